Source: an optimization exercise on an open RTL-to-GDS flow (aim: a short achievable clock period and few clock cycles). Production flows keep margins and buffers that such runs may drop. The RTL was checked by simulation tests, not by an equivalence proof against the original design. Runs are listed by start time; runs that overlapped did not see each other's results, and the first one shown may already differ from the original design. Not every run is shown, and edits may drop behaviour that the tests do not exercise. No activity file was given, so power comes from the tool's default toggle rates.

`run.sh`:
```
#!/bin/bash
# synth_recipe.tcl (not shown) runs the flow's synth.tcl, then flattens the netlist and writes it again
# the make line also repeats each setting of config.mk as NAME=value (left out here)
make -C /OpenROAD-flow-scripts/flow DESIGN_CONFIG=/design/flow/config.mk WORK_HOME=/design/flow/orfs CLKGATE_MAP_FILE= SYNTH_SCRIPT=/design/flow/synth_recipe.tcl finish
```
`config.mk`:
```
export PLATFORM = sky130hd
export DESIGN_NAME = sm_pcpu
export DESIGN_NICKNAME = sm_pcpu
export VERILOG_FILES = /design/flow/design.v
export SDC_FILE = /design/flow/constraint.sdc
export NUM_CORES = 4
export LEC_CHECK = 0
export CAP_MARGIN = 20
export CORE_MARGIN = 2
export CORE_UTILIZATION = 30
export SETUP_SLACK_MARGIN = 0.3
export SLEW_MARGIN = 20
```
`constraint.sdc`:
```
create_clock -name core_clock -period 6.5 [get_ports {clk}]
set_input_delay 1.3000 -clock core_clock [delete_from_list [all_inputs] [get_ports {clk}]]
set_output_delay 1.3000 -clock core_clock [all_outputs]
set_load 0.01 [all_outputs]
```
`design.v`:
```
module sm_register
#(
    parameter WIDTH = 1
)
(
    input                        clk,
    input      [ WIDTH - 1 : 0 ] d,
    output reg [ WIDTH - 1 : 0 ] q
);
    always @ (posedge clk)
        q <= d;
endmodule
module sm_register_c
#(
    parameter WIDTH = 1
)
(
    input                        clk,
    input                        rst_n,
    input      [ WIDTH - 1 : 0 ] d,
    output reg [ WIDTH - 1 : 0 ] q
);
    localparam RESET = { WIDTH { 1'b0 } };
    always @ (posedge clk or negedge rst_n)
        if(~rst_n)
            q <= RESET;
        else
            q <= d;
endmodule
module sm_register_we
#(
    parameter WIDTH = 1
)
(
    input                        clk,
    input                        rst_n,
    input                        we,
    input      [ WIDTH - 1 : 0 ] d,
    output reg [ WIDTH - 1 : 0 ] q
);
    localparam RESET = { WIDTH { 1'b0 } };
    always @ (posedge clk or negedge rst_n)
        if(~rst_n)
            q <= RESET;
        else
            if(we) q <= d;
endmodule
module sm_register_cs
#(
    parameter WIDTH = 1
)
(
    input                        clk,
    input                        rst_n,
    input                        clr_n,
    input      [ WIDTH - 1 : 0 ] d,
    output     [ WIDTH - 1 : 0 ] q
);
    localparam RESET = { WIDTH { 1'b0 } };
    wire [ WIDTH - 1 : 0 ] dc = ~clr_n ? RESET : d;
    sm_register_c #(WIDTH) r_cs (clk, rst_n, dc, q);
endmodule
module sm_register_wes
#(
    parameter WIDTH = 1
)
(
    input                        clk,
    input                        rst_n,
    input                        clr_n,
    input                        we,
    input      [ WIDTH - 1 : 0 ] d,
    output     [ WIDTH - 1 : 0 ] q
);
    localparam RESET = { WIDTH { 1'b0 } };
    wire [ WIDTH - 1 : 0 ] dc = ~clr_n ? RESET : d;
    sm_register_we #(WIDTH) r_cs (clk, rst_n, we, dc, q);
endmodule
module sm_cpu
(
    input           clk,         
    input           rst_n,       
    input   [ 4:0]  regAddr,     
    output  [31:0]  regData,     
    output  [31:0]  imAddr,      
    input   [31:0]  imData,      
    output  [31:0]  dmAddr,      
    output          dmWe,        
    output  [31:0]  dmWData,     
    output          dmValid,     
    input           dmReady,     
    input   [31:0]  dmRData      
);
    wire        pcSrc;
    wire [ 1:0] pcExc;
    wire        regDst;
    wire        regWrite;
    wire        aluSrc;
    wire        aluZero;
    wire [ 2:0] aluControl;
    wire        memToReg;
    wire        memWrite;
    wire        memAccess;
    wire        hz_stall;
    wire        hz_mem_en;
    wire [31:0] pc;
    wire [31:0] pcBranch;
    wire [31:0] pcNext  = pc + 4;
    wire [31:0] pc_new;
    wire [31:0] pc_flow = ~pcSrc ? pcNext : pcBranch;
    sm_register_we #(32) r_pc(clk ,rst_n, ~hz_stall, pc_new, pc);
    assign imAddr = pc >> 2;   
    wire [31:0] instr = imData;
    wire [31:0] rd0;
    assign regData = (regAddr != 0) ? rd0 : pc;
    wire [ 4:0] a3  = regDst ? instr[15:11] : instr[20:16];
    wire [31:0] rd1;
    wire [31:0] rd2;
    wire [31:0] wd3;
    sm_register_file rf
    (
        .clk        ( clk          ),
        .a0         ( regAddr      ),
        .a1         ( instr[25:21] ),
        .a2         ( instr[20:16] ),
        .a3         ( a3           ),
        .rd0        ( rd0          ),
        .rd1        ( rd1          ),
        .rd2        ( rd2          ),
        .wd3        ( wd3          ),
        .we3        ( regWrite     )
    );
    wire [31:0] signImm = { {16 { instr[15] }}, instr[15:0] };
    assign pcBranch = pcNext + (signImm << 2);
    wire [31:0] aluResult;
    wire [31:0] srcB = aluSrc ? signImm : rd2;
    sm_alu alu
    (
        .srcA       ( rd1          ),
        .srcB       ( srcB         ),
        .oper       ( aluControl   ),
        .shift      ( instr[10:6 ] ),
        .zero       ( aluZero      ),
        .result     ( aluResult    )
    );
    assign dmWe = memWrite;
    assign dmAddr = aluResult;
    assign dmWData = rd2;
    assign dmValid = hz_mem_en;
    wire        cw_cpzToReg;
    wire        cw_cpzRegWrite;
    wire        cp0_ExcAsync;        
    wire        cp0_ExcSync;         
    wire        cw_cpzExcEret;       
    wire        excRiFound;          
    wire        cw_epcSrc;
    wire        cw_branch;           
    sm_control sm_control
    (
        .cmdOper    ( instr[31:26] ),
        .cmdRegS    ( instr[25:21] ),
        .cmdFunk    ( instr[ 5:0 ] ),
        .aluZero    ( aluZero      ),
        .pcSrc      ( pcSrc        ),
        .pcExc      ( pcExc        ),
        .regDst     ( regDst       ),
        .regWrite   ( regWrite     ),
        .aluSrc     ( aluSrc       ),
        .aluControl ( aluControl   ),
        .memWrite   ( memWrite     ),
        .memToReg   ( memToReg     ),
        .memAccess  ( memAccess    ),
        .branch     ( cw_branch    ),
        .cw_cpzToReg    ( cw_cpzToReg    ),
        .cw_cpzRegWrite ( cw_cpzRegWrite ),
        .cw_cpzExcEret  ( cw_cpzExcEret  ),
        .excAsync       ( cp0_ExcAsync   ),
        .excSync        ( cp0_ExcSync    ),
        .cw_epcSrc      ( cw_epcSrc      ),
        .excRiFound     ( excRiFound     )
    );
    wire [31:0] cp0_EPC;                     
    wire [31:0] cp0_ExcHandler;              
    wire [ 4:0] cp0_regNum = instr[15:11];   
    wire [ 2:0] cp0_regSel = instr[ 2:0 ];   
    wire [31:0] cp0_regRD;                   
    wire [31:0] cp0_regWD   = rd2;           
    wire        cp0_TI;                      
    wire [ 5:0] cp0_ExcIP = { cp0_TI, 5'b0 };  
    wire        cp0_ExcRI   = excRiFound;    
    wire        cp0_ExcOv   = 1'b0;          
    wire        cp0_ExcAsyncRq;              
    wire [31:0] cp0_PC = cw_epcSrc ? pc : pc_flow;
    sm_cpz sm_cpz
    (
        .clk            ( clk            ),
        .rst_n          ( rst_n          ),
        .cp0_PC         ( cp0_PC         ),
        .cp0_EPC        ( cp0_EPC        ),
        .cp0_ExcHandler ( cp0_ExcHandler ),
        .cp0_ExcAsyncReq( cp0_ExcAsyncRq ),
        .cp0_ExcAsyncAck( cp0_ExcAsyncRq ),
        .cp0_ExcAsync   ( cp0_ExcAsync   ),
        .cp0_ExcSync    ( cp0_ExcSync    ),
        .cp0_ExcEret    ( cw_cpzExcEret  ),
        .cp0_regNum     ( cp0_regNum     ),
        .cp0_regSel     ( cp0_regSel     ),
        .cp0_regRD      ( cp0_regRD      ),
        .cp0_regWD      ( cp0_regWD      ),
        .cp0_regWE      ( cw_cpzRegWrite ),
        .cp0_ExcIP      ( cp0_ExcIP      ),
        .cp0_ExcRI      ( cp0_ExcRI      ),
        .cp0_ExcOv      ( cp0_ExcOv      ),
        .cp0_TI         ( cp0_TI         )
    );
    assign wd3 = memToReg    ? dmRData   :
                ( cw_cpzToReg ? cp0_regRD : aluResult );
    assign pc_new = pcExc == 2'b01  ?  cp0_ExcHandler :
                    pcExc == 2'b10 ?  cp0_EPC        :
                   pc_flow;
    wire memWait;
    wire memAccessStart    = ~memWait &  memAccess;
    wire memAccessDone     =  memWait &  dmReady;
    wire memAccessProgress =  memWait & ~dmReady;
    wire memWait_new = memAccessStart ? 1 :  
                       memAccessDone  ? 0 :  
                       memWait;
    sm_register_c r_memWait(clk ,rst_n, memWait_new, memWait);
    assign hz_stall  = memAccessStart | memAccessProgress;
    assign hz_mem_en = memAccessStart;
endmodule
module sm_control
(
    input      [5:0] cmdOper,
    input      [4:0] cmdRegS,
    input      [5:0] cmdFunk,
    input            aluZero,
    output           pcSrc,
    output     [1:0] pcExc,
    output reg       regDst,
    output reg       regWrite,
    output reg       aluSrc,
    output reg [2:0] aluControl,
    output reg       memWrite,
    output reg       memToReg,
    output reg       memAccess,
    output reg       branch,
    output reg       cw_cpzToReg,
    output reg       cw_cpzRegWrite,
    output reg       cw_cpzExcEret,
    input            excAsync,
    input            excSync,
    output           cw_epcSrc,
    output reg       excRiFound      
);
    reg          condZero;
    assign pcSrc = branch & (aluZero == condZero);
    assign cw_epcSrc = excSync;
    wire   exception = excAsync | excSync;
    assign pcExc = exception      ? 2'b01  :
                   cw_cpzExcEret  ? 2'b10 : 2'b00;
    always @ (*) begin
        branch      = 1'b0;
        condZero    = 1'b0;
        regDst      = 1'b0;
        regWrite    = 1'b0;
        aluSrc      = 1'b0;
        aluControl  = 3'b000;
        memWrite    = 1'b0;
        memToReg    = 1'b0;
        memAccess   = 1'b0;
        cw_cpzToReg    = 1'b0;
        cw_cpzRegWrite = 1'b0;
        cw_cpzExcEret  = 1'b0;
        excRiFound  = 1'b0;
        casez( {cmdOper,cmdFunk, cmdRegS} )
            default               : excRiFound = 1'b1;
            { 6'b000000,  6'b100001, 5'b????? } : begin regDst = 1'b1; regWrite = 1'b1; aluControl = 3'b000;  end
            { 6'b000000,  6'b100101,   5'b????? } : begin regDst = 1'b1; regWrite = 1'b1; aluControl = 3'b001;   end
            { 6'b000000,  6'b000010,  5'b????? } : begin regDst = 1'b1; regWrite = 1'b1; aluControl = 3'b011;  end
            { 6'b000000,  6'b000000,  5'b????? } : begin regDst = 1'b1; regWrite = 1'b1; aluControl = 3'b110;  end
            { 6'b000000,  6'b101011, 5'b????? } : begin regDst = 1'b1; regWrite = 1'b1; aluControl = 3'b100; end
            { 6'b000000,  6'b100011, 5'b????? } : begin regDst = 1'b1; regWrite = 1'b1; aluControl = 3'b101; end
            { 6'b001001, 6'b??????,  5'b????? } : begin regWrite = 1'b1; aluSrc = 1'b1; aluControl = 3'b000;  end
            { 6'b001111,   6'b??????,  5'b????? } : begin regWrite = 1'b1; aluSrc = 1'b1; aluControl = 3'b010;  end
            { 6'b100011,    6'b??????,  5'b????? } : begin regWrite = 1'b1; aluSrc = 1'b1; aluControl = 3'b000; 
                                                  memToReg = 1'b1; memAccess = 1'b1; end
            { 6'b101011,    6'b??????,  5'b????? } : begin memWrite = 1'b1; aluSrc = 1'b1; aluControl = 3'b000; 
                                                  memAccess = 1'b1; end
            { 6'b000100,   6'b??????,  5'b????? } : begin branch = 1'b1; condZero = 1'b1; aluControl = 3'b101; end
            { 6'b000101,   6'b??????,  5'b????? } : begin branch = 1'b1; aluControl = 3'b101; end
            { 6'b010000, 6'b??????, 5'b00000 } : begin cw_cpzToReg = 1'b1; regWrite = 1'b1; end
            { 6'b010000, 6'b??????, 5'b00100 } : begin cw_cpzRegWrite = 1'b1; end
            { 6'b010000, 6'b011000, 5'b10000   } : begin cw_cpzExcEret  = 1'b1; end
            { 6'b000000,  6'b000000,  5'b00000    } : ;
        endcase
    end
endmodule
module sm_alu
(
    input  [31:0] srcA,
    input  [31:0] srcB,
    input  [ 2:0] oper,
    input  [ 4:0] shift,
    output        zero,
    output reg [31:0] result
);
    always @ (*) begin
        case (oper)
            default   : result = srcA + srcB;
            3'b000  : result = srcA + srcB;
            3'b001   : result = srcA | srcB;
            3'b010  : result = (srcB << 16);
            3'b011  : result = srcB >> shift;
            3'b110  : result = srcB << shift;
            3'b100 : result = (srcA < srcB) ? 1 : 0;
            3'b101 : result = srcA - srcB;
        endcase
    end
    assign zero   = (result == 0);
endmodule
module sm_register_file
(
    input         clk,
    input  [ 4:0] a0,
    input  [ 4:0] a1,
    input  [ 4:0] a2,
    input  [ 4:0] a3,
    output [31:0] rd0,
    output [31:0] rd1,
    output [31:0] rd2,
    input  [31:0] wd3,
    input         we3
);
    reg [31:0] rf [31:0];
        assign rd0 = ( a0 == 5'b0      ) ? 32'b0 :
                     ( a0 == a3 && we3 ) ? wd3   : rf [a0];
        assign rd1 = ( a1 == 5'b0      ) ? 32'b0 :
                     ( a1 == a3 && we3 ) ? wd3   : rf [a1];
        assign rd2 = ( a2 == 5'b0      ) ? 32'b0 :
                     ( a2 == a3 && we3 ) ? wd3   : rf [a2];
    always @ (posedge clk)
        if(we3) rf [a3] <= wd3;
endmodule
module sm_cpz
(
    input         clk,
    input         rst_n,
    input  [31:0] cp0_PC,            
    output [31:0] cp0_EPC,           
    output [31:0] cp0_ExcHandler,    
    output        cp0_ExcAsyncReq,  
    input         cp0_ExcAsyncAck,
    output        cp0_ExcAsync,   
    output        cp0_ExcSync,    
    input         cp0_ExcEret,       
    input  [ 4:0] cp0_regNum,        
    input  [ 2:0] cp0_regSel,        
    output [31:0] cp0_regRD,         
    input  [31:0] cp0_regWD,         
    input         cp0_regWE,         
    input  [ 5:0] cp0_ExcIP,         
    input         cp0_ExcRI,         
    input         cp0_ExcOv,         
    output        cp0_TI             
);
    assign cp0_ExcHandler = 32'h100;
    wire [31:0] cp0_Status;          
    wire [ 7:0] cp0_StatusIM;        
    wire        cp0_StatusEXL;       
    wire        cp0_StatusIE;        
    wire [31:0] cp0_Cause;           
    wire        cp0_CauseTI;         
    wire        cp0_CauseDC;         
    wire [ 7:0] cp0_CauseIP;         
    wire [ 4:0] cp0_CauseExcCode;    
    wire [31:0] cp0_Compare;         
    wire [31:0] cp0_Count;           
    assign cp0_Status = {   16'b0,
                            cp0_StatusIM, 
                            6'b0, 
                            cp0_StatusEXL, 
                            cp0_StatusIE 
                        };
    assign cp0_Cause  = {   1'b0, 
                            cp0_CauseTI, 
                            2'b0, 
                            cp0_CauseDC, 
                            11'b0, 
                            cp0_CauseIP, 
                            1'b0, 
                            cp0_CauseExcCode, 
                            2'b0 
                        };
    wire cp0_Status_sel  =  (cp0_regNum == 5'd12)
                         && (cp0_regSel == 3'd0);
    wire cp0_Cause_sel   =  (cp0_regNum == 5'd13)
                         && (cp0_regSel == 3'd0);
    wire cp0_EPC_sel     =  (cp0_regNum == 5'd14)
                         && (cp0_regSel == 3'd0);
    wire cp0_Compare_sel =  (cp0_regNum == 5'd11)
                         && (cp0_regSel == 3'd0);
    wire cp0_Count_sel   =  (cp0_regNum == 5'd9)
                         && (cp0_regSel == 3'd0);
    assign cp0_regRD =  cp0_Compare_sel ? cp0_Compare : (
                        cp0_Count_sel   ? cp0_Count   : (
                        cp0_Status_sel  ? cp0_Status  : (
                        cp0_Cause_sel   ? cp0_Cause   : (
                        cp0_EPC_sel     ? cp0_EPC     : 32'b0 ))));
    wire        cp0_Compare_load  = cp0_Compare_sel & cp0_regWE;
    sm_register_we #(32) r_cp0_Compare(clk, rst_n, cp0_Compare_load, cp0_regWD, cp0_Compare);
    wire        cp0_Count_load  = cp0_Count_sel  & cp0_regWE;
    wire [31:0] cp0_Count_new   = cp0_Count_load ? cp0_regWD : cp0_Count + 1;
    wire        cp0_Count_we    = cp0_Count_load | ~cp0_CauseDC;
    sm_register_we #(32) r_cp0_Count(clk, rst_n, cp0_Count_we, cp0_Count_new, cp0_Count);
    wire cp0_Status_load = (cp0_regWE && cp0_Status_sel);
    wire cp0_StatusIE_new = cp0_regWD [0];
    sm_register_we r_cp0_StatusIE(clk, rst_n, cp0_Status_load, cp0_StatusIE_new, cp0_StatusIE);
    wire [ 7:0] cp0_StatusIM_new = cp0_regWD [15:8];
    sm_register_we #(8) r_cp0_StatusIM(clk, rst_n, cp0_Status_load, cp0_StatusIM_new, cp0_StatusIM);
    assign cp0_ExcAsyncReq =  |(cp0_CauseIP & cp0_StatusIM) & ~cp0_StatusEXL;
    wire cp0_RequestForSync  = cp0_ExcRI | cp0_ExcOv;
    wire cp0_StatusEXL_new = cp0_Status_load ? cp0_regWD [1] :
                             cp0_ExcEret     ? 1'b0          :
                             cp0_StatusEXL | cp0_ExcAsyncAck | cp0_RequestForSync;
    sm_register_c  r_cp0_StatusEXL(clk, rst_n, cp0_StatusEXL_new, cp0_StatusEXL);
    assign cp0_ExcAsync = cp0_ExcAsyncAck     & ~cp0_StatusEXL;
    assign cp0_ExcSync  = cp0_RequestForSync  & ~cp0_StatusEXL;
    wire cp0_ExcRequest = cp0_ExcAsync | cp0_ExcSync;
    wire cp0_Cause_load = (cp0_regWE && cp0_Cause_sel);
    wire cp0_CauseDC_next = cp0_regWD [27];
    sm_register_we r_cp0_CauseDC(clk, rst_n, cp0_Cause_load, cp0_CauseDC_next, cp0_CauseDC);
    assign cp0_TI = cp0_CauseTI;
    wire cp0_CauseTI_next = cp0_Compare_load ? 1'b0 :
                            cp0_CauseTI      ? 1'b1 :
                            cp0_StatusIE & ~cp0_CauseDC & (cp0_Compare == cp0_Count);
    sm_register_c r_cp0_CauseTI(clk, rst_n, cp0_CauseTI_next, cp0_CauseTI);
    wire [ 7:0] cp0_CauseIP_next;
    assign cp0_CauseIP_next [1:0] = cp0_Cause_load ? cp0_regWD [9:8] : cp0_CauseIP [1:0];
    assign cp0_CauseIP_next [7:2] = cp0_ExcEret   ? 6'b0              :
                                    cp0_StatusEXL ? cp0_CauseIP [7:2] :
                                    cp0_StatusIE  ? cp0_ExcIP         : cp0_CauseIP [7:2];
    sm_register_c #(8) r_cp0_CauseIP(clk, rst_n, cp0_CauseIP_next, cp0_CauseIP);
    wire [ 4:0] cp0_CauseExcCode_next = cp0_ExcRI ? 5'h0a : (
                                        cp0_ExcOv ? 5'h0c : 5'h00 );
    sm_register_we #(5) r_cp0_CauseExcCode(clk, rst_n, cp0_ExcRequest, cp0_CauseExcCode_next, cp0_CauseExcCode);
    wire cp0_EPC_load = (cp0_regWE && cp0_EPC_sel);
    wire [31:0] cp0_EPC_next = cp0_EPC_load   ? cp0_regWD : 
                               cp0_ExcRequest ? cp0_PC    : cp0_EPC;
    sm_register_c #(32) r_cp0_epc(clk, rst_n, cp0_EPC_next, cp0_EPC);
endmodule
module sm_pcpu
(
    input           clk,         
    input           rst_n,       
    input   [ 4:0]  regAddr,     
    output  [31:0]  regData,     
    output  [31:0]  imAddr,      
    input   [31:0]  imData,      
    output  [31:0]  dmAddr,      
    output          dmWe,        
    output  [31:0]  dmWData,     
    output          dmValid,     
    input           dmReady,     
    input   [31:0]  dmRData      
);
    wire cw_pcSrc_D;
    wire [ 1:0] cw_pcExc_D;
    wire hz_stall_n_F;
    wire hz_cancel_branch_F;
    wire hz_stall_n_D;
    wire hz_flush_n_D;    
    wire [1:0] hz_forwardEPC_F;
    wire [31:0] pc_F;
    wire [31:0] pcBranch_D;
    wire [31:0] pcNext_F  = pc_F + 4;
    wire [31:0] pcFlow_F  = cw_pcSrc_D & ~hz_cancel_branch_F ? pcBranch_D : pcNext_F;
    wire [31:0] cp0_ExcHandler_M;
    wire [31:0] cp0_EPC_M;
    wire [31:0] writeData_E;
    wire [31:0] writeData_M;
    wire [31:0] EPC_F     = ( hz_forwardEPC_F == 2'b10 ) ? writeData_E :
                            ( hz_forwardEPC_F == 2'b01 ) ? writeData_M :
                             cp0_EPC_M;
    wire [31:0] pcNew_F   = cw_pcExc_D == 2'b01  ?  cp0_ExcHandler_M :
                            cw_pcExc_D == 2'b10 ?  EPC_F            :
                           pcFlow_F;
    sm_register_we #(32) r_pc_f (clk ,rst_n, hz_stall_n_F, pcNew_F, pc_F);
    assign imAddr = pc_F >> 2;   
    wire [31:0] instr_F = imData;
    wire [31:0] pc_D;
    wire [31:0] pcNext_D;
    wire [31:0] instr_D;
    sm_register_wes #(32) r_pc_D (clk, rst_n, hz_flush_n_D, hz_stall_n_D, pc_F, pc_D);
    sm_register_wes #(32) r_pcNext_D (clk, rst_n, hz_flush_n_D, hz_stall_n_D, pcNext_F, pcNext_D);
    sm_register_wes #(32) r_instr_D  (clk, rst_n, hz_flush_n_D, hz_stall_n_D, instr_F, instr_D);
    wire [31:0] regData0_D;
    assign regData = (regAddr != 0) ? regData0_D : pc_F;
    wire cw_regWrite_W;
    wire cw_branch_D;
    wire hz_forwardA_D;   
    wire hz_forwardB_D;   
    wire hz_irq_disable_D;
    wire hz_flush_n_E;
    wire hz_stall_n_E;
    wire [ 5:0] instrOp_D  = instr_D[31:26];
    wire [ 5:0] instrFn_D  = instr_D[ 5:0 ];
    wire [ 4:0] instrRs_D  = instr_D[25:21];
    wire [ 4:0] instrRt_D  = instr_D[20:16];
    wire [ 4:0] instrRd_D  = instr_D[15:11];
    wire [15:0] instrImm_D = instr_D[15:0 ];
    wire [ 4:0] instrSa_D  = instr_D[10:6 ];
    wire [ 2:0] instrSel_D = instr_D[ 2:0 ];
    wire [ 4:0] writeReg_W;
    wire [31:0] regData1_D;
    wire [31:0] regData2_D;
    wire [31:0] writeData_W;
    sm_register_file rf
    (
        .clk        ( clk           ),
        .a0         ( regAddr       ),
        .a1         ( instrRs_D     ),
        .a2         ( instrRt_D     ),
        .a3         ( writeReg_W    ),
        .rd0        ( regData0_D    ),
        .rd1        ( regData1_D    ),
        .rd2        ( regData2_D    ),
        .wd3        ( writeData_W   ),
        .we3        ( cw_regWrite_W )
    );
    wire [31:0] signImm_D = { {16 { instrImm_D[15] }}, instrImm_D };
    assign pcBranch_D = pcNext_D + (signImm_D << 2);
    wire [31:0] aluResult_M;
    wire [31:0] regData1F_D = hz_forwardA_D ? aluResult_M : regData1_D;
    wire [31:0] regData2F_D = hz_forwardB_D ? aluResult_M : regData2_D;
    wire        aluZero_D = ( regData1F_D == regData2F_D );
    wire        cw_regDst_D;
    wire        cw_regWrite_D;
    wire        cw_aluSrc_D;
    wire [ 2:0] cw_aluCtrl_D;
    wire        cw_memWrite_D;
    wire        cw_memToReg_D;
    wire        cw_memAccess_D;
    wire        cw_cpzToReg_D;
    wire        cw_cpzRegWrite_D;
    wire        cw_cpzExcEret_D;
    wire        excRiFound_D;
    wire        cp0_ExcAsyncReq_M;
    wire        irqRequest_D  = cp0_ExcAsyncReq_M & ~hz_irq_disable_D;  
    wire        excSync_D     = excRiFound_D;
    wire        cw_epcSrc_D;
    wire [31:0] epcNext_D =  cw_epcSrc_D ? pc_D : pcFlow_F;
    sm_control sm_control
    (
        .cmdOper    ( instrOp_D       ),
        .cmdRegS    ( instrRs_D       ),
        .cmdFunk    ( instrFn_D       ),
        .aluZero    ( aluZero_D       ),
        .pcSrc      ( cw_pcSrc_D      ),
        .pcExc      ( cw_pcExc_D      ),
        .regDst     ( cw_regDst_D     ),
        .regWrite   ( cw_regWrite_D   ),
        .aluSrc     ( cw_aluSrc_D     ),
        .aluControl ( cw_aluCtrl_D    ),
        .memWrite   ( cw_memWrite_D   ),
        .memToReg   ( cw_memToReg_D   ),
        .memAccess  ( cw_memAccess_D  ),
        .branch     ( cw_branch_D     ),
        .cw_cpzToReg    ( cw_cpzToReg_D    ),
        .cw_cpzRegWrite ( cw_cpzRegWrite_D ),
        .cw_cpzExcEret  ( cw_cpzExcEret_D  ),
        .excAsync       ( irqRequest_D     ),
        .excSync        ( excSync_D        ),
        .cw_epcSrc      ( cw_epcSrc_D      ),
        .excRiFound     ( excRiFound_D     ) 
    );
    wire [31:0] epcNext_E;
    wire [31:0] regData1_E;
    wire [31:0] regData2_E;
    wire [31:0] signImm_E;
    wire [ 4:0] instrRs_E;
    wire [ 4:0] instrRt_E;
    wire [ 4:0] instrRd_E;
    wire [ 4:0] instrSa_E;
    wire [ 2:0] instrSel_E;
    wire        excRiFound_E;
    wire        irqRequest_E;
    sm_register_wes #(32) r_epcNext_E    (clk, rst_n, hz_flush_n_E, hz_stall_n_E, epcNext_D,    epcNext_E);
    sm_register_wes #(32) r_regData1_E   (clk, rst_n, hz_flush_n_E, hz_stall_n_E, regData1_D,   regData1_E);
    sm_register_wes #(32) r_regData2_E   (clk, rst_n, hz_flush_n_E, hz_stall_n_E, regData2_D,   regData2_E);
    sm_register_wes #(32) r_signImm_E    (clk, rst_n, hz_flush_n_E, hz_stall_n_E, signImm_D,    signImm_E);
    sm_register_wes #( 5) r_instrRs_E    (clk, rst_n, hz_flush_n_E, hz_stall_n_E, instrRs_D,    instrRs_E);
    sm_register_wes #( 5) r_instrRt_E    (clk, rst_n, hz_flush_n_E, hz_stall_n_E, instrRt_D,    instrRt_E);
    sm_register_wes #( 5) r_instrRd_E    (clk, rst_n, hz_flush_n_E, hz_stall_n_E, instrRd_D,    instrRd_E);
    sm_register_wes #( 5) r_instrSa_E    (clk, rst_n, hz_flush_n_E, hz_stall_n_E, instrSa_D,    instrSa_E);
    sm_register_wes #( 3) r_instrSel_E   (clk, rst_n, hz_flush_n_E, hz_stall_n_E, instrSel_D,   instrSel_E);
    sm_register_wes       r_excRiFound_E (clk, rst_n, hz_flush_n_E, hz_stall_n_E, excRiFound_D, excRiFound_E);
    sm_register_wes       r_irqRequest_E (clk, rst_n, hz_flush_n_E, hz_stall_n_E, irqRequest_D, irqRequest_E);
    wire        cw_regWrite_E;
    wire        cw_regDst_E;
    wire        cw_aluSrc_E;
    wire [2:0]  cw_aluCtrl_E;
    wire        cw_memWrite_E;
    wire        cw_memToReg_E;
    wire        cw_memAccess_E;
    wire        cw_cpzRegWrite_E;
    wire        cw_cpzExcEret_E;
    wire        cw_cpzToReg_E;
    sm_register_wes      r_cw_regWrite_E    (clk, rst_n, hz_flush_n_E, hz_stall_n_E, cw_regWrite_D, cw_regWrite_E);
    sm_register_wes      r_cw_regDst_E      (clk, rst_n, hz_flush_n_E, hz_stall_n_E, cw_regDst_D,   cw_regDst_E);
    sm_register_wes      r_cw_aluSrc_E      (clk, rst_n, hz_flush_n_E, hz_stall_n_E, cw_aluSrc_D,   cw_aluSrc_E);
    sm_register_wes #(3) r_cw_aluCtrl_E     (clk, rst_n, hz_flush_n_E, hz_stall_n_E, cw_aluCtrl_D,  cw_aluCtrl_E);
    sm_register_wes      r_cw_memWrite_E    (clk, rst_n, hz_flush_n_E, hz_stall_n_E, cw_memWrite_D, cw_memWrite_E);
    sm_register_wes      r_cw_memToReg_E    (clk, rst_n, hz_flush_n_E, hz_stall_n_E, cw_memToReg_D, cw_memToReg_E);
    sm_register_wes      r_cw_memAccess_E   (clk, rst_n, hz_flush_n_E, hz_stall_n_E, cw_memAccess_D,   cw_memAccess_E);
    sm_register_wes      r_cw_cpzRegWrite_E (clk, rst_n, hz_flush_n_E, hz_stall_n_E, cw_cpzRegWrite_D, cw_cpzRegWrite_E);
    sm_register_wes      r_cw_cpzExcEret_E  (clk, rst_n, hz_flush_n_E, hz_stall_n_E, cw_cpzExcEret_D,  cw_cpzExcEret_E);
    sm_register_wes      r_cw_cpzToReg_E    (clk, rst_n, hz_flush_n_E, hz_stall_n_E, cw_cpzToReg_D,    cw_cpzToReg_E);
    wire [31:0] instr_E;
    sm_register_wes #(32) r_instr_E  (clk, rst_n, hz_flush_n_E, hz_stall_n_E, instr_D, instr_E);
    wire [ 1:0] hz_forwardA_E;   
    wire [ 1:0] hz_forwardB_E;   
    wire        hz_forwardEPC_E;
    wire        hz_stall_n_M;
    wire [31:0] aluSrcA_E = ( hz_forwardA_E == 2'b01 ) ? writeData_W : (
                            ( hz_forwardA_E == 2'b10 ) ? aluResult_M : regData1_E );
    assign      writeData_E = ( hz_forwardB_E == 2'b01 ) ? writeData_W : (
                              ( hz_forwardB_E == 2'b10 ) ? aluResult_M : regData2_E );
    wire [31:0] aluSrcB_E =   cw_aluSrc_E ? signImm_E : writeData_E;
    wire        aluZero_E;       
    wire [31:0] aluResult_E;
    sm_alu alu
    (
        .srcA       ( aluSrcA_E    ),
        .srcB       ( aluSrcB_E    ),
        .oper       ( cw_aluCtrl_E ),
        .shift      ( instrSa_E    ),
        .zero       ( aluZero_E    ),
        .result     ( aluResult_E  ) 
    );
    wire [ 4:0] writeReg_E = cw_regDst_E ? instrRd_E : instrRt_E;
    wire [31:0] epcNext_f_E = hz_forwardEPC_E ? pcBranch_D : epcNext_E;
    wire [31:0] epcNext_M;
    wire [ 4:0] writeReg_M;
    wire [ 4:0] instrRd_M;
    wire [ 2:0] instrSel_M;
    wire        excRiFound_M;
    wire        irqRequest_M;
    sm_register_we #(32) r_epcNext_M    (clk, rst_n, hz_stall_n_M, epcNext_f_E,   epcNext_M);
    sm_register_we #(32) r_aluResult_M  (clk, rst_n, hz_stall_n_M, aluResult_E, aluResult_M);
    sm_register_we #(32) r_writeData_M  (clk, rst_n, hz_stall_n_M, writeData_E, writeData_M);
    sm_register_we #( 5) r_writeReg_M   (clk, rst_n, hz_stall_n_M, writeReg_E,  writeReg_M);
    sm_register_we #( 5) r_instrRd_M    (clk, rst_n, hz_stall_n_M, instrRd_E,   instrRd_M);
    sm_register_we #( 3) r_instrSel_M   (clk, rst_n, hz_stall_n_M, instrSel_E,  instrSel_M);
    sm_register_we       r_excRiFound_M (clk, rst_n, hz_stall_n_M, excRiFound_E, excRiFound_M);
    sm_register_we       r_irqRequest_M (clk, rst_n, hz_stall_n_M, irqRequest_E,  irqRequest_M);
    wire          cw_regWrite_M;
    wire          cw_memWrite_M;
    wire          cw_memToReg_M;
    wire          cw_memAccess_M;
    wire          cw_cpzRegWrite_M;
    wire          cw_cpzExcEret_M;
    wire          cw_cpzToReg_M;
    sm_register_we r_cw_regWrite_M    (clk, rst_n, hz_stall_n_M, cw_regWrite_E, cw_regWrite_M);
    sm_register_we r_cw_memWrite_M    (clk, rst_n, hz_stall_n_M, cw_memWrite_E, cw_memWrite_M);
    sm_register_we r_cw_memToReg_M    (clk, rst_n, hz_stall_n_M, cw_memToReg_E, cw_memToReg_M);
    sm_register_we r_cw_memAccess_M   (clk, rst_n, hz_stall_n_M, cw_memAccess_E,   cw_memAccess_M);
    sm_register_we r_cw_cpzRegWrite_M (clk, rst_n, hz_stall_n_M, cw_cpzRegWrite_E, cw_cpzRegWrite_M);
    sm_register_we r_cw_cpzExcEret_M  (clk, rst_n, hz_stall_n_M, cw_cpzExcEret_E,  cw_cpzExcEret_M);
    sm_register_we r_cw_cpzToReg_M    (clk, rst_n, hz_stall_n_M, cw_cpzToReg_E,    cw_cpzToReg_M);
    wire [31:0] instr_M;
    sm_register_we #(32) r_instr_M  (clk, rst_n, hz_stall_n_M, instr_E, instr_M);
    wire hz_stall_n_W;
    assign dmWe    = cw_memWrite_M;
    assign dmAddr  = aluResult_M;
    assign dmWData = writeData_M;
    assign dmValid = cw_memAccess_M;
    wire cp0_ExcSync_M;          
    wire cp0_ExcAsync_M;         
    wire cp0_ExcOv_M  = 1'b0;    
    wire [31:0] cp0_Data_M;
    wire cp0_TI_M;
    wire [5:0] cp0_ExcIP_M = { cp0_TI_M, 5'b0 };
    sm_cpz sm_cpz
    (
        .clk            ( clk              ),
        .rst_n          ( rst_n            ),
        .cp0_PC         ( epcNext_M        ),
        .cp0_EPC        ( cp0_EPC_M        ),
        .cp0_ExcHandler ( cp0_ExcHandler_M ),
        .cp0_ExcAsyncReq ( cp0_ExcAsyncReq_M ),
        .cp0_ExcAsyncAck ( irqRequest_M    ),
        .cp0_ExcAsync   ( cp0_ExcAsync_M   ),
        .cp0_ExcSync    ( cp0_ExcSync_M    ),
        .cp0_ExcEret    ( cw_cpzExcEret_M  ),
        .cp0_regNum     ( instrRd_M        ),
        .cp0_regSel     ( instrSel_M       ),
        .cp0_regRD      ( cp0_Data_M       ),
        .cp0_regWD      ( writeData_M      ),
        .cp0_regWE      ( cw_cpzRegWrite_M ),
        .cp0_ExcIP      ( cp0_ExcIP_M      ),
        .cp0_ExcRI      ( excRiFound_M     ),
        .cp0_ExcOv      ( cp0_ExcOv_M      ),
        .cp0_TI         ( cp0_TI_M         )
    );
    wire [31:0] aluResult_W;
    wire [31:0] cp0_Data_W;
    sm_register_we #(32) r_aluResult_W (clk, rst_n, hz_stall_n_W, aluResult_M, aluResult_W);
    sm_register_we #(32) r_cp0_Data_W  (clk, rst_n, hz_stall_n_W, cp0_Data_M,  cp0_Data_W);
    sm_register_we #(5)  r_writeReg_W  (clk, rst_n, hz_stall_n_W, writeReg_M,  writeReg_W);
    wire          cw_memToReg_W;
    wire          cw_cpzToReg_W;
    sm_register_we r_cw_memToReg_W (clk, rst_n, hz_stall_n_W, cw_memToReg_M, cw_memToReg_W);
    sm_register_we r_cw_cpzToReg_W (clk, rst_n, hz_stall_n_W, cw_cpzToReg_M, cw_cpzToReg_W);
    sm_register_we r_cw_regWrite_W (clk, rst_n, hz_stall_n_W, cw_regWrite_M, cw_regWrite_W);
    wire [31:0] instr_W;
    sm_register_we #(32) r_instr_W (clk, rst_n, hz_stall_n_W, instr_M, instr_W);
    wire [31:0] readData_W =  dmRData;
    wire         memBusy_W = ~dmReady;
    assign writeData_W = cw_memToReg_W ? readData_W : 
                         cw_cpzToReg_W ? cp0_Data_W : aluResult_W;
    sm_hazard_unit sm_hazard_unit
    (
        .instrRs_E      ( instrRs_E     ),
        .instrRt_E      ( instrRt_E     ),
        .writeReg_M     ( writeReg_M    ),
        .writeReg_W     ( writeReg_W    ),
        .cw_regWrite_M  ( cw_regWrite_M ),
        .cw_regWrite_W  ( cw_regWrite_W ),
        .hz_forwardA_E  ( hz_forwardA_E ),
        .hz_forwardB_E  ( hz_forwardB_E ),
        .instrRs_D      ( instrRs_D     ),
        .instrRt_D      ( instrRt_D     ),
        .writeReg_E     ( writeReg_E    ),
        .cw_memToReg_E  ( cw_memToReg_E ),
        .hz_stall_n_F   ( hz_stall_n_F  ),
        .hz_stall_n_D   ( hz_stall_n_D  ),
        .hz_flush_n_E   ( hz_flush_n_E  ),
        .memBusy_W      ( memBusy_W     ),
        .cw_memWrite_M  ( cw_memWrite_M ),
        .hz_stall_n_E   ( hz_stall_n_E  ),
        .hz_stall_n_M   ( hz_stall_n_M  ),
        .hz_stall_n_W   ( hz_stall_n_W  ),
        .cw_branch_D    ( cw_branch_D   ),
        .cw_regWrite_E  ( cw_regWrite_E ),
        .cw_memToReg_M  ( cw_memToReg_M ),
        .cw_cpzToReg_M  ( cw_cpzToReg_M ),
        .hz_forwardA_D  ( hz_forwardA_D ),
        .hz_forwardB_D  ( hz_forwardB_D ),
        .cw_cpzToReg_E      ( cw_cpzToReg_E      ),
        .cw_pcSrc_D         ( cw_pcSrc_D         ),
        .irqRequest_E       ( irqRequest_E       ),
        .irqRequest_M       ( irqRequest_M       ),
        .hz_flush_n_D       ( hz_flush_n_D       ),
        .cw_cpzExcEret_D    ( cw_cpzExcEret_D    ),
        .excSync_D          ( excSync_D          ),
        .hz_cancel_branch_F ( hz_cancel_branch_F ),
        .hz_forwardEPC_E    ( hz_forwardEPC_E    ),
        .hz_irq_disable_D   ( hz_irq_disable_D   ),
        .hz_forwardEPC_F    ( hz_forwardEPC_F    ),
        .cw_cpzRegWrite_E   ( cw_cpzRegWrite_E   ),
        .cw_cpzRegWrite_M   ( cw_cpzRegWrite_M   ),
        .instrRd_E          ( instrRd_E          ),
        .instrRd_M          ( instrRd_M          ),
        .instrSel_E         ( instrSel_E         ),
        .instrSel_M         ( instrSel_M         )
    );
endmodule
module sm_hazard_unit
(
    input   [ 4:0]  instrRs_E,
    input   [ 4:0]  instrRt_E,
    input   [ 4:0]  writeReg_M,
    input   [ 4:0]  writeReg_W,
    input           cw_regWrite_M,
    input           cw_regWrite_W,
    output  [ 1:0]  hz_forwardA_E,   
    output  [ 1:0]  hz_forwardB_E,   
    input   [ 4:0]  instrRs_D,
    input   [ 4:0]  instrRt_D,
    input   [ 4:0]  writeReg_E,
    input           cw_memToReg_E,
    output          hz_stall_n_F,    
    output          hz_stall_n_D,    
    output          hz_flush_n_E,    
    input           memBusy_W,
    input           cw_memWrite_M,
    output          hz_stall_n_E,
    output          hz_stall_n_M,
    output          hz_stall_n_W,
    input           cw_branch_D,
    input           cw_regWrite_E,
    input           cw_memToReg_M,
    input           cw_cpzToReg_M,
    output          hz_forwardA_D,   
    output          hz_forwardB_D,   
    input           cw_cpzToReg_E,
    input           cw_pcSrc_D,
    input           irqRequest_E,
    input           irqRequest_M,
    output          hz_flush_n_D,       
    input           cw_cpzExcEret_D,
    input           excSync_D,
    output          hz_cancel_branch_F,
    output          hz_forwardEPC_E,
    output          hz_irq_disable_D,
    output   [ 1:0] hz_forwardEPC_F,
    input           cw_cpzRegWrite_E,
    input           cw_cpzRegWrite_M,
    input   [ 4:0]  instrRd_E,
    input   [ 4:0]  instrRd_M,
    input   [ 2:0]  instrSel_E,
    input   [ 2:0]  instrSel_M
);
    assign hz_forwardA_E =  ( instrRs_E == 5'b0                        ) ? 2'b00 : (
                            ( instrRs_E == writeReg_M && cw_regWrite_M ) ? 2'b10   : (
                            ( instrRs_E == writeReg_W && cw_regWrite_W ) ? 2'b01   : 2'b00 ));
    assign hz_forwardB_E =  ( instrRt_E == 5'b0                        ) ? 2'b00 : (
                            ( instrRt_E == writeReg_M && cw_regWrite_M ) ? 2'b10   : (
                            ( instrRt_E == writeReg_W && cw_regWrite_W ) ? 2'b01   : 2'b00 ));
    wire hz_mem_stall = ( cw_cpzToReg_E || cw_memToReg_E ) && ( instrRs_D == writeReg_E || instrRt_D == writeReg_E );
    assign hz_forwardA_D = ( instrRs_D != 5'b0 && instrRs_D == writeReg_M && cw_regWrite_M );
    assign hz_forwardB_D = ( instrRt_D != 5'b0 && instrRt_D == writeReg_M && cw_regWrite_M );
    wire hz_branch_stall =  cw_branch_D && (
                             ( cw_regWrite_E && ( instrRs_D == writeReg_E || instrRt_D == writeReg_E ))
                          || ( (cw_memToReg_M || cw_cpzToReg_M) && ( instrRs_D == writeReg_M || instrRt_D == writeReg_M ))
                            );
    wire hz_stall_prior_to_E = hz_mem_stall || hz_branch_stall;
    wire   hz_branch_after_irq = cw_pcSrc_D & irqRequest_E;      
    assign hz_cancel_branch_F  = hz_branch_after_irq;            
    assign hz_forwardEPC_E     = hz_branch_after_irq;            
    assign hz_irq_disable_D = irqRequest_E | irqRequest_M;
    assign hz_flush_n_D = ~((cw_pcSrc_D & ~irqRequest_E)  
                           | cw_cpzExcEret_D              
                           | excSync_D );                 
    assign hz_forwardEPC_F = ( cw_cpzExcEret_D && cw_cpzRegWrite_E && 
                               instrRd_E  == 5'd14 && 
                               instrSel_E == 3'd0 ) ? 2'b10 :
                             ( cw_cpzExcEret_D && cw_cpzRegWrite_M && 
                               instrRd_M  == 5'd14 && 
                               instrSel_M == 3'd0 ) ? 2'b01 : 2'b00;
    wire hz_stall_prior_to_W = memBusy_W;
    assign hz_stall_n_F = ~hz_stall_prior_to_E & ~hz_stall_prior_to_W;
    assign hz_stall_n_D = ~hz_stall_prior_to_E & ~hz_stall_prior_to_W;
    assign hz_flush_n_E = ~hz_stall_prior_to_E;
    assign hz_stall_n_E = ~hz_stall_prior_to_W;
    assign hz_stall_n_M = ~hz_stall_prior_to_W;
    assign hz_stall_n_W = ~hz_stall_prior_to_W;
endmodule
```
==> results.py, run 1 <==
metrics = {
    "logic_synthesis": {
        "yosysMostFrequentCell": "edfxtp_1",
        "synth_common_cells": "edfxtp_1, mux4_2, dfrtp_1, nand2_1, mux2i_1",
        "ys_ff_latch": 1588,
        "seq_area_frac_synth_pct": 47.1,
        "yosysTopAreaCell": "edfxtp_1",
        "syn_area_per_cell_um2": 12.7,
        "synthArstFlopShare_pct": 35.5,
        "synth_flop_cell": "edfxtp_1",
        "synthTopCellsByArea": "edfxtp_1, mux4_2, dfrtp_1",
        "syn_inst": 7505,
        "ys_warn_count": 12,
        "synthesis.area_um2": 95200,
        "synth_edf_count": 1024,
        "synth_top_area_share_pct": 32.3,
        "ys_types": 101,
    },
    "global_route": {
        "grt_pass1_wl_um": 588000,
        "grt_pass1_vias": 73700,
        "grt_max_degree": 180,
        "antenna_found_initial": 27,
        "grt_usage_pct": 25.7,
        "grt-ovfl-total": 0,
    },
    "final_layout": {
        "ff_latch_area_um2": 44900,
        "multiInputGateArea_um2": 47400,
        "stdcell_count": 12200,
        "syn_to_final_growth_pct": 16.7,
        "drive_gt1_share_pct": 24.4,
        "n_fill_cell": 30500,
        "nNetsFinal": 8039,
    },
    "sta": {
        "maxSlewViolCount": 0,
        "fin_skew_ns": 0.0645,
        "period_needed_ns": 6.17,
        "hold_viol": 0,
        "rsz0062_at_grt": "true",
        "setup_tns_ns": 0,
        "min_period_over_period_pct": 95.0,
        "setup_viol": 0,
        "fmax_mhz": 162,
        "relSlewSlack_pct": 10.5,
        "tightest_slew_ns": 1.33,
    },
    "setup_path": {
        "arrival_ns": 6.93,
        "start_kind": "flop",
        "rr_worst_depth": 20,
        "path_max_fanout": 19,
        "crit_start": "r_instr_D.r_cs.q[19]$_DFFE_PN0P_",
        "cp.required_ns": 7.25,
        "reg2reg_slack_ns": 0.33,
        "r2r_end": "r_epcNext_E.r_cs.q[18]$_DFFE_PN0P_",
        "crit_type": "flop to flop",
        "rr_startpoint": "r_instr_D.r_cs.q[19]$_DFFE_PN0P_",
        "endpoint_kind": "flop",
    },
    "clocking": {
        "cts_num_sinks": 1588,
        "cts_root_buffer": "clkbuf_16",
        "clkLatencyLatePin_ns": 0.88,
        "htree_num_levels": 4,
        "numCtsBuffers": 171,
        "clk_pin_slew_worst_paths_ns": 0.06,
        "tritoncts": "built",
        "cts_max_path_buffers": 3,
        "cts_hold_repair.buffers": 0,
    },
    "placement": {
        "port_buffers": 199,
        "gp_congestion": 1.01,
        "hpwl_um": 296000,
        "place_inst": 11800,
    },
    "detailed_routing": {
        "wl_per_cell_um": 35.1,
        "drtIter0Drc": 11900,
        "first_pass_iters": 8,
        "detail_route.wirelength_um": 426000,
        "route.antenna.remaining_nets": 0,
        "via_count": 76500,
        "drcViolationCount": 0,
        "vias_per_cell": 6.30,
    },
    "power": {
        "pwr-share-comb_pct": 48.0,
        "p_seq_share_pct": 30.7,
        "leakage_nw": 39.5,
        "power_frac_clock_pct": 21.2,
        "p_per_area_nw_per_um2": 420,
        "p_switching_mw": 20.7,
        "switching_share_pct": 44.3,
        "internal_power_mw": 26.0,
        "irDropWorstVdd_mv": 0.410,
        "finalPower_mw": 46.7,
    },
    "floorplan": {
        "core_um2": 315000,
        "ios": 202,
        "die_h_um": 567,
        "die_w_um": 567,
        "dieArea_um2": 322000,
        "fp-row-count": 206,
        "start_util_pct": 30.2,
    },
    "min_path": {
        "min-delay-path-class": "input port to asynchronous set/reset pin",
    },
    "status": {
        "status": "no timing/DRC/antenna violations",
    },
    "flow_run": {
        "maxCapViolCount": 0,
    },
}
==> per-layer routing <==
metal | vias up | routed length, um | global-route usage, % | part of all wire [%]
li1 | 30300 | - | - | -
met1 | 39300 | 160000 | 33.3 | 38
met2 | 5690 | 184000 | 37.8 | 43
met3 | 1121 | 54700 | 8.19 | 13
met4 | 28 | 27600 | 14.2 | 6.5
met5 | - | 207 | 0 | 0.049
==> timing repair <==
action | 4_1_cts | 5_1_grt
resized for setup | 0 | 11
buffers inserted | 0 | 13
endpoints found under the setup margin | 0 | 166
==> critical path: stages (launching register included) <==
cell and delay (ns):
dfrtp_1 0.84, buf_4 0.31, nor2_4 0.08, nand4_1 0.22, buf_4 0.33, o21a_2 0.20
buf_4 0.27, nand3_1 0.42, and2_1 0.39, a2111oi_1 0.49, nand4_1 0.14, nor4_1 0.42
o2111ai_1 0.23, nor3_2 0.23, buf_4 0.18, mux2i_4 0.26, buf_12 0.20, buf_4 0.24
mux2i_1 0.27, mux2i_1 0.12, o2bb2ai_1 0.17
==> kinds of logic after synthesis <==
kind of cell               count (synthesis)  share of synthesized area (%)
AOI/OAI and AO/OA                       1784                           12.7
xor gates and xnor gates                 228                           2.11
adders and majority gates                129                           1.72
buffers and inverters                    828                           3.88
DFF                                     1588                           47.1
muxes                                   1438                           25.3
other                                      1                        0.00394
and+or+nand+nor                         1509                           7.08
==> worst max-delay path by stage <==
stage	end	slack [ns]	cells after the start
global route	r_aluResult_M.q[31]$_DFFE_PN0P_	0.18	24
CTS	r_aluResult_M.q[31]$_DFFE_PN0P_	0.36	19
floorplan	r_aluResult_M.q[31]$_DFFE_PN0P_	0.47	20
detailed placement	r_aluResult_M.q[31]$_DFFE_PN0P_	0.06	22
finish	r_epcNext_E.r_cs.q[18]$_DFFE_PN0P_	0.33	20
global placement	r_aluResult_M.q[31]$_DFFE_PN0P_	0.05	22
==> sequential cells by signal, summed over array words and instances, names as in the netlist, 8 cells and up <==
register / flops
r_writeData_M.q: 32
r_instr_D.r_cs.q: 32
r_aluResult_M.q: 32
sm_cpz.r_cp0_Compare.q: 32
r_cp0_Data_W.q: 32
r_pc_f.q: 32
r_epcNext_E.r_cs.q: 32
r_pcNext_D.r_cs.q: 30
sm_cpz.r_cp0_StatusIM.q: 8
r_regData1_E.r_cs.q: 32
sm_cpz.r_cp0_epc.q: 32
sm_cpz.r_cp0_Count.q: 32
r_pc_D.r_cs.q: 32
r_epcNext_M.q: 32
r_regData2_E.r_cs.q: 32
r_aluResult_W.q: 32
r_signImm_E.r_cs.q: 16
rf.rf: 1024
==> area by class of cell <==
type	instances	area share (%)
Multi-Input combinational cell	5090	42.7
Sequential cell	1588	40.4
Timing Repair Buffer	787	6.49
Tap cell	4160	4.69
Clock buffer	219	4.17
Clock inverter	93	0.835
Inverter	200	0.681
Antenna cell	14	0.0316
==> placed cells by master (no fill, tap or decap), types with 68 or more instances in the layout <==
master / n
clkdlybuf4s50_1: 192
dfrtp_1: 551
mux2_2: 171
o21ai_0: 332
a21oi_1: 370
nand3_1: 87
mux2i_1: 506
a22o_1: 145
o2bb2ai_1: 68
nor3_1: 98
xor2_1: 80
nand2_1: 560
mux4_2: 759
a22oi_1: 94
ha_1: 126
o22ai_1: 71
clkbuf_16: 174
o221ai_1: 83
xnor2_1: 147
buf_4: 529
inv_1: 189
nor2_1: 431
edfxtp_1: 1024
a211oi_1: 77
==> through the flow <==
step	setup WS [ns]	utilization (%)	instance area (um^2)	hold slack, ns
floorplan	0.470	-	95200	0.422
global placement	0.0464	33.3	105000	0.465
detailed placement	0.0593	33.4	105000	0.472
CTS	0.365	35.1	111000	0.407
global route	0.176	35.2	111000	0.444
finish	0.328	35.2	111000	0.418
==> power by group through the flow <==
stage | Clock [mW] | Combinational (mW) | Sequential (mW)
finish | 9.91 | 22.4 | 14.3
global route | 10.4 | 23.1 | 14.4
CTS | 9.98 | 21.5 | 14.3
detailed placement | 0 | 21.5 | 14.5
global placement | 0 | 21.4 | 14.5
floorplan | 0 | 11.8 | 13.6
Testbench counts, summed over its fixed seeds: cycles 99,369.
==> inputs of run 2 (changes only) <==
==> design.v (replaced) <==
module sm_register
#(
    parameter WIDTH = 1
)
(
    input                        clk,
    input      [ WIDTH - 1 : 0 ] d,
    output reg [ WIDTH - 1 : 0 ] q
);
    always @ (posedge clk)
        q <= d;
endmodule
module sm_register_c
#(
    parameter WIDTH = 1
)
(
    input                        clk,
    input                        rst_n,
    input      [ WIDTH - 1 : 0 ] d,
    output reg [ WIDTH - 1 : 0 ] q
);
    localparam RESET = { WIDTH { 1'b0 } };
    always @ (posedge clk or negedge rst_n)
        if(~rst_n)
            q <= RESET;
        else
            q <= d;
endmodule
module sm_register_we
#(
    parameter WIDTH = 1
)
(
    input                        clk,
    input                        rst_n,
    input                        we,
    input      [ WIDTH - 1 : 0 ] d,
    output reg [ WIDTH - 1 : 0 ] q
);
    localparam RESET = { WIDTH { 1'b0 } };
    always @ (posedge clk or negedge rst_n)
        if(~rst_n)
            q <= RESET;
        else
            if(we) q <= d;
endmodule
module sm_register_cs
#(
    parameter WIDTH = 1
)
(
    input                        clk,
    input                        rst_n,
    input                        clr_n,
    input      [ WIDTH - 1 : 0 ] d,
    output     [ WIDTH - 1 : 0 ] q
);
    localparam RESET = { WIDTH { 1'b0 } };
    wire [ WIDTH - 1 : 0 ] dc = ~clr_n ? RESET : d;
    sm_register_c #(WIDTH) r_cs (clk, rst_n, dc, q);
endmodule
module sm_register_wes
#(
    parameter WIDTH = 1
)
(
    input                        clk,
    input                        rst_n,
    input                        clr_n,
    input                        we,
    input      [ WIDTH - 1 : 0 ] d,
    output     [ WIDTH - 1 : 0 ] q
);
    localparam RESET = { WIDTH { 1'b0 } };
    wire [ WIDTH - 1 : 0 ] dc = ~clr_n ? RESET : d;
    sm_register_we #(WIDTH) r_cs (clk, rst_n, we, dc, q);
endmodule
module sm_cpu
(
    input           clk,         
    input           rst_n,       
    input   [ 4:0]  regAddr,     
    output  [31:0]  regData,     
    output  [31:0]  imAddr,      
    input   [31:0]  imData,      
    output  [31:0]  dmAddr,      
    output          dmWe,        
    output  [31:0]  dmWData,     
    output          dmValid,     
    input           dmReady,     
    input   [31:0]  dmRData      
);
    wire        pcSrc;
    wire [ 1:0] pcExc;
    wire        regDst;
    wire        regWrite;
    wire        aluSrc;
    wire        aluZero;
    wire [ 2:0] aluControl;
    wire        memToReg;
    wire        memWrite;
    wire        memAccess;
    wire        hz_stall;
    wire        hz_mem_en;
    wire [31:0] pc;
    wire [31:0] pcBranch;
    wire [31:0] pcNext  = pc + 4;
    wire [31:0] pc_new;
    wire [31:0] pc_flow = ~pcSrc ? pcNext : pcBranch;
    sm_register_we #(32) r_pc(clk ,rst_n, ~hz_stall, pc_new, pc);
    assign imAddr = pc >> 2;   
    wire [31:0] instr = imData;
    wire [31:0] rd0;
    assign regData = (regAddr != 0) ? rd0 : pc;
    wire [ 4:0] a3  = regDst ? instr[15:11] : instr[20:16];
    wire [31:0] rd1;
    wire [31:0] rd2;
    wire [31:0] wd3;
    sm_register_file rf
    (
        .clk        ( clk          ),
        .a0         ( regAddr      ),
        .a1         ( instr[25:21] ),
        .a2         ( instr[20:16] ),
        .a3         ( a3           ),
        .rd0        ( rd0          ),
        .rd1        ( rd1          ),
        .rd2        ( rd2          ),
        .wd3        ( wd3          ),
        .we3        ( regWrite     )
    );
    wire [31:0] signImm = { {16 { instr[15] }}, instr[15:0] };
    assign pcBranch = pcNext + (signImm << 2);
    wire [31:0] aluResult;
    wire [31:0] srcB = aluSrc ? signImm : rd2;
    sm_alu alu
    (
        .srcA       ( rd1          ),
        .srcB       ( srcB         ),
        .oper       ( aluControl   ),
        .shift      ( instr[10:6 ] ),
        .zero       ( aluZero      ),
        .result     ( aluResult    )
    );
    assign dmWe = memWrite;
    assign dmAddr = aluResult;
    assign dmWData = rd2;
    assign dmValid = hz_mem_en;
    wire        cw_cpzToReg;
    wire        cw_cpzRegWrite;
    wire        cp0_ExcAsync;        
    wire        cp0_ExcSync;         
    wire        cw_cpzExcEret;       
    wire        excRiFound;          
    wire        cw_epcSrc;
    wire        cw_branch;           
    sm_control sm_control
    (
        .cmdOper    ( instr[31:26] ),
        .cmdRegS    ( instr[25:21] ),
        .cmdFunk    ( instr[ 5:0 ] ),
        .aluZero    ( aluZero      ),
        .pcSrc      ( pcSrc        ),
        .pcExc      ( pcExc        ),
        .regDst     ( regDst       ),
        .regWrite   ( regWrite     ),
        .aluSrc     ( aluSrc       ),
        .aluControl ( aluControl   ),
        .memWrite   ( memWrite     ),
        .memToReg   ( memToReg     ),
        .memAccess  ( memAccess    ),
        .branch     ( cw_branch    ),
        .cw_cpzToReg    ( cw_cpzToReg    ),
        .cw_cpzRegWrite ( cw_cpzRegWrite ),
        .cw_cpzExcEret  ( cw_cpzExcEret  ),
        .excAsync       ( cp0_ExcAsync   ),
        .excSync        ( cp0_ExcSync    ),
        .cw_epcSrc      ( cw_epcSrc      ),
        .excRiFound     ( excRiFound     )
    );
    wire [31:0] cp0_EPC;                     
    wire [31:0] cp0_ExcHandler;              
    wire [ 4:0] cp0_regNum = instr[15:11];   
    wire [ 2:0] cp0_regSel = instr[ 2:0 ];   
    wire [31:0] cp0_regRD;                   
    wire [31:0] cp0_regWD   = rd2;           
    wire        cp0_TI;                      
    wire [ 5:0] cp0_ExcIP = { cp0_TI, 5'b0 };  
    wire        cp0_ExcRI   = excRiFound;    
    wire        cp0_ExcOv   = 1'b0;          
    wire        cp0_ExcAsyncRq;              
    wire [31:0] cp0_PC = cw_epcSrc ? pc : pc_flow;
    sm_cpz sm_cpz
    (
        .clk            ( clk            ),
        .rst_n          ( rst_n          ),
        .cp0_PC         ( cp0_PC         ),
        .cp0_EPC        ( cp0_EPC        ),
        .cp0_ExcHandler ( cp0_ExcHandler ),
        .cp0_ExcAsyncReq( cp0_ExcAsyncRq ),
        .cp0_ExcAsyncAck( cp0_ExcAsyncRq ),
        .cp0_ExcAsync   ( cp0_ExcAsync   ),
        .cp0_ExcSync    ( cp0_ExcSync    ),
        .cp0_ExcEret    ( cw_cpzExcEret  ),
        .cp0_regNum     ( cp0_regNum     ),
        .cp0_regSel     ( cp0_regSel     ),
        .cp0_regRD      ( cp0_regRD      ),
        .cp0_regWD      ( cp0_regWD      ),
        .cp0_regWE      ( cw_cpzRegWrite ),
        .cp0_ExcIP      ( cp0_ExcIP      ),
        .cp0_ExcRI      ( cp0_ExcRI      ),
        .cp0_ExcOv      ( cp0_ExcOv      ),
        .cp0_TI         ( cp0_TI         )
    );
    assign wd3 = memToReg    ? dmRData   :
                ( cw_cpzToReg ? cp0_regRD : aluResult );
    assign pc_new = pcExc == 2'b01  ?  cp0_ExcHandler :
                    pcExc == 2'b10 ?  cp0_EPC        :
                   pc_flow;
    wire memWait;
    wire memAccessStart    = ~memWait &  memAccess;
    wire memAccessDone     =  memWait &  dmReady;
    wire memAccessProgress =  memWait & ~dmReady;
    wire memWait_new = memAccessStart ? 1 :  
                       memAccessDone  ? 0 :  
                       memWait;
    sm_register_c r_memWait(clk ,rst_n, memWait_new, memWait);
    assign hz_stall  = memAccessStart | memAccessProgress;
    assign hz_mem_en = memAccessStart;
endmodule
module sm_control
(
    input      [5:0] cmdOper,
    input      [4:0] cmdRegS,
    input      [5:0] cmdFunk,
    input            aluZero,
    output           pcSrc,
    output     [1:0] pcExc,
    output reg       regDst,
    output reg       regWrite,
    output reg       aluSrc,
    output reg [2:0] aluControl,
    output reg       memWrite,
    output reg       memToReg,
    output reg       memAccess,
    output reg       branch,
    output reg       cw_cpzToReg,
    output reg       cw_cpzRegWrite,
    output reg       cw_cpzExcEret,
    input            excAsync,
    input            excSync,
    output           cw_epcSrc,
    output reg       excRiFound      
);
    reg          condZero;
    assign pcSrc = branch & (aluZero == condZero);
    assign cw_epcSrc = excSync;
    wire   exception = excAsync | excSync;
    assign pcExc = exception      ? 2'b01  :
                   cw_cpzExcEret  ? 2'b10 : 2'b00;
    always @ (*) begin
        branch      = 1'b0;
        condZero    = 1'b0;
        regDst      = 1'b0;
        regWrite    = 1'b0;
        aluSrc      = 1'b0;
        aluControl  = 3'b000;
        memWrite    = 1'b0;
        memToReg    = 1'b0;
        memAccess   = 1'b0;
        cw_cpzToReg    = 1'b0;
        cw_cpzRegWrite = 1'b0;
        cw_cpzExcEret  = 1'b0;
        excRiFound  = 1'b0;
        casez( {cmdOper,cmdFunk, cmdRegS} )
            default               : excRiFound = 1'b1;
            { 6'b000000,  6'b100001, 5'b????? } : begin regDst = 1'b1; regWrite = 1'b1; aluControl = 3'b000;  end
            { 6'b000000,  6'b100101,   5'b????? } : begin regDst = 1'b1; regWrite = 1'b1; aluControl = 3'b001;   end
            { 6'b000000,  6'b000010,  5'b????? } : begin regDst = 1'b1; regWrite = 1'b1; aluControl = 3'b011;  end
            { 6'b000000,  6'b000000,  5'b????? } : begin regDst = 1'b1; regWrite = 1'b1; aluControl = 3'b110;  end
            { 6'b000000,  6'b101011, 5'b????? } : begin regDst = 1'b1; regWrite = 1'b1; aluControl = 3'b100; end
            { 6'b000000,  6'b100011, 5'b????? } : begin regDst = 1'b1; regWrite = 1'b1; aluControl = 3'b101; end
            { 6'b001001, 6'b??????,  5'b????? } : begin regWrite = 1'b1; aluSrc = 1'b1; aluControl = 3'b000;  end
            { 6'b001111,   6'b??????,  5'b????? } : begin regWrite = 1'b1; aluSrc = 1'b1; aluControl = 3'b010;  end
            { 6'b100011,    6'b??????,  5'b????? } : begin regWrite = 1'b1; aluSrc = 1'b1; aluControl = 3'b000; 
                                                  memToReg = 1'b1; memAccess = 1'b1; end
            { 6'b101011,    6'b??????,  5'b????? } : begin memWrite = 1'b1; aluSrc = 1'b1; aluControl = 3'b000; 
                                                  memAccess = 1'b1; end
            { 6'b000100,   6'b??????,  5'b????? } : begin branch = 1'b1; condZero = 1'b1; aluControl = 3'b101; end
            { 6'b000101,   6'b??????,  5'b????? } : begin branch = 1'b1; aluControl = 3'b101; end
            { 6'b010000, 6'b??????, 5'b00000 } : begin cw_cpzToReg = 1'b1; regWrite = 1'b1; end
            { 6'b010000, 6'b??????, 5'b00100 } : begin cw_cpzRegWrite = 1'b1; end
            { 6'b010000, 6'b011000, 5'b10000   } : begin cw_cpzExcEret  = 1'b1; end
            { 6'b000000,  6'b000000,  5'b00000    } : ;
        endcase
    end
endmodule
module sm_alu
(
    input  [31:0] srcA,
    input  [31:0] srcB,
    input  [ 2:0] oper,
    input  [ 4:0] shift,
    output        zero,
    output reg [31:0] result
);
    always @ (*) begin
        case (oper)
            default   : result = srcA + srcB;
            3'b000  : result = srcA + srcB;
            3'b001   : result = srcA | srcB;
            3'b010  : result = (srcB << 16);
            3'b011  : result = srcB >> shift;
            3'b110  : result = srcB << shift;
            3'b100 : result = (srcA < srcB) ? 1 : 0;
            3'b101 : result = srcA - srcB;
        endcase
    end
    assign zero   = (result == 0);
endmodule
module sm_register_file
(
    input         clk,
    input  [ 4:0] a0,
    input  [ 4:0] a1,
    input  [ 4:0] a2,
    input  [ 4:0] a3,
    output [31:0] rd0,
    output [31:0] rd1,
    output [31:0] rd2,
    input  [31:0] wd3,
    input         we3
);
    reg [31:0] rf [31:0];
        assign rd0 = ( a0 == 5'b0      ) ? 32'b0 :
                     ( a0 == a3 && we3 ) ? wd3   : rf [a0];
        assign rd1 = ( a1 == 5'b0      ) ? 32'b0 :
                     ( a1 == a3 && we3 ) ? wd3   : rf [a1];
        assign rd2 = ( a2 == 5'b0      ) ? 32'b0 :
                     ( a2 == a3 && we3 ) ? wd3   : rf [a2];
    always @ (posedge clk)
        if(we3) rf [a3] <= wd3;
endmodule
module sm_cpz
(
    input         clk,
    input         rst_n,
    input  [31:0] cp0_PC,            
    output [31:0] cp0_EPC,           
    output [31:0] cp0_ExcHandler,    
    output        cp0_ExcAsyncReq,  
    input         cp0_ExcAsyncAck,
    output        cp0_ExcAsync,   
    output        cp0_ExcSync,    
    input         cp0_ExcEret,       
    input  [ 4:0] cp0_regNum,        
    input  [ 2:0] cp0_regSel,        
    output [31:0] cp0_regRD,         
    input  [31:0] cp0_regWD,         
    input         cp0_regWE,         
    input  [ 5:0] cp0_ExcIP,         
    input         cp0_ExcRI,         
    input         cp0_ExcOv,         
    output        cp0_TI             
);
    assign cp0_ExcHandler = 32'h100;
    wire [31:0] cp0_Status;          
    wire [ 7:0] cp0_StatusIM;        
    wire        cp0_StatusEXL;       
    wire        cp0_StatusIE;        
    wire [31:0] cp0_Cause;           
    wire        cp0_CauseTI;         
    wire        cp0_CauseDC;         
    wire [ 7:0] cp0_CauseIP;         
    wire [ 4:0] cp0_CauseExcCode;    
    wire [31:0] cp0_Compare;         
    wire [31:0] cp0_Count;           
    assign cp0_Status = {   16'b0,
                            cp0_StatusIM, 
                            6'b0, 
                            cp0_StatusEXL, 
                            cp0_StatusIE 
                        };
    assign cp0_Cause  = {   1'b0, 
                            cp0_CauseTI, 
                            2'b0, 
                            cp0_CauseDC, 
                            11'b0, 
                            cp0_CauseIP, 
                            1'b0, 
                            cp0_CauseExcCode, 
                            2'b0 
                        };
    wire cp0_Status_sel  =  (cp0_regNum == 5'd12)
                         && (cp0_regSel == 3'd0);
    wire cp0_Cause_sel   =  (cp0_regNum == 5'd13)
                         && (cp0_regSel == 3'd0);
    wire cp0_EPC_sel     =  (cp0_regNum == 5'd14)
                         && (cp0_regSel == 3'd0);
    wire cp0_Compare_sel =  (cp0_regNum == 5'd11)
                         && (cp0_regSel == 3'd0);
    wire cp0_Count_sel   =  (cp0_regNum == 5'd9)
                         && (cp0_regSel == 3'd0);
    assign cp0_regRD =  cp0_Compare_sel ? cp0_Compare : (
                        cp0_Count_sel   ? cp0_Count   : (
                        cp0_Status_sel  ? cp0_Status  : (
                        cp0_Cause_sel   ? cp0_Cause   : (
                        cp0_EPC_sel     ? cp0_EPC     : 32'b0 ))));
    wire        cp0_Compare_load  = cp0_Compare_sel & cp0_regWE;
    sm_register_we #(32) r_cp0_Compare(clk, rst_n, cp0_Compare_load, cp0_regWD, cp0_Compare);
    wire        cp0_Count_load  = cp0_Count_sel  & cp0_regWE;
    wire [31:0] cp0_Count_new   = cp0_Count_load ? cp0_regWD : cp0_Count + 1;
    wire        cp0_Count_we    = cp0_Count_load | ~cp0_CauseDC;
    sm_register_we #(32) r_cp0_Count(clk, rst_n, cp0_Count_we, cp0_Count_new, cp0_Count);
    wire cp0_Status_load = (cp0_regWE && cp0_Status_sel);
    wire cp0_StatusIE_new = cp0_regWD [0];
    sm_register_we r_cp0_StatusIE(clk, rst_n, cp0_Status_load, cp0_StatusIE_new, cp0_StatusIE);
    wire [ 7:0] cp0_StatusIM_new = cp0_regWD [15:8];
    sm_register_we #(8) r_cp0_StatusIM(clk, rst_n, cp0_Status_load, cp0_StatusIM_new, cp0_StatusIM);
    assign cp0_ExcAsyncReq =  |(cp0_CauseIP & cp0_StatusIM) & ~cp0_StatusEXL;
    wire cp0_RequestForSync  = cp0_ExcRI | cp0_ExcOv;
    wire cp0_StatusEXL_new = cp0_Status_load ? cp0_regWD [1] :
                             cp0_ExcEret     ? 1'b0          :
                             cp0_StatusEXL | cp0_ExcAsyncAck | cp0_RequestForSync;
    sm_register_c  r_cp0_StatusEXL(clk, rst_n, cp0_StatusEXL_new, cp0_StatusEXL);
    assign cp0_ExcAsync = cp0_ExcAsyncAck     & ~cp0_StatusEXL;
    assign cp0_ExcSync  = cp0_RequestForSync  & ~cp0_StatusEXL;
    wire cp0_ExcRequest = cp0_ExcAsync | cp0_ExcSync;
    wire cp0_Cause_load = (cp0_regWE && cp0_Cause_sel);
    wire cp0_CauseDC_next = cp0_regWD [27];
    sm_register_we r_cp0_CauseDC(clk, rst_n, cp0_Cause_load, cp0_CauseDC_next, cp0_CauseDC);
    assign cp0_TI = cp0_CauseTI;
    wire cp0_CauseTI_next = cp0_Compare_load ? 1'b0 :
                            cp0_CauseTI      ? 1'b1 :
                            cp0_StatusIE & ~cp0_CauseDC & (cp0_Compare == cp0_Count);
    sm_register_c r_cp0_CauseTI(clk, rst_n, cp0_CauseTI_next, cp0_CauseTI);
    wire [ 7:0] cp0_CauseIP_next;
    assign cp0_CauseIP_next [1:0] = cp0_Cause_load ? cp0_regWD [9:8] : cp0_CauseIP [1:0];
    assign cp0_CauseIP_next [7:2] = cp0_ExcEret   ? 6'b0              :
                                    cp0_StatusEXL ? cp0_CauseIP [7:2] :
                                    cp0_StatusIE  ? cp0_ExcIP         : cp0_CauseIP [7:2];
    sm_register_c #(8) r_cp0_CauseIP(clk, rst_n, cp0_CauseIP_next, cp0_CauseIP);
    wire [ 4:0] cp0_CauseExcCode_next = cp0_ExcRI ? 5'h0a : (
                                        cp0_ExcOv ? 5'h0c : 5'h00 );
    sm_register_we #(5) r_cp0_CauseExcCode(clk, rst_n, cp0_ExcRequest, cp0_CauseExcCode_next, cp0_CauseExcCode);
    wire cp0_EPC_load = (cp0_regWE && cp0_EPC_sel);
    wire [31:0] cp0_EPC_next = cp0_EPC_load   ? cp0_regWD : 
                               cp0_ExcRequest ? cp0_PC    : cp0_EPC;
    sm_register_c #(32) r_cp0_epc(clk, rst_n, cp0_EPC_next, cp0_EPC);
endmodule
module sm_pcpu
(
    input           clk,         
    input           rst_n,       
    input   [ 4:0]  regAddr,     
    output  [31:0]  regData,     
    output  [31:0]  imAddr,      
    input   [31:0]  imData,      
    output  [31:0]  dmAddr,      
    output          dmWe,        
    output  [31:0]  dmWData,     
    output          dmValid,     
    input           dmReady,     
    input   [31:0]  dmRData      
);
    localparam BHT_IW = 6;
    localparam BHT_N  = 1 << BHT_IW;
    localparam RS_ADD = 0, RS_SUB = 1, RS_OR = 2, RS_SLTU = 3,
               RS_SLL = 4, RS_SRL = 5, RS_IMM = 6, RS_CP0 = 7;
    reg  [31:0] pc_F;
    reg         v_E;
    reg  [31:0] pc_E;
    reg  [31:0] pcp4_E;
    reg  [31:0] btgt_E;
    reg         pred_E;
    reg  [31:0] opA_E;
    reg  [31:0] opB_E;
    reg  [31:0] opI_E;       
    reg         fwdA_E;      
    reg         fwdB_E;      
    reg         fwdI_E;
    reg         fwdWA_E;     
    reg         fwdWB_E;     
    reg         fwdWI_E;
    reg  [31:0] imm_E;
    reg  [ 4:0] sa_E;
    reg  [ 7:0] rsel_E;
    reg  [ 4:0] dst_E;
    reg         rw_E;
    reg         ld_E;
    reg         st_E;
    reg         br_E;
    reg         bne_E;
    reg         mtc0_E;
    reg         eret_E;
    reg         ri_E;
    reg  [ 4:0] cp0sel_E;    
    reg         v_M;
    reg  [31:0] res_M;
    reg  [31:0] wd_M;
    reg  [ 4:0] dst_M;
    reg         rw_M;
    reg         ld_M;
    reg         req_M;       
    reg         we_M;        
    reg  [31:0] cp0_Count;
    reg  [31:0] cp0_Compare;
    reg  [ 7:0] cp0_StatusIM;
    reg         cp0_StatusEXL;
    reg         cp0_StatusIE;
    reg         cp0_CauseDC;
    reg         cp0_CauseTI;
    reg  [ 7:0] cp0_CauseIP;
    reg  [ 4:0] cp0_CauseExcCode;
    reg  [31:0] cp0_EPC;
    reg         v_W;
    reg  [ 4:0] dst_W;
    reg         rw_W;
    reg         ld_W;
    wire hz_F;
    wire redirect_E;
    wire selBT_E, selP4_E, selH_E, selEPC_E;
    wire stall_W = v_W & ld_W & ~dmReady;
    wire stall_M = stall_W | (req_M & ~dmReady);
    wire stall_E = stall_M;
    wire stall_F = stall_E | hz_F;
    assign imAddr = pc_F >> 2;
    wire [31:0] instr_F = imData;
    wire [ 5:0] op_F  = instr_F[31:26];
    wire [ 4:0] rs_F  = instr_F[25:21];
    wire [ 4:0] rt_F  = instr_F[20:16];
    wire [ 4:0] rd_F  = instr_F[15:11];
    wire [ 4:0] sa_F  = instr_F[10:6 ];
    wire [ 5:0] fn_F  = instr_F[ 5:0 ];
    wire [15:0] imm_F = instr_F[15:0 ];
    wire [ 2:0] sel_F = instr_F[ 2:0 ];
    wire spec_F  = (op_F == 6'b000000);
    wire addu_F  = spec_F & (fn_F == 6'b100001);
    wire or_F    = spec_F & (fn_F == 6'b100101  );
    wire srl_F   = spec_F & (fn_F == 6'b000010 );
    wire sll_F   = spec_F & (fn_F == 6'b000000 );
    wire sltu_F  = spec_F & (fn_F == 6'b101011);
    wire subu_F  = spec_F & (fn_F == 6'b100011);
    wire addiu_F = (op_F == 6'b001001);
    wire lui_F   = (op_F == 6'b001111  );
    wire lw_F    = (op_F == 6'b100011   );
    wire sw_F    = (op_F == 6'b101011   );
    wire beq_F   = (op_F == 6'b000100  );
    wire bne_F   = (op_F == 6'b000101  );
    wire cop0_F  = (op_F == 6'b010000 );
    wire mfc0_F  = cop0_F & (rs_F == 5'b00000);
    wire mtc0_F  = cop0_F & (rs_F == 5'b00100);
    wire eret_F  = cop0_F & (rs_F == 5'b10000) & (fn_F == 6'b011000);
    wire rtype_F = addu_F | or_F | srl_F | sll_F | sltu_F | subu_F;
    wire br_F    = beq_F | bne_F;
    wire ri_F    = ~(rtype_F | addiu_F | lui_F | lw_F | sw_F | br_F
                   | mfc0_F | mtc0_F | eret_F);
    wire        useRs_F = addu_F | or_F | sltu_F | subu_F | addiu_F | lw_F | sw_F | br_F;
    wire        useRt_F = rtype_F | sw_F | br_F | mtc0_F;
    wire [ 4:0] dst_F   = rtype_F ? rd_F : rt_F;
    wire        wr_F    = rtype_F | addiu_F | lui_F | lw_F | mfc0_F;
    wire        rw_F    = wr_F & (dst_F != 5'b0);
    wire [ 7:0] rsel_F;
    assign rsel_F[RS_ADD ] = addu_F | addiu_F | lw_F | sw_F;
    assign rsel_F[RS_SUB ] = subu_F;
    assign rsel_F[RS_OR  ] = or_F;
    assign rsel_F[RS_SLTU] = sltu_F;
    assign rsel_F[RS_SLL ] = sll_F;
    assign rsel_F[RS_SRL ] = srl_F;
    assign rsel_F[RS_IMM ] = lui_F;
    assign rsel_F[RS_CP0 ] = mfc0_F;
    wire        immSel_F = addiu_F | lui_F | lw_F | sw_F;
    wire [31:0] sext_F   = { {16 { imm_F[15] }}, imm_F };
    wire [31:0] immv_F   = lui_F ? { imm_F, 16'b0 } : sext_F;
    wire [ 4:0] cp0sel_F;
    assign cp0sel_F[0] = (rd_F == 5'd9  ) & (sel_F == 3'd0  );
    assign cp0sel_F[1] = (rd_F == 5'd11) & (sel_F == 3'd0);
    assign cp0sel_F[2] = (rd_F == 5'd12 ) & (sel_F == 3'd0 );
    assign cp0sel_F[3] = (rd_F == 5'd13  ) & (sel_F == 3'd0  );
    assign cp0sel_F[4] = (rd_F == 5'd14    ) & (sel_F == 3'd0    );
    reg  [ 1:0] bht [0:BHT_N-1];
    wire [31:0] pcp4_F = { pc_F[31:2] + 30'd1, pc_F[1:0] };
    wire [29:0] btgtW_F;
    wire        btgtCo_F;
    sm_ks_add #(30) tgt_F (.a(pc_F[31:2]), .b(sext_F[29:0]), .ci(1'b1), .s(btgtW_F), .co(btgtCo_F));
    wire [31:0] btgt_F = { btgtW_F, pc_F[1:0] };
    wire        pred_F = br_F & bht[pc_F[BHT_IW+1:2]][1];
    wire        weM = v_M & rw_M & ~ld_M;
    wire        weW = v_W & rw_W & ld_W & dmReady;
    wire [31:0] rf [0:31];
    assign rf[0] = 32'b0;
    genvar g;
    generate
        for (g = 1; g < 32; g = g + 1) begin : gpr
            reg [31:0] q;
            always @ (posedge clk)
                if (weM && dst_M == g)
                    q <= res_M;
                else if (weW && dst_W == g)
                    q <= dmRData;
            assign rf[g] = q;
        end
    endgenerate
    wire bypMA_F = weM & (dst_M == rs_F);
    wire bypMB_F = weM & (dst_M == rt_F);
    wire bypWA_F = v_W & rw_W & ld_W & (dst_W == rs_F);
    wire bypWB_F = v_W & rw_W & ld_W & (dst_W == rt_F);
    wire [31:0] opA_F = bypMA_F ? res_M : bypWA_F ? dmRData : rf[rs_F];
    wire [31:0] opB_F = bypMB_F ? res_M : bypWB_F ? dmRData : rf[rt_F];
    wire fwdA_F  = v_E & rw_E & ~ld_E & (dst_E == rs_F);
    wire fwdB_F  = v_E & rw_E & ~ld_E & (dst_E == rt_F);
    wire fwdWA_F = ~fwdA_F & v_M & rw_M & ld_M & (dst_M == rs_F);
    wire fwdWB_F = ~fwdB_F & v_M & rw_M & ld_M & (dst_M == rt_F);
    assign hz_F = v_E & ld_E & rw_E & ((useRs_F & (rs_F == dst_E)) | (useRt_F & (rt_F == dst_E)));
    wire [31:0] pcSeq_F  = stall_F ? pc_F : (pred_F ? btgt_F : pcp4_F);
    wire [31:0] pcNext_F = ({32{selBT_E }} & btgt_E )
                         | ({32{selP4_E }} & pcp4_E )
                         | ({32{selH_E  }} & 32'h100)
                         | ({32{selEPC_E}} & cp0_EPC)
                         | ({32{~redirect_E}} & pcSeq_F);
    always @ (posedge clk or negedge rst_n)
        if (~rst_n)
            pc_F <= 32'b0;
        else
            pc_F <= pcNext_F;
    always @ (posedge clk or negedge rst_n)
        if (~rst_n)
            v_E <= 1'b0;
        else if (~stall_E)
            v_E <= ~hz_F & ~redirect_E;
    always @ (posedge clk)
        if (~stall_E) begin
            pc_E     <= pc_F;
            pcp4_E   <= pcp4_F;
            btgt_E   <= btgt_F;
            pred_E   <= pred_F;
            opA_E    <= opA_F;
            opB_E    <= opB_F;
            opI_E    <= immSel_F ? immv_F : opB_F;
            fwdA_E   <= fwdA_F;
            fwdB_E   <= fwdB_F;
            fwdI_E   <= fwdB_F & ~immSel_F;
            fwdWA_E  <= fwdWA_F;
            fwdWB_E  <= fwdWB_F;
            fwdWI_E  <= fwdWB_F & ~immSel_F;
            imm_E    <= immv_F;
            sa_E     <= sa_F;
            rsel_E   <= rsel_F;
            dst_E    <= dst_F;
            rw_E     <= rw_F;
            ld_E     <= lw_F;
            st_E     <= sw_F;
            br_E     <= br_F;
            bne_E    <= bne_F;
            mtc0_E   <= mtc0_F;
            eret_E   <= eret_F;
            ri_E     <= ri_F;
            cp0sel_E <= cp0sel_F;
        end
    wire [31:0] a_E  = fwdA_E ? res_M : fwdWA_E ? dmRData : opA_E;
    wire [31:0] b_E  = fwdB_E ? res_M : fwdWB_E ? dmRData : opB_E;
    wire [31:0] bi_E = fwdI_E ? res_M : fwdWI_E ? dmRData : opI_E;
    wire [31:0] sum_E;
    wire [31:0] dif_E;
    wire        sumCo_E;
    wire        difCo_E;
    sm_ks_add add_E (.a(a_E), .b(bi_E), .ci(1'b0), .s(sum_E), .co(sumCo_E));
    sm_ks_add sub_E (.a(a_E), .b(~b_E), .ci(1'b1), .s(dif_E), .co(difCo_E));
    wire [31:0] sll_E  = b_E << sa_E;
    wire [31:0] srl_E  = b_E >> sa_E;
    wire [31:0] cp0_Status = { 16'b0, cp0_StatusIM, 6'b0, cp0_StatusEXL, cp0_StatusIE };
    wire [31:0] cp0_Cause  = { 1'b0, cp0_CauseTI, 2'b0, cp0_CauseDC, 11'b0,
                               cp0_CauseIP, 1'b0, cp0_CauseExcCode, 2'b0 };
    wire [31:0] cp0rd_E = ({32{cp0sel_E[0]}} & cp0_Count  )
                        | ({32{cp0sel_E[1]}} & cp0_Compare)
                        | ({32{cp0sel_E[2]}} & cp0_Status )
                        | ({32{cp0sel_E[3]}} & cp0_Cause  )
                        | ({32{cp0sel_E[4]}} & cp0_EPC    );
    wire [31:0] res_E = ({32{rsel_E[RS_ADD ]}} & sum_E)
                      | ({32{rsel_E[RS_SUB ]}} & dif_E)
                      | ({32{rsel_E[RS_OR  ]}} & (a_E | b_E))
                      | ({32{rsel_E[RS_SLTU]}} & { 31'b0, ~difCo_E })
                      | ({32{rsel_E[RS_SLL ]}} & sll_E)
                      | ({32{rsel_E[RS_SRL ]}} & srl_E)
                      | ({32{rsel_E[RS_IMM ]}} & imm_E)
                      | ({32{rsel_E[RS_CP0 ]}} & cp0rd_E);
    wire eqRR_E    = (opA_E == opB_E);
    wire eqMR_E    = (res_M == opB_E);
    wire eqRM_E    = (opA_E == res_M);
    wire eqWR_E    = (dmRData == opB_E);
    wire eqRW_E    = (opA_E == dmRData);
    wire eqMW_E    = (res_M == dmRData);
    wire aR_E      = ~fwdA_E & ~fwdWA_E;
    wire bR_E      = ~fwdB_E & ~fwdWB_E;
    wire eq_E      = (aR_E    & bR_E    & eqRR_E)
                   | (aR_E    & fwdB_E  & eqRM_E)
                   | (aR_E    & fwdWB_E & eqRW_E)
                   | (fwdA_E  & bR_E    & eqMR_E)
                   | (fwdA_E  & fwdB_E)
                   | (fwdA_E  & fwdWB_E & eqMW_E)
                   | (fwdWA_E & bR_E    & eqWR_E)
                   | (fwdWA_E & fwdB_E  & eqMW_E)
                   | (fwdWA_E & fwdWB_E);
    wire cond_E    = eq_E ^ bne_E;
    wire taken_E   = br_E & cond_E;
    wire irqReq    = |(cp0_CauseIP & cp0_StatusIM) & ~cp0_StatusEXL;
    wire go_E      = v_E & ~stall_E;             
    wire ex_E      = go_E & ~irqReq;             
    wire irq_E     = go_E & irqReq;              
    wire ri_go_E   = ex_E & ri_E;
    wire eret_go_E = ex_E & eret_E;
    wire mtc0_go_E = ex_E & mtc0_E;
    wire excReq_E  = (irq_E | ri_go_E) & ~cp0_StatusEXL;
    assign selH_E    = irq_E | ri_go_E;
    assign selEPC_E  = eret_go_E;
    assign selBT_E   = ex_E & br_E & ~pred_E & cond_E;
    assign selP4_E   = ex_E & br_E &  pred_E & ~cond_E;
    assign redirect_E = selH_E | selEPC_E | selBT_E | selP4_E;
    wire cp0_Count_load   = mtc0_go_E & cp0sel_E[0];
    wire cp0_Compare_load = mtc0_go_E & cp0sel_E[1];
    wire cp0_Status_load  = mtc0_go_E & cp0sel_E[2];
    wire cp0_Cause_load   = mtc0_go_E & cp0sel_E[3];
    wire cp0_EPC_load     = mtc0_go_E & cp0sel_E[4];
    always @ (posedge clk or negedge rst_n)
        if (~rst_n) begin
            cp0_Count        <= 32'b0;
            cp0_Compare      <= 32'b0;
            cp0_StatusIM     <= 8'b0;
            cp0_StatusEXL    <= 1'b0;
            cp0_StatusIE     <= 1'b0;
            cp0_CauseDC      <= 1'b0;
            cp0_CauseTI      <= 1'b0;
            cp0_CauseIP      <= 8'b0;
            cp0_CauseExcCode <= 5'b0;
            cp0_EPC          <= 32'b0;
        end else begin
            if (cp0_Count_load)
                cp0_Count <= b_E;
            else if (~cp0_CauseDC)
                cp0_Count <= cp0_Count + 32'd1;
            if (cp0_Compare_load)
                cp0_Compare <= b_E;
            if (cp0_Status_load) begin
                cp0_StatusIE <= b_E[0];
                cp0_StatusIM <= b_E[15:8];
            end
            cp0_StatusEXL <= cp0_Status_load ? b_E[1] :
                             eret_go_E       ? 1'b0   :
                             cp0_StatusEXL | irq_E | ri_go_E;
            if (cp0_Cause_load)
                cp0_CauseDC <= b_E[27];
            cp0_CauseTI <= cp0_Compare_load ? 1'b0 :
                           cp0_CauseTI      ? 1'b1 :
                           cp0_StatusIE & ~cp0_CauseDC & (cp0_Compare == cp0_Count);
            if (cp0_Cause_load)
                cp0_CauseIP[1:0] <= b_E[9:8];
            cp0_CauseIP[7:2] <= eret_go_E     ? 6'b0 :
                                cp0_StatusEXL ? cp0_CauseIP[7:2] :
                                cp0_StatusIE  ? { cp0_CauseTI, 5'b0 } : cp0_CauseIP[7:2];
            if (excReq_E)
                cp0_CauseExcCode <= ri_go_E ? 5'h0a : 5'h00;
            if (cp0_EPC_load)
                cp0_EPC <= b_E;
            else if (excReq_E)
                cp0_EPC <= pc_E;
        end
    reg               bu_br;
    reg               bu_taken;
    reg  [BHT_IW-1:0] bu_idx;
    always @ (posedge clk or negedge rst_n)
        if (~rst_n)
            bu_br <= 1'b0;
        else
            bu_br <= ex_E & br_E;
    always @ (posedge clk) begin
        bu_taken <= cond_E;
        bu_idx   <= pc_E[BHT_IW+1:2];
    end
    wire [1:0] bu_cnt = bht[bu_idx];
    integer i;
    always @ (posedge clk or negedge rst_n)
        if (~rst_n) begin
            for (i = 0; i < BHT_N; i = i + 1)
                bht[i] <= 2'b10;
        end else if (bu_br)
            bht[bu_idx] <= bu_taken ? (bu_cnt == 2'b11 ? 2'b11 : bu_cnt + 2'b01)
                                    : (bu_cnt == 2'b00 ? 2'b00 : bu_cnt - 2'b01);
    always @ (posedge clk or negedge rst_n)
        if (~rst_n) begin
            v_M   <= 1'b0;
            req_M <= 1'b0;
            we_M  <= 1'b0;
        end else if (~stall_M) begin
            v_M   <= v_E & ~irqReq;
            req_M <= v_E & ~irqReq & (ld_E | st_E);
            we_M  <= v_E & ~irqReq & st_E;
        end
    always @ (posedge clk)
        if (~stall_M) begin
            res_M <= res_E;
            wd_M  <= b_E;
            dst_M <= dst_E;
            rw_M  <= rw_E;
            ld_M  <= ld_E;
        end
    assign dmValid = req_M;
    assign dmWe    = we_M;
    assign dmAddr  = res_M;
    assign dmWData = wd_M;
    always @ (posedge clk or negedge rst_n)
        if (~rst_n)
            v_W <= 1'b0;
        else if (~stall_W)
            v_W <= v_M & ~stall_M;
    always @ (posedge clk)
        if (~stall_W) begin
            dst_W <= dst_M;
            rw_W  <= rw_M;
            ld_W  <= ld_M;
        end
    reg [ 4:0] regAddr_q;
    reg [31:0] regData_q;
    always @ (posedge clk) begin
        regAddr_q <= regAddr;
        regData_q <= (regAddr_q != 5'b0) ? rf[regAddr_q] : pc_F;
    end
    assign regData = regData_q;
endmodule
module sm_ks_add
#(
    parameter W = 32,
    parameter L = 5          
)
(
    input  [W-1:0] a,
    input  [W-1:0] b,
    input          ci,
    output [W-1:0] s,
    output         co
);
    wire [W-1:0] p0 = a ^ b;
    wire [W-1:0] g0 = a & b;
    wire [W-1:0] gl [0:L];
    wire [W-1:0] pl [0:L];
    assign gl[0] = { g0[W-1:1], g0[0] | (p0[0] & ci) };
    assign pl[0] = p0;
    genvar l, k;
    generate
        for (l = 0; l < L; l = l + 1) begin : lvl
            for (k = 0; k < W; k = k + 1) begin : bitk
                if (k >= (1 << l)) begin : comb
                    assign gl[l+1][k] = gl[l][k] | (pl[l][k] & gl[l][k - (1 << l)]);
                    assign pl[l+1][k] = pl[l][k] & pl[l][k - (1 << l)];
                end else begin : pass
                    assign gl[l+1][k] = gl[l][k];
                    assign pl[l+1][k] = pl[l][k];
                end
            end
        end
    endgenerate
    wire [W:0] c = { gl[L], ci };
    assign s  = p0 ^ c[W-1:0];
    assign co = c[W];
endmodule
--- a/config.mk
+++ b/config.mk
@@ -5,8 +5,10 @@
 export SDC_FILE = /design/flow/constraint.sdc
 export NUM_CORES = 4
 export LEC_CHECK = 0
+export ABC_CLOCK_PERIOD_IN_PS = 1000
 export CAP_MARGIN = 20
 export CORE_MARGIN = 2
-export CORE_UTILIZATION = 30
-export SETUP_SLACK_MARGIN = 0.3
+export CORE_UTILIZATION = 25
+export SETUP_SLACK_MARGIN = 3.0
 export SLEW_MARGIN = 20
+export TNS_END_PERCENT = 5
==> results.py, run 2 <==
metrics = {
    "status": {
        "status": "no timing/DRC/antenna violations",
    },
    "clocking": {
        "cts_hold_repair.buffers": 0,
        "clkLatencyLatePin_ns": 1.02,
        "cts_num_sinks": 1650,
        "cts_max_path_buffers": 4,
        "tritoncts": "built",
        "htree_num_levels": 4,
        "numCtsBuffers": 193,
        "cts_root_buffer": "clkbuf_16",
        "clk_pin_slew_worst_paths_ns": 0.07,
    },
    "global_route": {
        "grt_pass1_vias": 95600,
        "grt_usage_pct": 33.7,
        "grt-ovfl-total": 0,
        "grt_pass1_wl_um": 945000,
        "grt_max_degree": 145,
        "antenna_found_initial": 90,
    },
    "placement": {
        "placed_area_um2": 114000,
        "dp_slack_ns": 0.406,
        "gp_congestion": 1.08,
        "port_buffers": 199,
        "hpwl_um": 482000,
    },
    "min_path": {
        "min-delay-path-class": "input port to asynchronous set/reset pin",
    },
    "setup_path": {
        "start_kind": "flop",
        "endpoint_kind": "flop",
        "path_max_fanout": 16,
        "cp.required_ns": 7.28,
        "crit_type": "flop to flop",
        "arrival_ns": 4.97,
    },
    "logic_synthesis": {
        "seq_area_frac_synth_pct": 46.5,
        "synth_flop_cell": "edfxtp_1",
        "ys_types": 106,
        "synthTopCellsByArea": "edfxtp_1, mux2_2, a22oi_1",
        "syn_area_per_cell_um2": 10.7,
        "synthesis.area_um2": 103000,
        "synth_common_cells": "edfxtp_1, mux2_2, a22oi_1, nand2_1, clkbuf_1",
        "ys_warn_count": 4,
        "yosysTopAreaCell": "edfxtp_1",
        "synth_top_area_share_pct": 38.8,
        "synthArstFlopShare_pct": 16.8,
        "ys_ff_latch": 1650,
        "synth_edf_count": 1328,
        "yosysMostFrequentCell": "edfxtp_1",
        "syn_inst": 9571,
    },
    "sta": {
        "tightest_slew_ns": 1.44,
        "fin_ws_ns": 2.31,
        "maxSlewViolCount": 0,
        "setup_viol": 0,
        "period_needed_ns": 4.19,
        "rsz0062_at_grt": "true",
        "fmax_mhz": 239,
        "relSlewSlack_pct": 4.28,
        "hold_viol": 0,
        "min_period_over_period_pct": 64.5,
        "fin_skew_ns": 0.124,
    },
    "floorplan": {
        "die_h_um": 645,
        "ios": 202,
        "die_w_um": 645,
        "start_util_pct": 25.1,
        "dieArea_um2": 416000,
        "core_um2": 410000,
        "fp-row-count": 235,
    },
    "detailed_routing": {
        "wl_per_cell_um": 47.0,
        "drcViolationCount": 0,
        "via_count": 105000,
        "detail_route.wirelength_um": 732000,
        "route.antenna.remaining_nets": 0,
        "vias_per_cell": 6.76,
        "drtIter0Drc": 22300,
        "first_pass_iters": 13,
    },
    "power": {
        "irDropWorstVdd_mv": 0.435,
        "p_per_area_nw_per_um2": 395,
        "leakage_nw": 44.3,
    },
    "final_layout": {
        "drive_gt1_share_pct": 28.7,
        "syn_to_final_growth_pct": 23.0,
        "design_area_um2": 126000,
        "nNetsFinal": 10100,
        "largest_reg_flops": 992,
        "final_common_cell": "edfxtp_1",
        "final_cell_mix": "edfxtp_1, mux2_2, a22oi_1, nand2_1, buf_4",
        "largest_registers": "gpr.q (992), bht (128)",
        "fin_util_pct": 30.9,
        "regMostFlops": "gpr.q",
    },
    "flow_run": {
        "maxCapViolCount": 0,
    },
}
## run 2: stage by stage
step	instances	setup TNS (ns)	hold WS [ns]	power (mW)
2_1_floorplan	9572	-400.22	0.348	25.5
3_3_place_gp	14800	0	0.431	34.5
3_5_place_dp	14800	0	0.434	34.4
4_1_cts	15500	0	0.389	48.5
5_1_grt	15500	0	0.406	50.8
6_report	15600	0	0.383	50.0
## run 2: cell families (layout without fill, tap and decap cells)
family | Yosys count | count (layout) | share of synthesized area, %
muxes | 1322 | 1322 | 14.5
xor gates and xnor gates | 393 | 393 | 3.37
buffers and inverters | 1101 | 1570 | 4.19
DFF | 1650 | 1650 | 46.5
other | 1 | 97 | 0.00365
AOI/OAI and AO/OA | 2845 | 2850 | 20.0
and+or+nand+nor | 2127 | 2127 | 9.79
adders and majority gates | 132 | 132 | 1.63
## run 2: worst paths after layout
path / startpoint / to / slack, ns / cells after the start
worst min register to register: pc_F[0]$_DFF_PN0_ / pc_E[0]$_DFFE_PN_ / 0.41 / 0
worst max-delay path: regAddr_q[0]$_DFF_P_ / regData_q[23]$_DFF_P_ / 2.31 / 7
worst max register to register: regAddr_q[0]$_DFF_P_ / regData_q[23]$_DFF_P_ / 2.31 / 7
worst min-delay path: rst_n / bht[22][0]$_DFFE_PN0P_ / 0.38 / 1
min in group core_clock: pc_F[0]$_DFF_PN0_ / pc_E[0]$_DFFE_PN_ / 0.41 / 0
max in group asynchronous: rst_n / pc_F[15]$_DFF_PN0_ / 4.85 / 2
## run 2: per-layer routing
metal	vias to the layer above	part of all wire, %	GRT usage (%)
met5	-	0.10	0.844
met4	56	11	27.6
met3	3504	15	15.4
met2	11300	39	45.9
met1	52400	35	40.1
li1	38200	-	-
## run 2: repair_timing
| action | in CTS | in global routing |
|---|---|---|
| gates resized for setup | 569 | 71 |
| pin swaps | 111 | 33 |
| setup buffers | 266 | 43 |
| cloned | 10 | 0 |
| endpoints found under the setup margin | 1240 | 1009 |
## run 2: area by class of cell
type,instances,area [um^2]
Multi-Input combinational cell,6826,53900
Antenna cell,95,238
Sequential cell,1650,47800
Tap cell,5451,6820
Inverter,127,526
Clock buffer,248,5230
Fill cell,41700,283000
Timing Repair Buffer,1087,10700
Clock inverter,108,1310
## run 2: power by group
group / leakage, nW / internal [mW] / switching [mW]
combinational: 24.7 / 7.85 / 14.7
sequential: 16.4 / 13.4 / 2.16
clock: 3.16 / 6.71 / 5.16
total: 44.3 / 27.9 / 22.0
## run 2: critical path, stage by stage, from the launching register on
cell and delay [ns]:
dfxtp_1 0.54, nand2b_1 0.53, nor2_4 1.00, buf_4 0.67
a22o_1 0.25, a221oi_1 0.06, nand4_1 0.14, o32a_1 0.72
Testbench counts for the RTL of run 2, summed over its fixed seeds: cycles 73,081.
==> inputs of run 3 (changes only) <==
--- a/design.v
+++ b/design.v
@@ -477,15 +477,13 @@
     reg  [31:0] opA_E;
     reg  [31:0] opB_E;
     reg  [31:0] opI_E;       
-    reg         fwdA_E;      
-    reg         fwdB_E;      
-    reg         fwdI_E;
-    reg         fwdWA_E;     
-    reg         fwdWB_E;     
-    reg         fwdWI_E;
+    reg  [ 5:0] srcA_E;
+    reg  [ 5:0] srcB_E;
+    reg  [ 5:0] srcI_E;
     reg  [31:0] imm_E;
     reg  [ 4:0] sa_E;
     reg  [ 7:0] rsel_E;
+    reg  [ 3:0] kind_E;      
     reg  [ 4:0] dst_E;
     reg         rw_E;
     reg         ld_E;
@@ -497,7 +495,11 @@
     reg         ri_E;
     reg  [ 4:0] cp0sel_E;    
     reg         v_M;
-    reg  [31:0] res_M;
+    reg  [31:0] sum_M;
+    reg  [31:0] dif_M;
+    reg         slt_M;
+    reg  [31:0] oth_M;
+    reg  [ 3:0] kind_M;
     reg  [31:0] wd_M;
     reg  [ 4:0] dst_M;
     reg         rw_M;
@@ -515,6 +517,7 @@
     reg  [ 4:0] cp0_CauseExcCode;
     reg  [31:0] cp0_EPC;
     reg         v_W;
+    reg  [31:0] wb_W;
     reg  [ 4:0] dst_W;
     reg         rw_W;
     reg         ld_W;
@@ -570,6 +573,11 @@
     assign rsel_F[RS_SRL ] = srl_F;
     assign rsel_F[RS_IMM ] = lui_F;
     assign rsel_F[RS_CP0 ] = mfc0_F;
+    wire [ 3:0] kind_F;
+    assign kind_F[0] = rsel_F[RS_ADD];
+    assign kind_F[1] = rsel_F[RS_SUB];
+    assign kind_F[2] = rsel_F[RS_SLTU];
+    assign kind_F[3] = rsel_F[RS_OR] | rsel_F[RS_SLL] | rsel_F[RS_SRL] | rsel_F[RS_IMM] | rsel_F[RS_CP0];
     wire        immSel_F = addiu_F | lui_F | lw_F | sw_F;
     wire [31:0] sext_F   = { {16 { imm_F[15] }}, imm_F };
     wire [31:0] immv_F   = lui_F ? { imm_F, 16'b0 } : sext_F;
@@ -581,13 +589,24 @@
     assign cp0sel_F[4] = (rd_F == 5'd14    ) & (sel_F == 3'd0    );
     reg  [ 1:0] bht [0:BHT_N-1];
     wire [31:0] pcp4_F = { pc_F[31:2] + 30'd1, pc_F[1:0] };
-    wire [29:0] btgtW_F;
-    wire        btgtCo_F;
-    sm_ks_add #(30) tgt_F (.a(pc_F[31:2]), .b(sext_F[29:0]), .ci(1'b1), .s(btgtW_F), .co(btgtCo_F));
-    wire [31:0] btgt_F = { btgtW_F, pc_F[1:0] };
+    wire [15:0] btgtL_F;
+    wire        btgtC_F;
+    sm_ks_add #(16, 4) tgt_F (.a(pc_F[17:2]), .b(imm_F), .ci(1'b1), .s(btgtL_F), .co(btgtC_F));
+    wire [13:0] pcH_F   = pc_F[31:18];
+    wire [13:0] pcHp1_F;
+    wire [13:0] pcHm1_F;
+    wire        pcHp1Co_F, pcHm1Co_F;
+    sm_ks_add #(14, 4) inc_F (.a(pcH_F), .b(14'h0000), .ci(1'b1), .s(pcHp1_F), .co(pcHp1Co_F));
+    sm_ks_add #(14, 4) dec_F (.a(pcH_F), .b(14'h3fff), .ci(1'b0), .s(pcHm1_F), .co(pcHm1Co_F));
+    wire [13:0] btgtH_F = (btgtC_F == imm_F[15]) ? pcH_F : (btgtC_F ? pcHp1_F : pcHm1_F);
+    wire [31:0] btgt_F  = { btgtH_F, btgtL_F, pc_F[1:0] };
     wire        pred_F = br_F & bht[pc_F[BHT_IW+1:2]][1];
-    wire        weM = v_M & rw_M & ~ld_M;
-    wire        weW = v_W & rw_W & ld_W & dmReady;
+    wire [31:0] res_M = ({32{kind_M[0]}} & sum_M)
+                      | ({32{kind_M[1]}} & dif_M)
+                      | ({32{kind_M[2]}} & { 31'b0, slt_M })
+                      | ({32{kind_M[3]}} & oth_M);
+    wire        weW = v_W & rw_W & (~ld_W | dmReady);
+    wire [31:0] wdW = ld_W ? dmRData : wb_W;
     wire [31:0] rf [0:31];
     assign rf[0] = 32'b0;
     genvar g;
@@ -595,23 +614,26 @@
         for (g = 1; g < 32; g = g + 1) begin : gpr
             reg [31:0] q;
             always @ (posedge clk)
-                if (weM && dst_M == g)
-                    q <= res_M;
-                else if (weW && dst_W == g)
-                    q <= dmRData;
+                if (weW && dst_W == g)
+                    q <= wdW;
             assign rf[g] = q;
         end
     endgenerate
-    wire bypMA_F = weM & (dst_M == rs_F);
-    wire bypMB_F = weM & (dst_M == rt_F);
-    wire bypWA_F = v_W & rw_W & ld_W & (dst_W == rs_F);
-    wire bypWB_F = v_W & rw_W & ld_W & (dst_W == rt_F);
-    wire [31:0] opA_F = bypMA_F ? res_M : bypWA_F ? dmRData : rf[rs_F];
-    wire [31:0] opB_F = bypMB_F ? res_M : bypWB_F ? dmRData : rf[rt_F];
+    wire        wrM     = v_M & rw_M & ~ld_M;
+    wire        wrW     = v_W & rw_W;
+    wire bypMA_F = wrM & (dst_M == rs_F);
+    wire bypMB_F = wrM & (dst_M == rt_F);
+    wire bypWA_F = wrW & (dst_W == rs_F);
+    wire bypWB_F = wrW & (dst_W == rt_F);
+    wire [31:0] opA_F = bypMA_F ? res_M : bypWA_F ? wdW : rf[rs_F];
+    wire [31:0] opB_F = bypMB_F ? res_M : bypWB_F ? wdW : rf[rt_F];
     wire fwdA_F  = v_E & rw_E & ~ld_E & (dst_E == rs_F);
     wire fwdB_F  = v_E & rw_E & ~ld_E & (dst_E == rt_F);
     wire fwdWA_F = ~fwdA_F & v_M & rw_M & ld_M & (dst_M == rs_F);
     wire fwdWB_F = ~fwdB_F & v_M & rw_M & ld_M & (dst_M == rt_F);
+    wire [ 5:0] srcA_F = { ~fwdA_F & ~fwdWA_F, fwdWA_F, {4{fwdA_F}} & kind_E };
+    wire [ 5:0] srcB_F = { ~fwdB_F & ~fwdWB_F, fwdWB_F, {4{fwdB_F}} & kind_E };
+    wire [ 5:0] srcI_F = immSel_F ? 6'b100000 : srcB_F;
     assign hz_F = v_E & ld_E & rw_E & ((useRs_F & (rs_F == dst_E)) | (useRt_F & (rt_F == dst_E)));
     wire [31:0] pcSeq_F  = stall_F ? pc_F : (pred_F ? btgt_F : pcp4_F);
     wire [31:0] pcNext_F = ({32{selBT_E }} & btgt_E )
@@ -638,12 +660,10 @@
             opA_E    <= opA_F;
             opB_E    <= opB_F;
             opI_E    <= immSel_F ? immv_F : opB_F;
-            fwdA_E   <= fwdA_F;
-            fwdB_E   <= fwdB_F;
-            fwdI_E   <= fwdB_F & ~immSel_F;
-            fwdWA_E  <= fwdWA_F;
-            fwdWB_E  <= fwdWB_F;
-            fwdWI_E  <= fwdWB_F & ~immSel_F;
+            srcA_E   <= srcA_F;
+            srcB_E   <= srcB_F;
+            srcI_E   <= srcI_F;
+            kind_E   <= kind_F;
             imm_E    <= immv_F;
             sa_E     <= sa_F;
             rsel_E   <= rsel_F;
@@ -658,9 +678,21 @@
             ri_E     <= ri_F;
             cp0sel_E <= cp0sel_F;
         end
-    wire [31:0] a_E  = fwdA_E ? res_M : fwdWA_E ? dmRData : opA_E;
-    wire [31:0] b_E  = fwdB_E ? res_M : fwdWB_E ? dmRData : opB_E;
-    wire [31:0] bi_E = fwdI_E ? res_M : fwdWI_E ? dmRData : opI_E;
+    function [31:0] opsel;
+        input [ 5:0] src;
+        input [31:0] sum, dif;
+        input        slt;
+        input [31:0] oth, ld, op;
+        opsel = ({32{src[0]}} & sum)
+              | ({32{src[1]}} & dif)
+              | ({32{src[2]}} & { 31'b0, slt })
+              | ({32{src[3]}} & oth)
+              | ({32{src[4]}} & ld)
+              | ({32{src[5]}} & op);
+    endfunction
+    wire [31:0] a_E  = opsel(srcA_E, sum_M, dif_M, slt_M, oth_M, dmRData, opA_E);
+    wire [31:0] b_E  = opsel(srcB_E, sum_M, dif_M, slt_M, oth_M, dmRData, opB_E);
+    wire [31:0] bi_E = opsel(srcI_E, sum_M, dif_M, slt_M, oth_M, dmRData, opI_E);
     wire [31:0] sum_E;
     wire [31:0] dif_E;
     wire        sumCo_E;
@@ -677,31 +709,34 @@
                         | ({32{cp0sel_E[2]}} & cp0_Status )
                         | ({32{cp0sel_E[3]}} & cp0_Cause  )
                         | ({32{cp0sel_E[4]}} & cp0_EPC    );
-    wire [31:0] res_E = ({32{rsel_E[RS_ADD ]}} & sum_E)
-                      | ({32{rsel_E[RS_SUB ]}} & dif_E)
-                      | ({32{rsel_E[RS_OR  ]}} & (a_E | b_E))
-                      | ({32{rsel_E[RS_SLTU]}} & { 31'b0, ~difCo_E })
+    wire [31:0] oth_E = ({32{rsel_E[RS_OR  ]}} & (a_E | b_E))
                       | ({32{rsel_E[RS_SLL ]}} & sll_E)
                       | ({32{rsel_E[RS_SRL ]}} & srl_E)
                       | ({32{rsel_E[RS_IMM ]}} & imm_E)
                       | ({32{rsel_E[RS_CP0 ]}} & cp0rd_E);
-    wire eqRR_E    = (opA_E == opB_E);
-    wire eqMR_E    = (res_M == opB_E);
-    wire eqRM_E    = (opA_E == res_M);
-    wire eqWR_E    = (dmRData == opB_E);
-    wire eqRW_E    = (opA_E == dmRData);
-    wire eqMW_E    = (res_M == dmRData);
-    wire aR_E      = ~fwdA_E & ~fwdWA_E;
-    wire bR_E      = ~fwdB_E & ~fwdWB_E;
-    wire eq_E      = (aR_E    & bR_E    & eqRR_E)
-                   | (aR_E    & fwdB_E  & eqRM_E)
-                   | (aR_E    & fwdWB_E & eqRW_E)
-                   | (fwdA_E  & bR_E    & eqMR_E)
-                   | (fwdA_E  & fwdB_E)
-                   | (fwdA_E  & fwdWB_E & eqMW_E)
-                   | (fwdWA_E & bR_E    & eqWR_E)
-                   | (fwdWA_E & fwdB_E  & eqMW_E)
-                   | (fwdWA_E & fwdWB_E);
+    wire [31:0] srcV_E [0:6];
+    assign srcV_E[0] = sum_M;
+    assign srcV_E[1] = dif_M;
+    assign srcV_E[2] = { 31'b0, slt_M };
+    assign srcV_E[3] = oth_M;
+    assign srcV_E[4] = dmRData;
+    assign srcV_E[5] = opA_E;
+    assign srcV_E[6] = opB_E;
+    wire [35:0] eqm_E;
+    genvar ea, eb;
+    generate
+        for (ea = 0; ea < 6; ea = ea + 1) begin : geqa
+            for (eb = 0; eb < 6; eb = eb + 1) begin : geqb
+                if (ea == eb && ea < 5) begin : same
+                    assign eqm_E[ea * 6 + eb] = srcA_E[ea] & srcB_E[eb];
+                end else begin : cmp
+                    assign eqm_E[ea * 6 + eb] = srcA_E[ea] & srcB_E[eb]
+                                              & (srcV_E[ea] == srcV_E[eb == 5 ? 6 : eb]);
+                end
+            end
+        end
+    endgenerate
+    wire eq_E      = |eqm_E;
     wire cond_E    = eq_E ^ bne_E;
     wire taken_E   = br_E & cond_E;
     wire irqReq    = |(cp0_CauseIP & cp0_StatusIM) & ~cp0_StatusEXL;
@@ -777,15 +812,16 @@
         bu_taken <= cond_E;
         bu_idx   <= pc_E[BHT_IW+1:2];
     end
-    wire [1:0] bu_cnt = bht[bu_idx];
-    integer i;
-    always @ (posedge clk or negedge rst_n)
-        if (~rst_n) begin
-            for (i = 0; i < BHT_N; i = i + 1)
-                bht[i] <= 2'b10;
-        end else if (bu_br)
-            bht[bu_idx] <= bu_taken ? (bu_cnt == 2'b11 ? 2'b11 : bu_cnt + 2'b01)
-                                    : (bu_cnt == 2'b00 ? 2'b00 : bu_cnt - 2'b01);
+    generate
+        for (g = 0; g < BHT_N; g = g + 1) begin : gbht
+            always @ (posedge clk or negedge rst_n)
+                if (~rst_n)
+                    bht[g] <= 2'b10;
+                else if (bu_br && bu_idx == g)
+                    bht[g] <= bu_taken ? (bht[g] == 2'b11 ? 2'b11 : bht[g] + 2'b01)
+                                       : (bht[g] == 2'b00 ? 2'b00 : bht[g] - 2'b01);
+        end
+    endgenerate
     always @ (posedge clk or negedge rst_n)
         if (~rst_n) begin
             v_M   <= 1'b0;
@@ -798,7 +834,11 @@
         end
     always @ (posedge clk)
         if (~stall_M) begin
-            res_M <= res_E;
+            sum_M  <= sum_E;
+            dif_M  <= dif_E;
+            slt_M  <= ~difCo_E;
+            oth_M  <= oth_E;
+            kind_M <= kind_E;
             wd_M  <= b_E;
             dst_M <= dst_E;
             rw_M  <= rw_E;
@@ -806,7 +846,7 @@
         end
     assign dmValid = req_M;
     assign dmWe    = we_M;
-    assign dmAddr  = res_M;
+    assign dmAddr  = sum_M;
     assign dmWData = wd_M;
     always @ (posedge clk or negedge rst_n)
         if (~rst_n)
@@ -815,15 +855,27 @@
             v_W <= v_M & ~stall_M;
     always @ (posedge clk)
         if (~stall_W) begin
+            wb_W  <= res_M;
             dst_W <= dst_M;
             rw_W  <= rw_M;
             ld_W  <= ld_M;
         end
-    reg [ 4:0] regAddr_q;
+    wire [31:0] dbg [0:31];
+    assign dbg[0] = pc_F;
+    generate
+        for (g = 1; g < 32; g = g + 1) begin : gdbg
+            assign dbg[g] = rf[g];
+        end
+    endgenerate
+    reg [ 2:0] regGrp_q;
+    reg [31:0] regPart_q [0:7];
     reg [31:0] regData_q;
+    integer j;
     always @ (posedge clk) begin
-        regAddr_q <= regAddr;
-        regData_q <= (regAddr_q != 5'b0) ? rf[regAddr_q] : pc_F;
+        regGrp_q <= regAddr[4:2];
+        for (j = 0; j < 8; j = j + 1)
+            regPart_q[j] <= dbg[{ j[2:0], regAddr[1:0] }];
+        regData_q <= regPart_q[regGrp_q];
     end
     assign regData = regData_q;
 endmodule
==> results.py, run 3 <==
metrics = {
    "status": {
        "status": "no timing/DRC/antenna violations",
    },
    "clocking": {
        "numCtsBuffers": 218,
        "clk_pin_slew_worst_paths_ns": 0.06,
        "cts_num_sinks": 2018,
        "cts_max_path_buffers": 4,
        "clkLatencyLatePin_ns": 1.02,
        "cts_hold_repair.buffers": 0,
        "htree_num_levels": 4,
        "cts_root_buffer": "clkbuf_16",
        "tritoncts": "built",
    },
    "final_layout": {
        "drive_gt1_share_pct": 21.9,
        "largest_registers": "gpr.q (992), regPart_q (256), bht (128)",
        "design_area_um2": 134000,
        "stdcell_count": 16300,
        "nNetsFinal": 10600,
        "syn_to_final_growth_pct": 24.8,
        "largest_reg_flops": 992,
        "final_cell_mix": "edfxtp_1, nand2_1, buf_4, a22oi_1, nor2_1",
        "n_fill_cell": 42700,
        "final_common_cell": "edfxtp_1",
        "regMostFlops": "gpr.q",
    },
    "power": {
        "finalPower_mw": 62.3,
        "p_per_area_nw_per_um2": 466,
        "irDropWorstVdd_mv": 0.307,
        "leakage_nw": 48.1,
    },
    "setup_path": {
        "reg2reg_slack_ns": 2.01,
        "endpoint_kind": "flop",
        "start_kind": "flop",
        "arrival_ns": 5.16,
        "path_max_fanout": 6,
        "crit_type": "flop to flop",
        "cp.required_ns": 7.18,
    },
    "logic_synthesis": {
        "synth_common_cells": "edfxtp_1, nand2_1, a22oi_1, nor2_1, a21oi_1",
        "synthArstFlopShare_pct": 13.8,
        "ys_ff_latch": 2018,
        "yosysMostFrequentCell": "edfxtp_1",
        "seq_area_frac_synth_pct": 52.6,
        "synth_top_area_share_pct": 40.5,
        "ys_types": 92,
        "synthTopCellsByArea": "edfxtp_1, a22oi_1, mux4_2",
        "synth_edf_count": 1442,
        "syn_inst": 9700,
        "syn_area_per_cell_um2": 11.0,
        "ys_warn_count": 6,
        "synth_flop_cell": "edfxtp_1",
        "synthesis.area_um2": 107000,
        "yosysTopAreaCell": "edfxtp_1",
    },
    "floorplan": {
        "fp-row-count": 240,
        "die_w_um": 658,
        "ios": 202,
        "dieArea_um2": 433000,
        "start_util_pct": 25.1,
        "core_um2": 427000,
        "die_h_um": 658,
    },
    "sta": {
        "fin_ws_ns": 2.01,
        "tightest_slew_ns": 1.31,
        "fmax_mhz": 223,
        "rsz0062_at_grt": "true",
        "relSlewSlack_pct": 12.7,
        "setup_viol": 0,
        "fin_skew_ns": 0.135,
        "period_needed_ns": 4.49,
        "hold_viol": 0,
        "maxSlewViolCount": 0,
        "min_period_over_period_pct": 69.0,
        "setup_tns_ns": 0,
    },
    "detailed_routing": {
        "drtIter0Drc": 21100,
        "wl_per_cell_um": 38.5,
        "first_pass_iters": 17,
        "via_count": 101000,
        "detail_route.wirelength_um": 629000,
        "drcViolationCount": 0,
        "route.antenna.remaining_nets": 0,
        "vias_per_cell": 6.20,
    },
    "placement": {
        "gp_congestion": 1.05,
        "hpwl_um": 403000,
        "placed_area_um2": 118000,
        "place_inst": 15300,
        "port_buffers": 199,
        "dp_slack_ns": 0.206,
    },
    "global_route": {
        "grt_pass1_vias": 92200,
        "antenna_found_initial": 131,
        "grt_max_degree": 155,
        "grt_pass1_wl_um": 827000,
        "grt-ovfl-total": 0,
        "grt_usage_pct": 27.7,
    },
    "flow_run": {
        "maxCapViolCount": 0,
    },
    "min_path": {
        "min-delay-path-class": "flop to flop",
    },
}
[run 3: cells by family (layout without fill, tap and decap cells)]
family | after synthesis | after routing | synth area share (%)
buf+inv | 1014 | 1869 | 3.79
other cells | 1 | 89 | 0.00350
compound gates | 2475 | 2477 | 16.1
xor+xnor | 696 | 696 | 5.71
mux | 474 | 474 | 7.68
flops | 2018 | 2018 | 52.6
fa+ha+maj | 121 | 121 | 1.44
simple gates | 2901 | 2904 | 12.7
[run 3: final cells by class]
| type | count | area [um^2] | share of cell area [%] |
|---|---|---|---|
| flip-flops and latches | 2018 | 56300 | 42.2 |
| clock inverters | 133 | 1610 | 1.21 |
| clock buffers | 275 | 5970 | 4.47 |
| well taps | 5687 | 7120 | 5.33 |
| multi-input cells | 6674 | 49200 | 36.8 |
| inverters | 188 | 719 | 0.539 |
| diodes | 87 | 218 | 0.163 |
| repair buffers | 1273 | 12400 | 9.31 |
[run 3: repair_timing]
item	in CTS	in global routing
gates resized for setup	497	116
pin swaps	177	59
buffers inserted	483	67
setup endpoints to repair	921	616
cloned	17	0
[run 3: worst paths after layout]
path | start | end | cells past startpoint
max in group asynchronous | rst_n | cp0_Compare[16]$_DFFE_PN0P_ | 2
min in group asynchronous | rst_n | cp0_EPC[14]$_DFFE_PN0P_ | 1
hold reg to reg | pc_E[6]$_DFFE_PN_ | bu_idx[4]$_DFF_P_ | 0
hold / removal | pc_E[6]$_DFFE_PN_ | bu_idx[4]$_DFF_P_ | 0
setup / recovery | srcI_E[1]$_SDFFCE_PN0N_ | sum_M[30]$_DFFE_PN_ | 16
setup reg to reg | srcI_E[1]$_SDFFCE_PN0N_ | sum_M[30]$_DFFE_PN_ | 16
[run 3: critical path: stages, from the launching register on]
cell	delay (ns)
edfxtp_1	0.40
buf_6	0.18
buf_6	0.13
buf_6	0.12
buf_4	0.13
a222oi_1	0.60
nand2_1	0.22
ha_4	0.30
a21boi_2	0.18
o41a_1	0.50
o211ai_1	0.20
buf_4	0.18
a22oi_2	0.09
a221o_1	0.37
o31ai_4	0.28
nor3_2	0.05
a311o_1	0.27
[run 3: per-stage QoR]
stage          hold slack (ns)  utilization (%)
2_1_floorplan            0.348                -
3_3_place_gp             0.373             27.7
3_5_place_dp             0.378             27.7
4_1_cts                  0.388             31.0
5_1_grt                  0.386             31.3
6_report                 0.389             31.3
[run 3: per-layer routing]
| metal | GRT usage, % | wire (um) | vias to the layer above |
|---|---|---|---|
| met5 | 0.709 | 532 | - |
| met4 | 21.4 | 60700 | 53 |
| met3 | 12.7 | 101000 | 3076 |
| met2 | 38.3 | 250000 | 10200 |
| met1 | 33.1 | 216000 | 49500 |
| li1 | - | - | 38500 |
[run 3: power breakdown]
part / switching (mW) / internal [mW]
registers: 2.41 / 17.6
logic: 18.7 / 9.99
clock network: 5.90 / 7.67
Testbench counts for the RTL of run 3, summed over its fixed seeds: cycles 73,081.
==> inputs of run 4 (changes only) <==
--- a/design.v
+++ b/design.v
@@ -480,6 +480,9 @@
     reg  [ 5:0] srcA_E;
     reg  [ 5:0] srcB_E;
     reg  [ 5:0] srcI_E;
+    reg  [ 5:0] srcAn_E;
+    reg  [ 5:0] srcBn_E;
+    reg  [ 5:0] srcIn_E;
     reg  [31:0] imm_E;
     reg  [ 4:0] sa_E;
     reg  [ 7:0] rsel_E;
@@ -625,8 +628,20 @@
     wire bypMB_F = wrM & (dst_M == rt_F);
     wire bypWA_F = wrW & (dst_W == rs_F);
     wire bypWB_F = wrW & (dst_W == rt_F);
-    wire [31:0] opA_F = bypMA_F ? res_M : bypWA_F ? wdW : rf[rs_F];
-    wire [31:0] opB_F = bypMB_F ? res_M : bypWB_F ? wdW : rf[rt_F];
+    wire [31:0] rsHot_F = 32'b1 << rs_F;
+    wire [31:0] rtHot_F = 32'b1 << rt_F;
+    reg  [31:0] rfA_F, rfB_F;
+    integer r;
+    always @ (*) begin
+        rfA_F = 32'b0;
+        rfB_F = 32'b0;
+        for (r = 1; r < 32; r = r + 1) begin
+            rfA_F = rfA_F | ({32{rsHot_F[r]}} & rf[r]);
+            rfB_F = rfB_F | ({32{rtHot_F[r]}} & rf[r]);
+        end
+    end
+    wire [31:0] opA_F = bypMA_F ? res_M : bypWA_F ? wdW : rfA_F;
+    wire [31:0] opB_F = bypMB_F ? res_M : bypWB_F ? wdW : rfB_F;
     wire fwdA_F  = v_E & rw_E & ~ld_E & (dst_E == rs_F);
     wire fwdB_F  = v_E & rw_E & ~ld_E & (dst_E == rt_F);
     wire fwdWA_F = ~fwdA_F & v_M & rw_M & ld_M & (dst_M == rs_F);
@@ -663,6 +678,9 @@
             srcA_E   <= srcA_F;
             srcB_E   <= srcB_F;
             srcI_E   <= srcI_F;
+            srcAn_E  <= ~srcA_F;
+            srcBn_E  <= ~srcB_F;
+            srcIn_E  <= ~srcI_F;
             kind_E   <= kind_F;
             imm_E    <= immv_F;
             sa_E     <= sa_F;
@@ -690,9 +708,15 @@
               | ({32{src[4]}} & ld)
               | ({32{src[5]}} & op);
     endfunction
-    wire [31:0] a_E  = opsel(srcA_E, sum_M, dif_M, slt_M, oth_M, dmRData, opA_E);
-    wire [31:0] b_E  = opsel(srcB_E, sum_M, dif_M, slt_M, oth_M, dmRData, opB_E);
-    wire [31:0] bi_E = opsel(srcI_E, sum_M, dif_M, slt_M, oth_M, dmRData, opI_E);
+    wire [31:0] aL_E  = opsel( srcA_E,  sum_M, dif_M, slt_M, oth_M, dmRData, opA_E);
+    wire [31:0] bL_E  = opsel( srcB_E,  sum_M, dif_M, slt_M, oth_M, dmRData, opB_E);
+    wire [31:0] biL_E = opsel( srcI_E,  sum_M, dif_M, slt_M, oth_M, dmRData, opI_E);
+    wire [31:0] aH_E  = opsel(~srcAn_E, sum_M, dif_M, slt_M, oth_M, dmRData, opA_E);
+    wire [31:0] bH_E  = opsel(~srcBn_E, sum_M, dif_M, slt_M, oth_M, dmRData, opB_E);
+    wire [31:0] biH_E = opsel(~srcIn_E, sum_M, dif_M, slt_M, oth_M, dmRData, opI_E);
+    wire [31:0] a_E  = { aH_E[31:16],  aL_E[15:0]  };
+    wire [31:0] b_E  = { bH_E[31:16],  bL_E[15:0]  };
+    wire [31:0] bi_E = { biH_E[31:16], biL_E[15:0] };
     wire [31:0] sum_E;
     wire [31:0] dif_E;
     wire        sumCo_E;
==> flow/run.sh (new file) <==
#!/bin/bash
# Own layout flow: the standard synthesis, unchanged, then the standard flow's
# standard layout (standard.sh) with two differences:
#  - the port buffers are inserted as sky130_fd_sc_hd__buf_4 instead of the
#    delay buffer that buffer_ports picks by default;
#  - delay cells (clkdlybuf4s*, dlygate4sd*, dlymetal6s*) are added to the
#    platform's don't-use list (flow/dont_use.txt repeats the platform's own
#    list first), so timing repair sizes with real buffers.
# Each make run's full output goes to its own log in the work folder; ORFS
# also keeps each tool's log under orfs/logs/.
set -euo pipefail
DU="$(cat flow/dont_use.txt)"
bash standard.sh synth > synth.log 2>&1
bash standard.sh "DONT_USE_CELLS=$DU" "BUFFER_PORTS_ARGS=-buffer_cell sky130_fd_sc_hd__buf_4" finish > layout.log 2>&1
test -s out/final.def
==> flow/dont_use.txt (new file) <==
sky130_fd_sc_hd__probe_p_8 sky130_fd_sc_hd__probec_p_8 sky130_fd_sc_hd__lpflow_bleeder_1 sky130_fd_sc_hd__lpflow_clkbufkapwr_1 sky130_fd_sc_hd__lpflow_clkbufkapwr_16 sky130_fd_sc_hd__lpflow_clkbufkapwr_2 sky130_fd_sc_hd__lpflow_clkbufkapwr_4 sky130_fd_sc_hd__lpflow_clkbufkapwr_8 sky130_fd_sc_hd__lpflow_clkinvkapwr_1 sky130_fd_sc_hd__lpflow_clkinvkapwr_16 sky130_fd_sc_hd__lpflow_clkinvkapwr_2 sky130_fd_sc_hd__lpflow_clkinvkapwr_4 sky130_fd_sc_hd__lpflow_clkinvkapwr_8 sky130_fd_sc_hd__lpflow_decapkapwr_12 sky130_fd_sc_hd__lpflow_decapkapwr_3 sky130_fd_sc_hd__lpflow_decapkapwr_4 sky130_fd_sc_hd__lpflow_decapkapwr_6 sky130_fd_sc_hd__lpflow_decapkapwr_8 sky130_fd_sc_hd__lpflow_inputiso0n_1 sky130_fd_sc_hd__lpflow_inputiso0p_1 sky130_fd_sc_hd__lpflow_inputiso1n_1 sky130_fd_sc_hd__lpflow_inputiso1p_1 sky130_fd_sc_hd__lpflow_inputisolatch_1 sky130_fd_sc_hd__lpflow_isobufsrc_1 sky130_fd_sc_hd__lpflow_isobufsrc_16 sky130_fd_sc_hd__lpflow_isobufsrc_2 sky130_fd_sc_hd__lpflow_isobufsrc_4 sky130_fd_sc_hd__lpflow_isobufsrc_8 sky130_fd_sc_hd__lpflow_isobufsrckapwr_16 sky130_fd_sc_hd__lpflow_lsbuf_lh_hl_isowell_tap_1 sky130_fd_sc_hd__lpflow_lsbuf_lh_hl_isowell_tap_2 sky130_fd_sc_hd__lpflow_lsbuf_lh_hl_isowell_tap_4 sky130_fd_sc_hd__lpflow_lsbuf_lh_isowell_4 sky130_fd_sc_hd__lpflow_lsbuf_lh_isowell_tap_1 sky130_fd_sc_hd__lpflow_lsbuf_lh_isowell_tap_2 sky130_fd_sc_hd__lpflow_lsbuf_lh_isowell_tap_4 sky130_fd_sc_hd__clkdlybuf4s15_1 sky130_fd_sc_hd__clkdlybuf4s15_2 sky130_fd_sc_hd__clkdlybuf4s18_1 sky130_fd_sc_hd__clkdlybuf4s18_2 sky130_fd_sc_hd__clkdlybuf4s25_1 sky130_fd_sc_hd__clkdlybuf4s25_2 sky130_fd_sc_hd__clkdlybuf4s50_1 sky130_fd_sc_hd__clkdlybuf4s50_2 sky130_fd_sc_hd__dlygate4sd1_1 sky130_fd_sc_hd__dlygate4sd2_1 sky130_fd_sc_hd__dlygate4sd3_1 sky130_fd_sc_hd__dlymetal6s2s_1 sky130_fd_sc_hd__dlymetal6s4s_1 sky130_fd_sc_hd__dlymetal6s6s_1 
==> standard.sh (new file) <==
#!/bin/bash
# synth_recipe.tcl (not shown) runs the flow's synth.tcl, then flattens the netlist and writes it again
# the make line also repeats each setting of config.mk as NAME=value (left out here)
make -C /OpenROAD-flow-scripts/flow DESIGN_CONFIG=/design/flow/config.mk WORK_HOME=/design/flow/orfs CLKGATE_MAP_FILE= SYNTH_SCRIPT=/design/flow/synth_recipe.tcl "${@:-finish}"
--- a/config.mk
+++ b/config.mk
@@ -8,7 +8,8 @@
 export ABC_CLOCK_PERIOD_IN_PS = 1000
 export CAP_MARGIN = 20
 export CORE_MARGIN = 2
-export CORE_UTILIZATION = 25
+export CORE_UTILIZATION = 35
+export PLACE_DENSITY = 0.65
 export SETUP_SLACK_MARGIN = 3.0
 export SLEW_MARGIN = 20
-export TNS_END_PERCENT = 5
+export TNS_END_PERCENT = 100
removed: run.sh
==> results.py, run 4 <==
metrics = {
    "setup_path": {
        "critPathMaxStageDelay_ns": 0.50,
        "start_kind": "flop",
        "arrival_ns": 4.63,
        "cp_common_cell": "a21o_1",
        "crit_path_top_delay_cell": "a222oi_1",
        "path_max_fanout": 11,
        "cpLargestDelayFamily": "compound AO/OA/AOI/OAI gates",
        "endpoint_kind": "flop",
        "cp.required_ns": 7.13,
        "crit_type": "flop to flop",
        "cp_cell_sequence": "clkinvlp_4, buf_2, buf_1, a222oi_1, o221ai_1, ha_1, a21o_1, a21o_1, or4_1, a31oi_2, xnor2_1",
        "crit_buf_inv": 3,
    },
    "sta": {
        "tightest_slew_ns": 1.27,
        "maxSlewViolCount": 0,
        "rsz0062_at_grt": "true",
        "setup_viol": 0,
        "hold_viol": 0,
        "min_period_over_period_pct": 61.5,
        "period_needed_ns": 4.00,
        "fmax_mhz": 250,
        "relSlewSlack_pct": 15.6,
        "fin_skew_ns": 0.138,
    },
    "placement": {
        "hpwl_um": 428000,
        "port_buffers": 199,
        "gp_congestion": 1.10,
        "place_inst": 13500,
        "placed_area_um2": 115000,
    },
    "logic_synthesis": {
        "ys_warn_count": 6,
        "synthTopCellsByArea": "edfxtp_1, mux4_2, dfxtp_1",
        "synth_edf_count": 1457,
        "synth_top_area_share_pct": 40.7,
        "synth_common_cells": "edfxtp_1, nand2_1, a22oi_1, nor2_1, clkbuf_1",
        "ys_ff_latch": 2033,
        "synth_flop_cell": "edfxtp_1",
        "syn_area_per_cell_um2": 11.3,
        "yosysTopAreaCell": "edfxtp_1",
        "synthArstFlopShare_pct": 13.7,
        "synthesis.area_um2": 108000,
        "yosysMostFrequentCell": "edfxtp_1",
        "syn_inst": 9502,
        "seq_area_frac_synth_pct": 52.8,
        "ys_types": 100,
    },
    "final_layout": {
        "drive_gt1_share_pct": 25.4,
        "multiInputGateArea_um2": 50900,
        "ff_latch_area_um2": 56800,
        "regMostFlops": "gpr.q",
        "stdcell_count": 15100,
        "n_fill_cell": 28300,
        "final_common_cell": "edfxtp_1",
        "syn_to_final_growth_pct": 25.5,
        "design_area_um2": 135000,
        "fin_util_pct": 44.1,
        "largest_registers": "gpr.q (992), regPart_q (256), bht (128)",
        "largest_reg_flops": 992,
        "final_cell_mix": "edfxtp_1, nand2_1, a22oi_1, nor2_1, buf_1",
        "nNetsFinal": 10900,
    },
    "global_route": {
        "grt_max_degree": 106,
        "grt_pass1_wl_um": 875000,
        "grt-ovfl-total": 0,
        "antenna_found_initial": 73,
        "grt_usage_pct": 41.4,
        "grt_pass1_vias": 97200,
    },
    "clocking": {
        "clkLatencyLatePin_ns": 1.00,
        "numCtsBuffers": 226,
        "cts_max_path_buffers": 4,
        "clk_pin_slew_worst_paths_ns": 0.06,
        "tritoncts": "built",
        "htree_num_levels": 4,
        "cts_root_buffer": "clkbuf_16",
        "cts_num_sinks": 2033,
    },
    "power": {
        "irDropWorstVdd_mv": 0.255,
        "p_per_area_nw_per_um2": 456,
        "leakage_nw": 49.3,
        "finalPower_mw": 61.5,
    },
    "floorplan": {
        "ios": 202,
        "dieArea_um2": 312000,
        "die_w_um": 558,
        "core_um2": 306000,
        "start_util_pct": 35.2,
        "die_h_um": 558,
        "fp-row-count": 203,
    },
    "min_path": {
        "min-delay-path-class": "input port to asynchronous set/reset pin",
    },
    "detailed_routing": {
        "wl_per_cell_um": 44.4,
        "first_pass_iters": 15,
        "route.antenna.remaining_nets": 0,
        "drtIter0Drc": 22600,
        "detail_route.wirelength_um": 670000,
        "drcViolationCount": 0,
        "via_count": 105000,
        "vias_per_cell": 6.99,
    },
    "flow_run": {
        "maxCapViolCount": 0,
    },
    "status": {
        "status": "no timing/DRC/antenna violations",
    },
}
run 4: per-layer routing:
| metal | up-vias | part of all wire [%] | global-route usage [%] |
|---|---|---|---|
| met2 | 10800 | 40 | 57.2 |
| met5 | - | 0.15 | 1.54 |
| met4 | 60 | 11 | 36.0 |
| met3 | 3476 | 16 | 18.9 |
| met1 | 51800 | 33 | 48.2 |
| li1 | 39300 | - | - |
run 4: cells by family (layout without fill, tap and decap cells):
group | after synthesis | in the layout | share of synthesized area (%)
and+or+nand+nor | 2598 | 2611 | 11.5
adders and majority gates | 121 | 121 | 1.43
other | 1 | 71 | 0.00349
AOI/OAI and AO/OA | 2455 | 2457 | 16.5
buffers and inverters | 1070 | 2456 | 3.95
DFF | 2033 | 2033 | 52.8
muxes | 530 | 530 | 8.22
xor gates and xnor gates | 694 | 694 | 5.65
run 4: metrics by stage:
stage / setup TNS (ns) / worst slack (ns) / hold slack [ns]
detailed placement: 0 / 0.867 / 0.365
finish: 0 / 2.50 / 0.363
floorplan: -883.23 / -1.93 / 0.348
global placement: 0 / 0.800 / 0.366
global route: 0 / 2.50 / 0.386
CTS: 0 / 2.63 / 0.378
run 4: what timing repair did:
item                                    in CTS  in global routing
hold buffers                                 0                  0
pin swaps                                  226                212
cloned                                      16                  7
endpoints found under the setup margin     356               1113
setup buffers                              860                224
hold endpoints to repair                     0                  0
resized for setup                          531                413
run 4: worst reg2reg max path, stage by stage, from the launching register on:
cell and delay [ns]:
edfxtp_1 0.47, clkinvlp_4 0.31, buf_2 0.23, buf_1 0.13, a222oi_1 0.50, o221ai_1 0.43
ha_1 0.50, a21o_1 0.20, a21o_1 0.18, or4_1 0.48, a31oi_2 0.24, xnor2_1 0.08
run 4: cell type report:
type	instances	share of cell area (%)
Tap cell	4100	3.80
Multi-Input combinational cell	6415	37.7
Sequential cell	2033	42.1
Inverter	264	0.828
Clock inverter	103	1.00
Antenna cell	69	0.128
Clock buffer	317	4.65
Timing Repair Buffer	1772	9.81
run 4: final timing paths:
path / startpoint / to / slack, ns / depth (start not counted)
worst max-delay path: srcAn_E[5]$_DFFE_PN_ / sum_M[31]$_DFFE_PN_ / 2.50 / 11
worst min-delay path: rst_n / bht[16][0]$_DFFE_PN0P_ / 0.36 / 1
worst max register to register: srcAn_E[5]$_DFFE_PN_ / sum_M[31]$_DFFE_PN_ / 2.50 / 11
worst min register to register: pc_E[7]$_DFFE_PN_ / bu_idx[5]$_DFF_P_ / 0.39 / 0
max in group asynchronous: rst_n / pc_F[5]$_DFF_PN0_ / 4.69 / 2
min in group core_clock: pc_E[7]$_DFFE_PN_ / bu_idx[5]$_DFF_P_ / 0.39 / 0
run 4: report_power, final:
group / internal (mW) / switching (mW)
Sequential: 17.5 / 2.20
Combinational: 9.72 / 18.4
Clock: 7.87 / 5.79
Total: 35.1 / 26.4
Testbench counts for the RTL of run 4, summed over its fixed seeds: cycles 73,081.
==> inputs of run 5 (changes only) <==
--- a/config.mk
+++ b/config.mk
@@ -8,8 +8,8 @@
 export ABC_CLOCK_PERIOD_IN_PS = 1000
 export CAP_MARGIN = 20
 export CORE_MARGIN = 2
-export CORE_UTILIZATION = 35
-export PLACE_DENSITY = 0.65
-export SETUP_SLACK_MARGIN = 3.0
+export CORE_UTILIZATION = 30
+export PLACE_DENSITY = 0.55
+export SETUP_SLACK_MARGIN = 2.8
 export SLEW_MARGIN = 20
 export TNS_END_PERCENT = 100
==> results.py, run 5 <==
metrics = {
    "power": {
        "power_frac_clock_pct": 22.9,
        "internal_power_mw": 34.9,
        "irDropWorstVdd_mv": 0.284,
        "pwr-share-comb_pct": 45.2,
        "switching_share_pct": 43.3,
        "finalPower_mw": 61.5,
        "p_seq_share_pct": 31.9,
        "p_switching_mw": 26.7,
        "p_per_area_nw_per_um2": 460,
        "leakage_nw": 48.5,
    },
    "floorplan": {
        "ios": 202,
        "core_um2": 356000,
        "die_w_um": 603,
        "die_h_um": 603,
        "dieArea_um2": 363000,
        "start_util_pct": 30.2,
        "fp-row-count": 219,
    },
    "setup_path": {
        "reg2reg_slack_ns": 2.49,
        "path_max_fanout": 18,
        "cp.required_ns": 7.27,
        "arrival_ns": 4.82,
        "start_kind": "input port",
        "endpoint_kind": "flop",
        "crit_type": "input port to flop",
    },
    "logic_synthesis": {
        "synthTopCellsByArea": "edfxtp_1, mux4_2, dfxtp_1",
        "yosysMostFrequentCell": "edfxtp_1",
        "seq_area_frac_synth_pct": 52.8,
        "ys_types": 100,
        "synth_flop_cell": "edfxtp_1",
        "syn_area_per_cell_um2": 11.3,
        "syn_inst": 9502,
        "synth_top_area_share_pct": 40.7,
        "synthesis.area_um2": 108000,
        "synth_edf_count": 1457,
        "synthArstFlopShare_pct": 13.7,
        "yosysTopAreaCell": "edfxtp_1",
        "synth_common_cells": "edfxtp_1, nand2_1, a22oi_1, nor2_1, clkbuf_1",
        "ys_ff_latch": 2033,
        "ys_warn_count": 6,
    },
    "clocking": {
        "numCtsBuffers": 237,
        "cts_hold_repair.buffers": 0,
        "clkLatencyLatePin_ns": 1.04,
        "htree_num_levels": 4,
        "cts_num_sinks": 2033,
        "cts_max_path_buffers": 4,
        "cts_root_buffer": "clkbuf_16",
        "clk_pin_slew_worst_paths_ns": 0.06,
        "tritoncts": "built",
    },
    "final_layout": {
        "largest_registers": "gpr.q (992), regPart_q (256), bht (128)",
        "syn_to_final_growth_pct": 24.3,
        "drive_gt1_share_pct": 23.7,
        "nNetsFinal": 10700,
        "largest_reg_flops": 992,
        "regMostFlops": "gpr.q",
        "final_common_cell": "edfxtp_1",
        "design_area_um2": 134000,
        "final_cell_mix": "edfxtp_1, nand2_1, a22oi_1, nor2_1, buf_1",
        "stdcell_count": 15600,
    },
    "detailed_routing": {
        "vias_per_cell": 6.71,
        "detail_route.wirelength_um": 694000,
        "drtIter0Drc": 21900,
        "via_count": 104000,
        "first_pass_iters": 16,
        "wl_per_cell_um": 44.5,
        "drcViolationCount": 0,
        "route.antenna.remaining_nets": 0,
    },
    "sta": {
        "rsz0062_at_grt": "true",
        "relSlewSlack_pct": 16.8,
        "min_period_over_period_pct": 62.2,
        "setup_viol": 0,
        "maxSlewViolCount": 0,
        "period_needed_ns": 4.04,
        "tightest_slew_ns": 1.25,
        "fin_skew_ns": 0.117,
        "setup_tns_ns": 0,
        "fin_hold_ws_ns": 0.335,
        "hold_viol": 0,
        "fmax_mhz": 247,
    },
    "placement": {
        "port_buffers": 199,
        "hpwl_um": 438000,
        "gp_congestion": 1.06,
        "placed_area_um2": 116000,
        "place_inst": 14100,
    },
    "global_route": {
        "grt_pass1_wl_um": 892000,
        "grt_max_degree": 156,
        "grt_usage_pct": 36.2,
        "antenna_found_initial": 87,
        "grt_pass1_vias": 95400,
        "grt-ovfl-total": 0,
    },
    "status": {
        "status": "no timing/DRC/antenna violations",
    },
    "min_path": {
        "min-delay-path-class": "input port to asynchronous set/reset pin",
    },
    "flow_run": {
        "maxCapViolCount": 0,
    },
}
run 5: area by class of cell:
class	instances	area, um^2
diodes	71	178
clock buffers	310	6470
clock inverters	137	1490
fillers	34300	223000
inverters	264	1070
multi-input cells	6417	49800
flip-flops and latches	2033	56800
well taps	4751	5940
repair buffers	1587	12000
run 5: per-layer routing:
metal	wire, um	vias to the layer above	GRT usage [%]	part of all wire, %
met5	869	-	0.806	0.13
met4	72300	64	28.9	10
met3	97400	3289	13.9	14
met2	286000	10400	52.7	41
met1	237000	51800	42.4	34
li1	-	38900	-	-
run 5: cells by family after synthesis:
kind of cell               count (synthesis)  share of synthesized area, %
adders and majority gates                121                          1.43
muxes                                    530                          8.22
DFF                                     2033                          52.8
buffers and inverters                   1070                          3.95
AOI/OAI and AO/OA                       2455                          16.5
xor gates and xnor gates                 694                          5.65
other                                      1                       0.00349
and+or+nand+nor                         2598                          11.5
run 5: repair_timing:
| action | 4_1_cts | 5_1_grt |
|---|---|---|
| gates resized for setup | 273 | 303 |
| buffers inserted | 720 | 217 |
| pin swaps | 140 | 131 |
| setup endpoints to repair | 302 | 229 |
| gates cloned | 3 | 17 |
run 5: metrics by stage:
stage,util [%],worst slack (ns)
after CTS,36.7,2.52
after floorplan,-,-1.93
after global routing,37.5,2.51
after detailed placement,32.5,1.05
final,37.5,2.46
after global placement,32.4,0.446
run 5: path summary, 6_finish.rpt:
check,from,end,depth (start not counted)
max in group asynchronous,rst_n,pc_F[6]$_DFF_PN0_,2
min in group core_clock,regAddr[3],regGrp_q[1]$_DFF_P_,1
setup reg to reg,sum_M[13]$_DFFE_PN_,sum_M[30]$_DFFE_PN_,14
hold reg to reg,pc_E[5]$_DFFE_PN_,bu_idx[3]$_DFF_P_,0
hold / removal,rst_n,req_M$_DFFE_PN0N_,1
setup / recovery,imData[17],opI_E[0]$_DFFE_PN_,11
run 5: power by group through the flow:
stage | clock network (mW) | logic (mW) | registers, mW
floorplan | 0 | 12.2 | 18.7
global placement | 0 | 18.2 | 22.9
detailed placement | 0 | 18.4 | 22.7
CTS | 14.1 | 25.2 | 19.5
global route | 14.6 | 28.1 | 19.7
finish | 14.1 | 27.8 | 19.6
run 5: worst max-delay path, stage by stage:
cell	delay (ns)
buf_6	0.29
nor2b_4	0.41
and2_4	0.62
buf_2	0.59
a22oi_1	0.17
nand3_1	0.10
nor4_1	0.06
a2bb2o_1	0.31
mux2i_2	0.46
nor2_1	0.10
a211oi_1	0.30

[separate check: timing with driven ports]
Ports are ideal in the flow. The routed layouts listed here were re-timed in OpenROAD. Step 1 assumes that a clkbuf_16 drives the clock port and a buf_2 every other input. Step 2 moves the port delays by t, midway between the first and last clock arrival at a register: inputs arrive t later, outputs are due t later. That takes back most of the time a late clock gives input paths. a / b / c = ideal / step 1 / step 2; a / b = the first two.
| run | t (ns) | setup slack, ns | worst data-port slew with drivers (ns) | cell pins on the clock port's net |
|---|---|---|---|---|
| run 1 | 0.943 | 0.328 / 0.311 / 0.029 | 0.10 | 1 |
| run 2 | 1.063 | 2.309 / 2.309 / 1.492 | 0.32 | 1 |
| run 3 | 1.038 | 2.014 / 2.014 / 1.242 | 0.42 | 1 |
| run 4 | 1.034 | 2.504 / 2.504 / 1.735 | 0.11 | 1 |
| run 5 | 1.102 | 2.458 / 2.485 / 1.383 | 0.26 | 1 |
After both steps every run listed still meets setup and hold. For run 5, which loses most, drivers alone change the setup slack by +0.027 ns; drivers and shift together by -1.075 ns.
